This design comes from an exercise in tuning for a short achievable clock period and few clock cycles on the open sky130 flow, not from production work. The RTL was checked by simulation tests, not by an equivalence proof against the original design. Order is by start time. A run may have started before the one above it ended, and the first run may already hold edits. The series may have gaps, and a smaller design here may also do less where the tests do not look. Power is estimated from default activity; no workload was simulated.

[flow/design.v]
`timescale 1ns / 1ps
module adder(output [31:0] pcout, input [31:0] pcin);
  assign pcout = pcin + 1;
endmodule
`timescale 1ns / 1ps
module add(
    output [31:0] result,
    input [31:0] a, b
    );
    assign result = a + b;
endmodule
`timescale 1ns / 1ps
module mux(
    output wire [31:0] y,
    input wire [31:0] a, b, 
    input wire sel
    );
    assign y = sel ? a: b;
endmodule
`timescale 1ns / 1ps
module mux5(
    output wire [4:0] y,
    input wire [4:0] a, b, 
    input wire sel
    );
    assign y = sel ? a: b;
endmodule
`timescale 1ns / 1ps
module and_gate(
    input Branch,
    input Zero,
    output PCSrc
    );
    assign PCSrc = Branch & Zero;  
endmodule
`timescale 1ns / 1ps
module sign_extend(
    input wire [15:0] immediate,       
    output wire [31:0] extended        
);
    assign extended = {{16{immediate[15]}}, immediate};   
endmodule
`timescale 1ns / 1ps
module program_counter(output reg [31:0] pc, input [31:0] npc, input clk, reset, en);
  always @(posedge clk) begin
    if (reset)   pc <= 0;
    else if (en) pc <= npc;
  end
endmodule
`timescale 1ns / 1ps
module if_id_latch(
  input clk, reset, en, flush,
  input [31:0] npc, instr,
  output reg [31:0] npcout, instrout
);
  always @(posedge clk) begin
    if (reset || flush) begin
      npcout <= 0;
      instrout <= 0;
    end else if (en) begin
      npcout <= npc;
      instrout <= instr;
    end
  end
endmodule
`timescale 1ns / 1ps
module IF_stage (
    input  wire        clk,
    input  wire        reset,
    input  wire        stall,           
    input  wire        ex_mem_pcrsrc,   
    input  wire [31:0] ex_mem_npc,      
    output wire [31:0] imem_addr,       
    input  wire [31:0] imem_data,       
    output wire [31:0] IF_ID_npc,       
    output wire [31:0] IF_ID_instr      
);
    wire [31:0] pc;          
    wire [31:0] pc_plus_1;   
    wire [31:0] npc;         
    program_counter PC (
        .clk   (clk),
        .reset (reset),
        .en    (~stall | ex_mem_pcrsrc),
        .npc   (npc),
        .pc    (pc)
    );
    adder ADD_PC (
        .pcin  (pc),
        .pcout (pc_plus_1)
    );
    assign npc = ex_mem_pcrsrc ? ex_mem_npc : pc_plus_1;
    assign imem_addr = pc;
    if_id_latch IF_ID (
        .clk      (clk),
        .reset    (reset),
        .en       (~stall),
        .flush    (ex_mem_pcrsrc),
        .npc      (pc_plus_1),
        .instr    (imem_data),
        .npcout   (IF_ID_npc),
        .instrout (IF_ID_instr)
    );
endmodule
`timescale 1ns / 1ps
module control(
    output reg [1:0] wb,             
    output reg [2:0] mem,            
    output reg [3:0] ex,             
    input [5:0] opcode               
    );
    parameter RTYPE = 6'b000000;
    parameter LW = 6'b100011;
    parameter SW = 6'b101011;
    parameter BEQ = 6'b000100;
    always @(*) begin
        case(opcode)
            RTYPE: begin
                wb = 2'b11;          
                mem = 3'b000;        
                ex = 4'b1010;        
            end
            LW: begin
                wb = 2'b10;          
                mem = 3'b001;        
                ex = 4'b0001;        
            end
            SW: begin
                wb = 2'b00;          
                mem = 3'b010;        
                ex = 4'b0001;        
            end
            BEQ: begin
                wb = 2'b00;          
                mem = 3'b100;        
                ex = 4'b0111;        
            end
            default: begin
                wb = 2'b00;          
                mem = 3'b000;        
                ex = 4'b0000;        
            end
        endcase
    end
endmodule
`timescale 1ns / 1ps
module register(
    output [31:0] A_readdat1,       
    output [31:0] B_readdat2,       
    input [4:0] rs,                 
    input [4:0] rt,                 
    input [4:0] rd,                 
    input [31:0] write_data,        
    input regwrite,                 
    input clk                       
    );
    reg [31:0] REG [31:1];
    always @(posedge clk) begin
        if (regwrite && rd != 5'd0)
            REG[rd] <= write_data;
    end
    assign A_readdat1 = (rs == 5'd0) ? 32'b0 : REG[rs];
    assign B_readdat2 = (rt == 5'd0) ? 32'b0 : REG[rt];
endmodule
`timescale 1ns / 1ps
module hazard_unit(
    input [4:0] rs, rt,
    input       ex_regwrite,
    input [4:0] ex_dest,
    input       mem_regwrite,
    input [4:0] mem_dest,
    input       wb_regwrite,
    input [4:0] wb_dest,
    output      stall
    );
    wire ex_hit  = ex_regwrite  && ex_dest  != 5'd0 && (ex_dest  == rs || ex_dest  == rt);
    wire mem_hit = mem_regwrite && mem_dest != 5'd0 && (mem_dest == rs || mem_dest == rt);
    wire wb_hit  = wb_regwrite  && wb_dest  != 5'd0 && (wb_dest  == rs || wb_dest  == rt);
    assign stall = ex_hit | mem_hit | wb_hit;
endmodule
`timescale 1ns / 1ps
module latch(
    output reg [1:0] wb_out,
    output reg [2:0] mem_out,
    output reg [3:0] ctl_out,
    output reg [4:0] instr_bits_20_16_out, instr_bits_15_11_out,
    output reg [31:0] npc_out, readdat1_out, readdat2_out, sign_ext_out,
    input clk,                     
    input rst,                     
    input flush,                   
    input [1:0] ctl_wb,
    input [2:0] ctl_mem,
    input [3:0] ctl_ex,
    input [4:0] instr_bits_20_16, instr_bits_15_11,
    input [31:0] npc, readdat1, readdat2, sign_ext
    );
    always @(posedge clk) begin
        if (rst) begin
            wb_out <= 2'b00;
            mem_out <= 3'b000;
            ctl_out <= 4'b0000;
            instr_bits_20_16_out <= 5'b00000;
            instr_bits_15_11_out <= 5'b00000;
            npc_out <= 32'b0;
            readdat1_out <= 32'b0;
            readdat2_out <= 32'b0;
            sign_ext_out <= 32'b0;
        end
        else begin
            wb_out <= flush ? 2'b00 : ctl_wb;
            mem_out <= flush ? 3'b000 : ctl_mem;
            ctl_out <= ctl_ex;
            instr_bits_20_16_out <= instr_bits_20_16;
            instr_bits_15_11_out <= instr_bits_15_11;
            npc_out <= npc;
            readdat1_out <= readdat1;
            readdat2_out <= readdat2;
            sign_ext_out <= sign_ext;
        end
    end
endmodule
`timescale 1ns / 1ps
module ID_stage(
    input wire          clk,
                        rst,
                        flush,
                        wb_reg_write,
    input wire [4:0]    wb_write_reg_location,
    input wire  [31:0]  mem_wb_write_data,
                        if_id_instr,
                        if_id_npc,
    input wire          ex_regwrite,
    input wire [4:0]    ex_dest,
    input wire          mem_regwrite,
    input wire [4:0]    mem_dest,
    output wire         stall,
    output wire [1:0]   id_ex_wb,
    output wire [2:0]    id_ex_mem,
    output wire [3:0]    id_ex_execute,
    output wire [31:0]   id_ex_npc,
                        id_ex_readdat1,
                        id_ex_readdat2,
                        id_ex_sign_ext,
    output wire [4:0]    id_ex_instr_bits_20_16,
                        id_ex_instr_bits_15_11
);
    wire [31:0] sign_ext_internal,
                readdat1_internal,
                readdat2_internal;
    wire [1:0] wb_internal;
    wire [2:0] mem_internal;
    wire [3:0] ex_internal;
    sign_extend sE0(
        .immediate(if_id_instr[15:0]),   
        .extended(sign_ext_internal)      
    );
    register rf0(
        .clk(clk),                          
        .regwrite(wb_reg_write),            
        .rs(if_id_instr[25:21]),           
        .rt(if_id_instr[20:16]),           
        .rd(wb_write_reg_location),        
        .write_data(mem_wb_write_data),     
        .A_readdat1(readdat1_internal),    
        .B_readdat2(readdat2_internal)     
    );
    control c0(
        .opcode(if_id_instr[31:26]),       
        .wb(wb_internal),                  
        .mem(mem_internal),                
        .ex(ex_internal)                   
    );
    hazard_unit hz0(
        .rs(if_id_instr[25:21]),
        .rt(if_id_instr[20:16]),
        .ex_regwrite(ex_regwrite),
        .ex_dest(ex_dest),
        .mem_regwrite(mem_regwrite),
        .mem_dest(mem_dest),
        .wb_regwrite(wb_reg_write),
        .wb_dest(wb_write_reg_location),
        .stall(stall)
    );
    latch iEL0(
        .clk(clk),                          
        .rst(rst),                          
        .flush(flush | stall),             
        .ctl_wb(wb_internal),               
        .ctl_mem(mem_internal),             
        .ctl_ex(ex_internal),               
        .npc(if_id_npc),                   
        .readdat1(readdat1_internal),      
        .readdat2(readdat2_internal),      
        .sign_ext(sign_ext_internal),      
        .instr_bits_20_16(if_id_instr[20:16]),   
        .instr_bits_15_11(if_id_instr[15:11]),   
        .wb_out(id_ex_wb),                 
        .mem_out(id_ex_mem),               
        .ctl_out(id_ex_execute),           
        .npc_out(id_ex_npc),               
        .readdat1_out(id_ex_readdat1),     
        .readdat2_out(id_ex_readdat2),     
        .sign_ext_out(id_ex_sign_ext),     
        .instr_bits_20_16_out(id_ex_instr_bits_20_16),  
        .instr_bits_15_11_out(id_ex_instr_bits_15_11)   
    );
endmodule
`timescale 1ns / 1ps
module alu_control (
    output reg [2:0] select,
    input [5:0] funct,
    input [1:0] alu_op
    );
    always @(*) begin
        case (alu_op)
            2'b00: select = 3'b010;  
            2'b01: select = 3'b110;  
            2'b10: begin
                case (funct)
                    6'b100000: select = 3'b010;  
                    6'b100010: select = 3'b110;  
                    6'b100100: select = 3'b000;  
                    6'b100101: select = 3'b001;  
                    6'b101010: select = 3'b111;  
                    default:   select = 3'b011;  
                endcase
            end
            default: select = 3'b011;
        endcase
    end
endmodule
`timescale 1ns / 1ps
module alu(
    input  [31:0] a, b,
    input  [2:0] control,
    output reg [31:0] result,
    output zero
    );
    always @(*) begin
        case (control)
            3'b000: result = a & b;        
            3'b001: result = a | b;        
            3'b010: result = a + b;        
            3'b110: result = a - b;        
            3'b111: result = (a < b) ? 1 : 0;  
            default: result = 32'b0;
        endcase
    end
    assign zero = (result == 0);
endmodule
`timescale 1ns / 1ps
module ex_latch #(parameter WIDTH = 32) (
    input wire clk,
    input wire reset,
    input wire [WIDTH-1:0] in,
    output reg [WIDTH-1:0] out
    );
    always @(posedge clk) begin
        if (reset)
            out <= 0;
        else
            out <= in;
    end
endmodule
`timescale 1ns / 1ps
module EX_stage(
    input clk,
    input reset,
    input flush,
    input [1:0] ctlwb_in,
    input [2:0] ctlm_in,
    input [31:0] npc, rdata1, rdata2, s_extend,
    input [4:0] instr_2016, instr_1511,
    input [1:0] alu_op,
    input [5:0] funct,
    input alusrc, regdst,
    output [4:0] dest,
    output [1:0] ctlwb_out,
    output [2:0] ctlm_out,
    output [31:0] adder_out, alu_result_out, rdata2_out,
    output zero_out,
    output [4:0] muxout_out
);
    wire [31:0] alu_in2;
    wire [2:0] alu_control;
    wire alu_zero;
    wire [4:0] regdst_muxout;
    wire [31:0] adder_wire, alu_result;
    add adder_inst(
        .a(npc),
        .b(s_extend),
        .result(adder_wire)
    );
    mux mux32_inst(
        .a(rdata2),
        .b(s_extend),
        .sel(alusrc),
        .y(alu_in2)
    );
    alu_control alu_ctrl_inst(
        .alu_op(alu_op),
        .funct(funct),
        .select(alu_control)
    );
    alu alu(
        .a(rdata1),
        .b(alu_in2),
        .control(alu_control),
        .result(alu_result),
        .zero(alu_zero)
    );
    mux5 regdst_mux(
        .a(instr_2016),
        .b(instr_1511),
        .sel(regdst),
        .y(regdst_muxout)
    );
    assign dest = regdst_muxout;
    ex_latch #(2) ex_mem_reg_ctlwb(
        .clk(clk),
        .reset(reset | flush),
        .in(ctlwb_in),
        .out(ctlwb_out)
    );
    ex_latch #(3) ex_mem_reg_ctlm(
        .clk(clk),
        .reset(reset | flush),
        .in(ctlm_in),
        .out(ctlm_out)
    );
    ex_latch #(32) ex_mem_reg_adder(
        .clk(clk),
        .reset(1'b0),
        .in(adder_wire),
        .out(adder_out)
    );
    ex_latch #(32) ex_mem_reg_alu_result(
        .clk(clk),
        .reset(1'b0),
        .in(alu_result),
        .out(alu_result_out)
    );
    ex_latch #(1) ex_mem_reg_zero(
        .clk(clk),
        .reset(1'b0),
        .in(alu_zero),
        .out(zero_out)
    );
    ex_latch #(32) ex_mem_reg_rdata2(
        .clk(clk),
        .reset(1'b0),
        .in(rdata2),
        .out(rdata2_out)
    );
    ex_latch #(5) ex_mem_reg_muxout(
        .clk(clk),
        .reset(1'b0),
        .in(regdst_muxout),
        .out(muxout_out)
    );
endmodule
`timescale 1ns / 1ps
module mem_wb_latch(
    input clk,
    input reset,
    input [31:0] ALUResult_in,
    input [31:0] ReadData_in,
    input [4:0] WriteReg_in,
    input [1:0] WBControl_in,
    output reg [31:0] ALUResult_out,
    output reg [31:0] ReadData_out,
    output reg [4:0] WriteReg_out,
    output reg [1:0] WBControl_out
    );
    always @(posedge clk) begin
        ALUResult_out <= ALUResult_in;
        ReadData_out <= ReadData_in;
        WriteReg_out <= WriteReg_in;
        WBControl_out <= reset ? 2'b00 : WBControl_in;
    end
endmodule
`timescale 1ns / 1ps
module MEM_stage(
    input clk,
    input reset,
    input [31:0] ALUResult,
    input [31:0] WriteData,
    input [4:0] WriteReg,
    input [1:0] WBControl,
    input MemWrite,
    input MemRead,
    input Branch,
    input Zero,
    output [31:0] dmem_addr,
    output [31:0] dmem_wdata,
    output dmem_we,
    input [31:0] dmem_rdata,
    output [31:0] ReadData,
    output [31:0] ALUResult_out,
    output [4:0] WriteReg_out,
    output [1:0] WBControl_out,
    output PCSrc
    );
    and_gate andGate(
        .Branch(Branch),
        .Zero(Zero),
        .PCSrc(PCSrc)
    );
    assign dmem_addr = ALUResult;
    assign dmem_wdata = WriteData;
    assign dmem_we = MemWrite;
    mem_wb_latch memwb(
        .clk(clk),
        .reset(reset),
        .ALUResult_in(ALUResult),
        .ReadData_in(dmem_rdata),
        .WriteReg_in(WriteReg),
        .WBControl_in(WBControl),
        .ALUResult_out(ALUResult_out),
        .ReadData_out(ReadData),
        .WriteReg_out(WriteReg_out),
        .WBControl_out(WBControl_out)
    );
endmodule
`timescale 1ns / 1ps
module WB_stage (
    input [31:0] mem_Read_data,
    input [31:0] mem_ALU_result,
    input MemtoReg,
    output [31:0] wb_data
    );
    mux mux_wb (
        .a(mem_ALU_result),
        .b(mem_Read_data),
        .sel(MemtoReg),
        .y(wb_data)
    );
endmodule
`timescale 1ns / 1ps
module pipeline (
    input wire clk,
    input wire reset,                         
    output wire [31:0] imem_addr,
    input wire [31:0] imem_data,
    output wire [31:0] dmem_addr,
    output wire [31:0] dmem_wdata,
    output wire dmem_we,
    input wire [31:0] dmem_rdata,
    output wire reg_write_out,                
    output wire [4:0] write_reg_out,          
    output wire [31:0] write_data_out         
);
    wire [31:0] IF_ID_instr;
    wire [31:0] IF_ID_npc;
    wire        stall;
    wire [1:0]  id_ex_wb;
    wire [2:0]  id_ex_mem;
    wire [3:0]  id_ex_execute;
    wire [31:0] id_ex_npc, id_ex_readdat1, id_ex_readdat2, id_ex_sign_ext;
    wire [4:0]  id_ex_instr_bits_20_16, id_ex_instr_bits_15_11;
    wire [1:0]  ex_mem_wb;
    wire [2:0]  ex_mem_mem;
    wire        ex_mem_zero;
    wire [31:0] ex_mem_target, alu_result, ex_mem_rdata2;
    wire [4:0]  ex_mem_muxout, ex_dest;
    wire [1:0]  mem_wb_wb;
    wire [31:0] mem_read_data, mem_alu_result;
    wire [4:0]  mem_write_reg;
    wire        pcsrc;
    wire [31:0] wb_data;
    IF_stage IF (
        .clk(clk),
        .reset(reset),
        .stall(stall),
        .ex_mem_pcrsrc(pcsrc),
        .ex_mem_npc(ex_mem_target),
        .imem_addr(imem_addr),
        .imem_data(imem_data),
        .IF_ID_npc(IF_ID_npc),
        .IF_ID_instr(IF_ID_instr)
    );
    ID_stage ID (
        .clk(clk),
        .rst(reset),
        .flush(pcsrc),
        .wb_reg_write(mem_wb_wb[1]),
        .wb_write_reg_location(mem_write_reg),
        .mem_wb_write_data(wb_data),
        .if_id_instr(IF_ID_instr),
        .if_id_npc(IF_ID_npc),
        .ex_regwrite(id_ex_wb[1]),
        .ex_dest(ex_dest),
        .mem_regwrite(ex_mem_wb[1]),
        .mem_dest(ex_mem_muxout),
        .stall(stall),
        .id_ex_wb(id_ex_wb),
        .id_ex_mem(id_ex_mem),
        .id_ex_execute(id_ex_execute),
        .id_ex_npc(id_ex_npc),
        .id_ex_readdat1(id_ex_readdat1),
        .id_ex_readdat2(id_ex_readdat2),
        .id_ex_sign_ext(id_ex_sign_ext),
        .id_ex_instr_bits_20_16(id_ex_instr_bits_20_16),
        .id_ex_instr_bits_15_11(id_ex_instr_bits_15_11)
    );
    EX_stage EX (
        .clk(clk),
        .reset(reset),
        .flush(pcsrc),
        .ctlwb_in(id_ex_wb),
        .ctlm_in(id_ex_mem),
        .npc(id_ex_npc),
        .rdata1(id_ex_readdat1),
        .rdata2(id_ex_readdat2),
        .s_extend(id_ex_sign_ext),
        .instr_2016(id_ex_instr_bits_20_16),
        .instr_1511(id_ex_instr_bits_15_11),
        .alu_op(id_ex_execute[3:2]),
        .funct(id_ex_sign_ext[5:0]),        
        .alusrc(id_ex_execute[1]),
        .regdst(id_ex_execute[0]),
        .dest(ex_dest),
        .ctlwb_out(ex_mem_wb),
        .ctlm_out(ex_mem_mem),
        .adder_out(ex_mem_target),
        .alu_result_out(alu_result),
        .rdata2_out(ex_mem_rdata2),
        .zero_out(ex_mem_zero),
        .muxout_out(ex_mem_muxout)
    );
    MEM_stage MEM (
        .clk(clk),
        .reset(reset),
        .ALUResult(alu_result),
        .WriteData(ex_mem_rdata2),
        .WriteReg(ex_mem_muxout),
        .WBControl(ex_mem_wb),
        .MemWrite(ex_mem_mem[1]),
        .MemRead(ex_mem_mem[0]),
        .Branch(ex_mem_mem[2]),
        .Zero(ex_mem_zero),
        .dmem_addr(dmem_addr),
        .dmem_wdata(dmem_wdata),
        .dmem_we(dmem_we),
        .dmem_rdata(dmem_rdata),
        .ReadData(mem_read_data),
        .ALUResult_out(mem_alu_result),
        .WriteReg_out(mem_write_reg),
        .WBControl_out(mem_wb_wb),
        .PCSrc(pcsrc)
    );
    WB_stage WB (
        .mem_Read_data(mem_read_data),
        .mem_ALU_result(mem_alu_result),
        .MemtoReg(mem_wb_wb[0]),
        .wb_data(wb_data)
    );
    assign reg_write_out = mem_wb_wb[1] && (mem_write_reg != 5'd0);
    assign write_reg_out = mem_write_reg;    
    assign write_data_out = wb_data;         
endmodule
[flow/run.sh]
#!/bin/bash
# synth_recipe.tcl (not shown) runs the flow's synth.tcl, then flattens the netlist and writes it again
# the make line also repeats each setting of config.mk as NAME=value (left out here)
make -C /OpenROAD-flow-scripts/flow DESIGN_CONFIG=/design/flow/config.mk WORK_HOME=/design/flow/orfs CLKGATE_MAP_FILE= SYNTH_SCRIPT=/design/flow/synth_recipe.tcl finish
[flow/config.mk]
export PLATFORM = sky130hd
export DESIGN_NAME = pipeline
export DESIGN_NICKNAME = pipeline
export VERILOG_FILES = /design/flow/design.v
export SDC_FILE = /design/flow/constraint.sdc
export NUM_CORES = 4
export LEC_CHECK = 0
export CAP_MARGIN = 20
export CORE_MARGIN = 2
export CORE_UTILIZATION = 40
export SLEW_MARGIN = 20
[flow/constraint.sdc]
create_clock -name core_clock -period 8.0 [get_ports {clk}]
set_input_delay 1.6000 -clock core_clock [delete_from_list [all_inputs] [get_ports {clk}]]
set_output_delay 1.6000 -clock core_clock [all_outputs]
set_load 0.01 [all_outputs]
==> results.txt, run 1 <==
worst setup path category=register to register; peak supply drop=0.2152 mV; Pre-antenna DRT Iters=6; syn_area_per_cell=14.89 sq um; Area growth syn-to-layout=14.91%; total CTS buffers=150; Num Clock Sinks=1,390; count leader, synth=edfxtp_1; Mapped Cells=4,325; leakage power=24.43 nW; R2R Path End=EX.ex_mem_reg_zero.out; RSZ-0062 raised after global routing=false; via count=41,490; Post-synth EDFFs=992; Worst-Margin Slew=1.231 ns; top_reg_cell synth=edfxtp_1; PwrDens=232.8 nW/um^2; Yosys top cell area share=46.26%; 1st-iter DRT viols=4,739; GR Overflow Total=0; final setup fails=0; Port Buf Inserts=200; hold path startpoint=EX.ex_mem_reg_alu_result.out[3]; pin count of the biggest net entering global routing=94; Synth cell types=105; gpl congestion=0.8823; clk latency of the worst-skew pair=0.81 ns; core footprint=160,200 sq um; setup tns final=0 ns; Worst Setup SP=ID.iEL0.ctl_out[1]; Root Buffer=clkbuf_16; number of setup buffers added after CTS=0; Synth top cells by count=edfxtp_1, mux4_2, dfxtp_1; Synth area leader=edfxtp_1; Max transition margin=17.31%; CP max FO=34; htree depth=4; number of antenna violations at the first check in global routing=19; register bit count reported by yosys=1,390; Final HPWL DP=126,500 microns; Setup crit end kind=register; top post-synthesis cells by area=edfxtp_1, mux4_2, dfxtp_1; Seq/Total Area, Yosys=58.64%; startpoint types=register; Filler cells=13,790; hold-critical path depth=0; Hold Path Class=register to register; GRT Util Overall=25.08%; first-pass GRT wire length=294,900 microns; Nets=4,671; vias in the first global route=40,810; Mapped Area=64,390 sq um; hold_buf cts=0; I/O pin cnt=201; worst hold slack=0.3596 ns; pins over their slew limit=0; Worst-path clk slew=0.06 ns; ratio of final minimum period to clock period=63.64%; CTS tree=done; status=no timing/DRC/antenna violations; crit path time final=5.091 ns; worst reg2reg path depth=16; Die Ht=405.2 microns; f_max=196.4 MHz; maxcap violations=0; post-CTS sizing=0; share of cells above drive strength 1=21.48%; Reg2Reg Launch Point=ID.iEL0.ctl_out[1]; Ys Warns=13; Req. time, crit path=8.72 ns; CP arrival=5.81 ns; starting density of the core=40.19%; Routed Wire Length=208,100 microns; Routed Antenna Nets=0; Fin. Hold Viols=0; Die X=405.2 microns; clock buffer depth=3; Max Clock Skew=0.04985 ns; Post-route DRC=0; row cnt=147; Synth async-reset ratio=0%; slack of the worst reg-to-reg path=2.91 ns; full die area=164,200 sq um; via/cell ratio=6.151; Avg WL per Cell=30.84 microns; hold endpoint=MEM.memwb.ALUResult_out[3]
==> registers in the layout (all words and copies together) (netlist names) <==
register                      cells
IF.IF_ID.instrout                32
EX.ex_mem_reg_alu_result.out     32
IF.IF_ID.npcout                  32
MEM.memwb.WriteReg_out            5
EX.ex_mem_reg_rdata2.out         32
ID.iEL0.sign_ext_out             16
ID.iEL0.npc_out                  32
ID.iEL0.ctl_out                   4
EX.ex_mem_reg_ctlwb.out           2
ID.iEL0.readdat2_out             32
ID.iEL0.mem_out                   2
ID.iEL0.wb_out                    2
EX.ex_mem_reg_muxout.out          5
EX.ex_mem_reg_ctlm.out            2
ID.iEL0.instr_bits_20_16_out      5
ID.iEL0.readdat1_out             32
EX.ex_mem_reg_adder.out          32
ID.rf0.REG                      992
IF.PC.pc                         32
MEM.memwb.ReadData_out           32
MEM.memwb.WBControl_out           2
MEM.memwb.ALUResult_out          32
EX.ex_mem_reg_zero.out            1
==> cells in the final DEF (no fill, tap or decap), drive strengths merged, types with 116 or more instances in the layout <==
master / synthesis / final
a21oi: 190 / 190
a221oi: 123 / 123
clkbuf: 210 / 212
clkdlybuf4s50: 0 / 199
dfxtp: 398 / 398
edfxtp: 992 / 992
ha: 137 / 137
inv: 111 / 116
mux2: 144 / 144
mux2i: 178 / 178
mux4: 422 / 422
nand2: 141 / 141
nor2: 176 / 176
o21ai: 148 / 148
==> area by class of cell <==
class,count,area (sq um),share of cell area [%]
repair buffers,291,2745,3.710
clock inverters,60,757.0,1.023
clock buffers,212,4283,5.788
multi-input cells,2520,25280,34.17
diodes,1,2.502,0.003382
well taps,2160,2703,3.653
inverters,112,420.4,0.5682
flip-flops and latches,1390,37800,51.08
==> logic make-up after synthesis <==
group	synth area share (%)
AND/OR/NAND/NOR	5.608
flip-flops	58.64
buffers and inverters	2.606
adder cells (fa/ha/maj)	2.755
multiplexers	20.05
XOR/XNOR	1.646
AO/OA/AOI/OAI	8.700
==> critical path, cell delays in order, from the launching register on <==
cell and delay (ns):
dfxtp_2 0.89, mux2i_1 0.23, inv_1 0.12, ha_1 0.19, inv_1 0.07, fa_1 0.42
or2_1 0.27, a21oi_1 0.31, o311ai_1 0.22, o31ai_1 0.68, a211oi_2 0.22, a21oi_1 0.29
o221ai_1 0.17, a22o_1 0.24, a2111oi_1 0.42, nand4_1 0.15, nor2b_1 0.12
==> routing by layer <==
layer / GRT usage [%] / wire (microns)
met5: 0 / 13
met2: 38.83 / 95120
met4: 7.148 / 6052
met1: 35.15 / 84420
met3: 6.054 / 22460
==> report_power, final <==
part	switching [mW]	internal (mW)	total [mW]	leakage [nW]
clock network	2.98	4.06	7.04	2.45
logic	1.24	0.824	2.06	9.77
registers	0.226	7.90	8.12	12.2
total	4.45	12.8	17.2	24.4
==> worst max path at each step <==
stage | slack [ns] | endpoint | depth (start not counted)
after floorplan | 3.72 | EX.ex_mem_reg_zero.out | 18
after global placement | 2.92 | EX.ex_mem_reg_zero.out | 16
after detailed placement | 2.96 | EX.ex_mem_reg_zero.out | 16
final | 2.91 | EX.ex_mem_reg_zero.out | 16
after global routing | 2.54 | EX.ex_mem_reg_zero.out | 16
after CTS | 2.92 | EX.ex_mem_reg_zero.out | 16
==> per-stage QoR <==
stage	total power [mW]	instance area (sq um)	cells	util [%]	setup WS, ns
floorplan	9.422	64390	4325	-	3.717
global placement	10.29	68920	6473	43.02	2.917
detailed placement	10.29	68920	6473	43.02	2.955
CTS	17.29	73960	6745	46.17	2.918
global route	17.73	73990	6745	46.19	2.537
finish	17.23	73990	6746	46.19	2.909
Testbench counts, summed over its fixed seeds: cycles 16,158.
==> run 2: changes to the inputs <==
==> flow/design.v (replaced) <==
`timescale 1ns / 1ps
module pipeline (
    input wire clk,
    input wire reset,                         
    output wire [31:0] imem_addr,
    input wire [31:0] imem_data,
    output wire [31:0] dmem_addr,
    output wire [31:0] dmem_wdata,
    output wire dmem_we,
    input wire [31:0] dmem_rdata,
    output wire reg_write_out,
    output wire [4:0] write_reg_out,
    output wire [31:0] write_data_out
);
    reg [31:0] pc;
    reg        fd_v;
    reg [31:0] fd_ins, fd_pc, fd_ptgt;
    reg        fd_pt, fd_hit;
    reg [1:0]  fd_ctr;
    reg        de_v, de_wr, de_ld, de_st, de_br;
    reg [4:0]  de_dst;
    reg [31:0] de_a, de_b, de_s;
    reg        de_fa, de_fb, de_fs, de_fsl;
    reg        de_sub, de_and, de_or, de_slt, de_zero;
    reg        de_early, de_etaken, de_ebad, de_tok, de_fok, de_hit;
    reg [1:0]  de_ctr;
    reg [31:0] de_tgt, de_pc1;
    reg [15:0] de_pc;
    reg        em_wr, em_ld, em_st;
    reg [4:0]  em_dst;
    reg [31:0] em_res, em_sd;
    reg        mw_wr;
    reg [4:0]  mw_dst;
    reg [31:0] mw_val;
    reg [31:0] rf [1:31];
    reg        bt_v   [0:31];
    reg [10:0] bt_tag [0:31];
    reg [31:0] bt_tgt [0:31];
    reg [1:0]  bt_ctr [0:31];
    wire [4:0]  f_idx  = pc[4:0];
    wire        f_hit  = bt_v[f_idx] && bt_tag[f_idx] == pc[15:5];
    wire [1:0]  f_ctr  = bt_ctr[f_idx];
    wire [31:0] f_tgt  = bt_tgt[f_idx];
    wire        f_pt   = f_hit && f_ctr[1];
    wire [31:0] pc1    = pc + 32'd1;
    assign imem_addr = pc;
    wire [5:0] op = fd_ins[31:26];
    wire [5:0] fn = fd_ins[5:0];
    wire [4:0] rs = fd_ins[25:21];
    wire [4:0] rt = fd_ins[20:16];
    wire [4:0] rd = fd_ins[15:11];
    wire [31:0] imm = {{16{fd_ins[15]}}, fd_ins[15:0]};
    wire isR = op == 6'h00;
    wire isL = op == 6'h23;
    wire isS = op == 6'h2B;
    wire isB = op == 6'h04;
    wire useA = isR | isL | isS | isB;
    wire useB = isR | isB;
    wire [4:0] dst = isR ? rd : rt;
    wire wr = (isR | isL) && dst != 5'd0;
    wire eA = de_v && de_wr && de_dst == rs;
    wire eB = de_v && de_wr && de_dst == rt;
    wire mA = em_wr && em_dst == rs;
    wire mB = em_wr && em_dst == rt;
    wire wA = mw_wr && mw_dst == rs;
    wire wB = mw_wr && mw_dst == rt;
    wire [31:0] rfA = (rs == 5'd0) ? 32'd0 : rf[rs];
    wire [31:0] rfB = (rt == 5'd0) ? 32'd0 : rf[rt];
    wire [31:0] cA = mA ? em_res : wA ? mw_val : rfA;
    wire [31:0] cB = mB ? em_res : wB ? mw_val : rfB;
    wire [31:0] vA = (mA && em_ld) ? dmem_rdata : cA;
    wire [31:0] vB = (mB && em_ld) ? dmem_rdata : cB;
    wire stall = fd_v && de_v && de_ld && ((useA && eA) || (useB && eB));
    wire [31:0] d_pc1 = fd_pc + 32'd1;
    wire [31:0] d_tgt = d_pc1 + imm;
    wire [31:0] d_next = fd_pt ? fd_ptgt : d_pc1;    
    wire d_tok = d_next == d_tgt;
    wire d_fok = !fd_pt;
    wire d_ready  = !eA && !eB && !(mA && em_ld) && !(mB && em_ld);
    wire d_taken  = cA == cB;
    wire d_early  = isB && d_ready;
    wire misD_raw = fd_v && !stall && ((d_early && d_taken != fd_pt) || (fd_pt && !isB));
    wire [31:0] redirD = (isB && d_taken) ? d_tgt : d_pc1;
    wire [31:0] xa = de_fa ? em_res : de_a;
    wire [31:0] xb = de_fb ? em_res : de_b;
    wire        bsub = de_sub | de_slt;
    wire [32:0] sum = {1'b0, xa} + {1'b0, bsub ? ~xb : xb} + {32'd0, bsub};
    wire [31:0] res = de_and  ? (xa & xb) :
                      de_or   ? (xa | xb) :
                      de_slt  ? {31'd0, ~sum[32]} :
                      de_zero ? 32'd0 : sum[31:0];
    wire e_eq    = xa == xb;
    wire e_taken = de_early ? de_etaken : e_eq;
    wire misE    = de_v && de_br && (de_early ? de_ebad : (e_eq ? !de_tok : !de_fok));
    wire [31:0] redirE = e_taken ? de_tgt : de_pc1;
    wire misD    = misD_raw && !misE;
    always @(posedge clk) begin
        if (reset)
            pc <= 32'd0;
        else if (misE)
            pc <= redirE;
        else if (stall)
            pc <= pc;
        else if (misD)
            pc <= redirD;
        else if (f_pt)
            pc <= f_tgt;
        else
            pc <= pc1;
    end
    always @(posedge clk) begin
        if (reset || misE || misD)
            fd_v <= 1'b0;
        else if (!stall)
            fd_v <= 1'b1;
        if (!stall) begin
            fd_ins  <= imem_data;
            fd_pc   <= pc;
            fd_ptgt <= f_tgt;
            fd_pt   <= f_pt;
            fd_hit  <= f_hit;
            fd_ctr  <= f_ctr;
        end
    end
    wire go = fd_v && !stall && !misE && !reset;
    always @(posedge clk) begin
        de_v   <= go;
        de_wr  <= go && wr;
        de_ld  <= go && isL;
        de_st  <= go && isS;
        de_br  <= go && isB;
        de_dst <= dst;
        de_a   <= vA;
        de_b   <= (isL || isS) ? imm : vB;
        de_s   <= vB;
        de_fa  <= eA;
        de_fb  <= eB && useB;
        de_fs  <= eB && !de_ld;
        de_fsl <= eB && de_ld;
        de_sub <= isB || (isR && fn == 6'h22);
        de_and <= isR && fn == 6'h24;
        de_or  <= isR && fn == 6'h25;
        de_slt <= isR && fn == 6'h2A;
        de_zero <= isR && fn != 6'h20 && fn != 6'h22 && fn != 6'h24 && fn != 6'h25 && fn != 6'h2A;
        de_early  <= d_early;
        de_etaken <= d_taken;
        de_ebad   <= d_taken && fd_pt && !d_tok;
        de_tok <= d_tok;
        de_fok <= d_fok;
        de_hit <= fd_hit;
        de_ctr <= fd_ctr;
        de_tgt <= d_tgt;
        de_pc1 <= d_pc1;
        de_pc  <= fd_pc[15:0];
    end
    always @(posedge clk) begin
        em_wr  <= de_v && de_wr && !reset;
        em_ld  <= de_v && de_ld && !reset;
        em_st  <= de_v && de_st && !reset;
        em_dst <= de_dst;
        em_res <= res;
        em_sd  <= de_fsl ? dmem_rdata : de_fs ? em_res : de_s;
    end
    assign dmem_addr  = em_res;
    assign dmem_wdata = em_sd;
    assign dmem_we    = em_st;
    always @(posedge clk) begin
        mw_wr  <= em_wr && !reset;
        mw_dst <= em_dst;
        mw_val <= em_ld ? dmem_rdata : em_res;
    end
    always @(posedge clk) begin
        if (mw_wr)
            rf[mw_dst] <= mw_val;
    end
    assign reg_write_out  = mw_wr;
    assign write_reg_out  = mw_dst;
    assign write_data_out = mw_val;
    wire [4:0] u_idx = de_pc[4:0];
    integer i;
    always @(posedge clk) begin
        if (reset) begin
            for (i = 0; i < 32; i = i + 1)
                bt_v[i] <= 1'b0;
        end else if (de_v && de_br) begin
            if (de_hit) begin
                bt_ctr[u_idx] <= e_taken ? (de_ctr == 2'b11 ? 2'b11 : de_ctr + 2'b01)
                                         : (de_ctr == 2'b00 ? 2'b00 : de_ctr - 2'b01);
            end else if (e_taken) begin
                bt_v[u_idx]   <= 1'b1;
                bt_tag[u_idx] <= de_pc[15:5];
                bt_tgt[u_idx] <= de_tgt;
                bt_ctr[u_idx] <= 2'b10;
            end
        end
    end
endmodule
==> results.txt, run 2 <==
worst setup path category=register to register; Die Ht=566.2 microns (+40%); Worst Setup SP=fd_ins[23]; Avg WL per Cell=34.93 microns (+13%); cell internal pwr=27.69 mW (+120%); Post-route DRC=0 (unchanged); Port Buf Inserts=200 (unchanged); final setup fails=0 (unchanged); Setup crit end kind=register; 1st-iter DRT viols=10,100 (+110%); Largest stage delay, worst path=0.88 ns (about the same); number of setup buffers added after CTS=0 (unchanged); Routed Wire Length=415,100 microns (+100%); Post-synth EDFFs=2,532 (+160%); Hold Path Class=register to register; post-CTS sizing=0 (unchanged); switch share=25.33% (-0.47 points); Max Clock Skew=0.06112 ns (+0.01127 ns); Yosys top cell area share=60.13% (+14 points); gpl congestion=0.9593 (+8.7%); Synth cell types=85 (-19%); via count=73,950 (+78%); Final HPWL DP=249,200 microns (+97%); Max transition margin=13.75% (-3.6 points); Die X=566.2 microns (+40%); syn_area_per_cell=17.73 sq um (+19%); Cell Chain, Critical Path=xnor2_1 -> nand4_1 -> o22ai_4 -> nor2_2 -> buf_4 -> a222oi_1 -> xnor2_1 -> nand3_1 -> nor4_4 -> nand3_1 -> nor3_1 -> buf_4 -> ha_1 -> a22o_1 -> and3_1 -> nor2_1 -> a221oi_1 -> o32ai_1; Non-Filler Instances=11,880 (+76%); worst path bufs/invs=2 (unchanged); Routed Antenna Nets=0 (unchanged); full die area=320,600 sq um (+95%); Ys Warns=1 (-12); Worst-path clk slew=0.07 ns (about the same); cell area after layout=144,800 sq um (+96%); Reg power frac=49.6% (+2.5 points); placed inst area=134,600 sq um (+95%); Fin. Hold Viols=0 (unchanged); first-pass GRT wire length=576,800 microns (+96%); via/cell ratio=6.223 (+1.2%); maxcap violations=0 (unchanged); share of cells above drive strength 1=24.95% (+3.5 points); crit path time final=7.270 ns (+2.179 ns); I/O pin cnt=201 (unchanged); Req. time, crit path=8.76 ns (+0.04 ns); pins over their slew limit=0 (unchanged); count leader, synth=edfxtp_1; Placed Cells=11,310 (+75%); Net Switching=9.394 mW (+110%); core footprint=314,700 sq um (+96%); Mapped Area=126,400 sq um (+96%); most frequent cells in the layout=edfxtp_1, mux4_2, dfxtp_1; Synth async-reset ratio=0% (unchanged); row cnt=206 (+40%); clock buffer depth=4 (+1); delay-heaviest family, CP=simple AND/OR/NAND/NOR gates; metal2 WL=195,400 microns (+110%); Root Buffer=clkbuf_16; Regs by FF count=bt_tgt: 1024 flops, rf: 992 flops, bt_tag: 352 flops; leakage power=46.92 nW (+92%); hold path startpoint=fd_hit; Num Clock Sinks=2,925 (+110%); ratio of final minimum period to clock period=90.88% (+27 points); Pre-antenna DRT Iters=6 (unchanged); top_reg_cell synth=edfxtp_1; GR Overflow Total=0 (unchanged); vias in the first global route=73,260 (+79%); peak supply drop=0.2280 mV (+5.9%); total CTS buffers=308 (+110%); uppermost layer routed=met5; Mapped Cells=7,131 (+65%); met3 WL=38,810 microns (+73%); pin count of the biggest net entering global routing=123 (+31%); starting density of the core=40.18% (about the same); Nets=7,665 (+64%); Worst-Margin Slew=1.294 ns (+0.06290 ns); GRT Util Overall=25.42% (+0.33 points); DRT met1 WL=157,300 microns (+86%); Biggest register=bt_tgt; Final Core Density=46.00% (-0.19 points); Synth top cells by count=edfxtp_1, mux4_2, dfxtp_1; CTS tree=done; max reg flops=1,024 (+3.2%); Clk pwr share=38.9% (-2.0 points); clk latency of the worst-skew pair=0.89 ns (+0.08 ns); RSZ-0062 raised after global routing=false; number of antenna violations at the first check in global routing=28 (+9); CP max FO=16 (-53%); CP arrival=8.03 ns (+2.22 ns); Gate power share=11.5% (-0.5 points); htree depth=5 (+1); register bit count reported by yosys=2,925 (+110%); PwrDens=256.2 nW/um^2 (+10%); Seq/Total Area, Yosys=66.36% (+7.7 points); f_max=137.6 MHz (-30%); top post-synthesis cells by area=edfxtp_1, mux4_2, dfxtp_1; commonest non-fill, non-tap cell in the layout=edfxtp_1; setup tns final=0 ns (unchanged); hold_buf cts=0 (unchanged); Reg2Reg Launch Point=fd_ins[23]; startpoint types=register; CP max-delay cell=o22ai_4; Synth area leader=edfxtp_1; status=no timing/DRC/antenna violations; Area growth syn-to-layout=14.50%
-- run 2: changes by cell type after synthesis, moves of 48 or more --
| cell | delta |
|---|---|
| o22ai_1 | +66 |
| mux4_2 | +497 |
| edfxtp_1 | +1540 |
| mux2i_1 | +144 |
| nor3_1 | -66 |
| a221oi_1 | -78 |
| clkbuf_1 | +48 |
| o221ai_1 | -49 |
| xnor2_1 | +73 |
| inv_1 | +63 |
| a211oi_1 | +67 |
| nor2b_1 | -55 |
| nand2_1 | +98 |
| nor2_1 | +158 |
-- run 2: power by group through the flow --
stage | sequential [mW] | combinational [mW] | clock, mW
after floorplan | 18.7 | 1.86 | 0
after global placement | 18.7 | 4.18 | 0
after global routing | 18.4 | 4.48 | 15.2
final | 18.4 | 4.26 | 14.4
after detailed placement | 18.7 | 4.24 | 0
after CTS | 18.4 | 4.25 | 14.6
-- run 2: worst reg2reg max path: cells and delay by family (launching register included) --
family	cells	cell delay [ns]
adder cells (fa/ha/maj)	1	0.22
AND/OR/NAND/NOR	8	3.09
buffers and inverters	2	0.54
flip-flops	1	0.51
AO/OA/AOI/OAI	5	2.32
XOR/XNOR	2	0.46
-- run 2: layout make-up --
| type | count | area, sq um |
|---|---|---|
| timing repair buffer | 468 | 4379 |
| inverter | 173 | 654.4 |
| multi-input combinational | 3587 | 40450 |
| sequential | 2925 | 83990 |
| fill | 26530 | 169900 |
| tap | 4160 | 5205 |
| antenna | 12 | 30.03 |
| clock buffer | 408 | 8454 |
| clock inverter | 150 | 1604 |
-- run 2: through the flow --
step                power, mW  worst slack [ns]  hold WS, ns
global placement        22.87            0.9346       0.3480
detailed placement      22.95             1.065       0.3378
floorplan               20.58             1.827       0.3233
CTS                     37.25            0.9919       0.3524
global route            38.08            0.5845       0.3616
finish                  37.09            0.7299       0.3539
-- run 2: cell families after synthesis --
kind of cell / after synthesis / synth area share [%]
muxes: 1378 / 20.14
and+or+nand+nor: 944 / 3.534
DFF: 2925 / 66.36
AOI/OAI and AO/OA: 889 / 4.791
xor gates and xnor gates: 240 / 1.695
buffers and inverters: 619 / 2.128
adders and majority gates: 136 / 1.358
-- run 2: worst paths after layout --
check | end | slack [ns] | cells after the start
hold reg to reg | de_hit | 0.35 | 0
hold / removal | de_hit | 0.35 | 0
setup reg to reg | pc[29] | 0.73 | 18
setup / recovery | pc[29] | 0.73 | 18
-- run 2: metal layers --
layer  track usage (%)  vias to the layer above
met5                 0                        -
met4             12.60                        8
met1             33.11                    39060
li1                  -                    29780
met3             5.399                      912
met2             40.43                     4192
Testbench counts for the RTL of run 2, summed over its fixed seeds: cycles 10,703.
==> run 3: changes to the inputs <==
==> flow/design.v (replaced) <==
`timescale 1ns / 1ps
module pipeline (
    input wire clk,
    input wire reset,                         
    output wire [31:0] imem_addr,
    input wire [31:0] imem_data,
    output wire [31:0] dmem_addr,
    output wire [31:0] dmem_wdata,
    output wire dmem_we,
    input wire [31:0] dmem_rdata,
    output wire reg_write_out,
    output wire [4:0] write_reg_out,
    output wire [31:0] write_data_out
);
    reg [31:0] pc;
    reg        fd_v;
    reg [31:0] fd_ins, fd_tgt;
    reg [31:1] fd_rsoh, fd_rtoh;              
    reg        de_v, de_wr, de_ld, de_st, de_br, de_sub;
    reg [4:0]  de_dst;
    reg [31:0] de_a, de_b, de_s, de_tgt;
    reg        de_fa, de_fb, de_fs, de_fsl;
    reg        de_oadd, de_osub, de_oand, de_oor, de_oslt;
    reg        em_wr, em_ld, em_st;
    reg [4:0]  em_dst;
    reg [31:0] em_res, em_addr, em_sd;
    reg        mw_wr;
    reg [4:0]  mw_dst;
    reg [31:0] mw_val, mw_out;
    reg [31:0] rf [1:31];
    wire [31:0] pc1    = pc + 32'd1;
    wire [31:0] f_tgt  = pc1 + {{16{imem_data[15]}}, imem_data[15:0]};
    wire        f_jump = imem_data[31:26] == 6'h04 && imem_data[25:21] == imem_data[20:16];
    assign imem_addr = pc;
    wire [5:0] op = fd_ins[31:26];
    wire [5:0] fn = fd_ins[5:0];
    wire [4:0] rs = fd_ins[25:21];
    wire [4:0] rt = fd_ins[20:16];
    wire [4:0] rd = fd_ins[15:11];
    wire [31:0] imm = {{16{fd_ins[15]}}, fd_ins[15:0]};
    wire isR = op == 6'h00;
    wire isL = op == 6'h23;
    wire isS = op == 6'h2B;
    wire isB = op == 6'h04 && rs != rt;       
    wire useA = isR | isL | isS | isB;
    wire useB = isR | isB;
    wire [4:0] dst = isR ? rd : rt;
    wire wr = (isR | isL) && dst != 5'd0;
    wire eA = de_v && de_wr && de_dst == rs;
    wire eB = de_v && de_wr && de_dst == rt;
    wire mA = em_wr && em_dst == rs;
    wire mB = em_wr && em_dst == rt;
    wire wA = mw_wr && mw_dst == rs;
    wire wB = mw_wr && mw_dst == rt;
    reg [31:0] rfA, rfB;
    integer k;
    always @(*) begin
        rfA = 32'd0;
        rfB = 32'd0;
        for (k = 1; k < 32; k = k + 1) begin
            rfA = rfA | ({32{fd_rsoh[k]}} & rf[k]);
            rfB = rfB | ({32{fd_rtoh[k]}} & rf[k]);
        end
    end
    wire [31:0] vA = mA ? (em_ld ? dmem_rdata : em_res) : wA ? mw_val : rfA;
    wire [31:0] vB = mB ? (em_ld ? dmem_rdata : em_res) : wB ? mw_val : rfB;
    wire stall = fd_v && de_v && de_ld && ((useA && eA) || (useB && eB));
    wire dv    = fd_v && !stall;
    wire d_fuse = isB && de_sub &&
                  ((rs == de_dst && rt == 5'd0) || (rt == de_dst && rs == 5'd0));
    wire [31:0] xa = de_fa ? em_res : de_a;
    wire [31:0] xb = de_fb ? em_res : de_b;
    wire [31:0] s_add = xa + xb;
    wire [32:0] s_sub = {1'b0, xa} - {1'b0, xb};
    wire [31:0] res = ({32{de_oadd}} & s_add) |
                      ({32{de_osub}} & s_sub[31:0]) |
                      ({32{de_oand}} & (xa & xb)) |
                      ({32{de_oor}}  & (xa | xb)) |
                      {31'd0, de_oslt & s_sub[32]};
    wire e_eq = xa == xb;
    wire misE = e_eq && de_br;
    wire misD = e_eq && !de_br && dv && d_fuse;
    wire [31:0] base = stall ? pc : f_jump ? f_tgt : pc1;
    wire [31:0] redir = de_br ? de_tgt : fd_tgt;
    always @(posedge clk) begin
        if (reset)
            pc <= 32'd0;
        else if (e_eq && (de_br || (dv && d_fuse)))
            pc <= redir;
        else
            pc <= base;
    end
    integer j;
    always @(posedge clk) begin
        if (reset || misE || misD)
            fd_v <= 1'b0;
        else if (!stall)
            fd_v <= 1'b1;
        if (!stall) begin
            fd_ins <= imem_data;
            fd_tgt <= f_tgt;
            for (j = 1; j < 32; j = j + 1) begin
                fd_rsoh[j] <= imem_data[25:21] == j;
                fd_rtoh[j] <= imem_data[20:16] == j;
            end
        end
    end
    wire go = dv && !misE && !reset;
    always @(posedge clk) begin
        de_v   <= go;
        de_wr  <= go && wr;
        de_ld  <= go && isL;
        de_st  <= go && isS;
        de_br  <= go && isB && !d_fuse;
        de_sub <= go && wr && isR && fn == 6'h22;
        de_dst <= dst;
        de_a   <= vA;
        de_b   <= (isL || isS) ? imm : vB;
        de_s   <= vB;
        de_tgt <= fd_tgt;
        de_fa  <= eA;
        de_fb  <= eB && useB;
        de_fs  <= eB && !de_ld;
        de_fsl <= eB && de_ld;
        de_oadd <= isL || isS || (isR && fn == 6'h20);
        de_osub <= isR && fn == 6'h22;
        de_oand <= isR && fn == 6'h24;
        de_oor  <= isR && fn == 6'h25;
        de_oslt <= isR && fn == 6'h2A;
    end
    always @(posedge clk) begin
        em_wr   <= de_v && de_wr && !reset;
        em_ld   <= de_v && de_ld && !reset;
        em_st   <= de_v && de_st && !reset;
        em_dst  <= de_dst;
        em_res  <= res;
        em_addr <= s_add;
        em_sd   <= de_fsl ? dmem_rdata : de_fs ? em_res : de_s;
    end
    assign dmem_addr  = em_addr;
    assign dmem_wdata = em_sd;
    assign dmem_we    = em_st;
    always @(posedge clk) begin
        mw_wr  <= em_wr && !reset;
        mw_dst <= em_dst;
        mw_val <= em_ld ? dmem_rdata : em_res;
        if (em_wr)
            mw_out <= em_ld ? dmem_rdata : em_res;
    end
    always @(posedge clk) begin
        if (mw_wr)
            rf[mw_dst] <= mw_val;
    end
    assign reg_write_out  = mw_wr;
    assign write_reg_out  = mw_dst;
    assign write_data_out = mw_out;
endmodule
--- a/flow/config.mk
+++ b/flow/config.mk
@@ -5,7 +5,9 @@
 export SDC_FILE = /design/flow/constraint.sdc
 export NUM_CORES = 4
 export LEC_CHECK = 0
+export ABC_CLOCK_PERIOD_IN_PS = 2500
 export CAP_MARGIN = 20
 export CORE_MARGIN = 2
 export CORE_UTILIZATION = 40
+export SETUP_SLACK_MARGIN = 5
 export SLEW_MARGIN = 20
==> results.txt, run 3 <==
starting density of the core=40.15% (about the same); startpoint types=register; Reg2Reg Launch Point=pc[6]; Yosys top cell area share=53.69% (-6.4 points); pin count of the biggest net entering global routing=65 (-47%); syn_area_per_cell=13.04 sq um (-26%); hold_buf cts=0 (unchanged); Die Ht=405.0 microns (-28%); peak supply drop=0.2696 mV (+18%); most frequent cells in the layout=edfxtp_1, a22oi_1, buf_4; Synth top cells by count=edfxtp_1, a22oi_1, dfxtp_1; Largest stage delay, worst path=0.49 ns (-0.39 ns); Routed Wire Length=292,300 microns (-30%); RSZ-0062 raised after global routing=true; maxcap violations=0 (unchanged); Place WS=3.077 ns (+2.012 ns); gpl congestion=0.9589 (about the same); slack of the critical path=4.240 ns (+3.510 ns); pins over their slew limit=0 (unchanged); Final Core Density=50.90% (+4.9 points); number of antenna violations at the first check in global routing=7 (-75%); Port Buf Inserts=200 (unchanged); worst reg2reg path depth=16 (-2); final setup fails=0 (unchanged); Mapped Area=64,320 sq um (-49%); CP arrival=4.41 ns (-3.62 ns); worst setup path category=register to register; Fin. Hold Viols=0 (unchanged); Seq/Total Area, Yosys=63.74% (-2.6 points); Avg WL per Cell=37.83 microns (+8.3%); Num Clock Sinks=1,473 (-50%); Synth cell types=85 (unchanged); Mapped Cells=4,933 (-31%); Max transition margin=22.78% (+9.0 points); CP max FO=4 (-12); Setup crit end=pc[25]; Post-route DRC=0 (unchanged); GRT Util Overall=34.29% (+8.9 points); clk latency of the worst-skew pair=0.80 ns (-0.09 ns); ratio of final minimum period to clock period=47.00% (-44 points); top_reg_cell synth=edfxtp_1; Worst Setup SP=pc[6]; crit path time final=3.760 ns (-3.510 ns); Area growth syn-to-layout=26.77%; f_max=265.9 MHz (+93%); 1st-iter DRT viols=11,490 (+14%); commonest non-fill, non-tap cell in the layout=edfxtp_1; R2R Path End=pc[25]; Synth area leader=edfxtp_1; status=no timing/DRC/antenna violations; full die area=164,000 sq um (-49%); setup tns final=0 ns (unchanged); share of cells above drive strength 1=26.10% (+1.1 points); htree depth=4 (-1); clock buffer depth=3 (-1); count leader, synth=edfxtp_1; slack of the worst reg-to-reg path=4.24 ns (+3.51 ns); Final HPWL DP=150,600 microns (-40%); Root Buffer=clkbuf_16; top post-synthesis cells by area=edfxtp_1, dfxtp_1, a22oi_1; Synth async-reset ratio=0% (unchanged); Nets=5,637 (-26%); row cnt=147 (-29%); via/cell ratio=7.050 (+13%); via count=54,490 (-26%); worst hold slack=0.3640 ns (+0.01017 ns); Pre-antenna DRT Iters=11 (+5); leakage power=28.32 nW (-40%); I/O pin cnt=201 (unchanged); Worst-Margin Slew=1.157 ns (-0.1371 ns); Hold Path Class=register to register; Req. time, crit path=8.65 ns (-0.11 ns); CP max-delay cell=a2111o_1; Setup crit end kind=register; core footprint=160,200 sq um (-49%); CTS tree=done; Max Clock Skew=0.03508 ns (-0.02604 ns); total CTS buffers=150 (-51%); Die X=405.0 microns (-28%); Ys Warns=1 (unchanged); Routed Antenna Nets=0 (unchanged); PwrDens=240.0 nW/um^2 (-6.3%); GR Overflow Total=0 (unchanged); Biggest register=rf; Cell Chain, Critical Path=nand4_1 -> or3_4 -> buf_4 -> xnor2_4 -> ha_4 -> nand2_1 -> o21ai_2 -> a211o_1 -> nand2_4 -> a2111o_1 -> buf_4 -> a21boi_1 -> xor2_1 -> mux2_4 -> nand2_1 -> a21oi_1; Worst-path clk slew=0.06 ns (about the same); first-pass GRT wire length=395,600 microns (-31%); register bit count reported by yosys=1,473 (-50%); vias in the first global route=52,370 (-29%); max reg flops=992 (-3.1%); Post-synth EDFFs=1,150 (-55%)
==> run 3: logic make-up (layout without fill, tap and decap cells) <==
group / after synthesis / in the layout / share of synthesized area (%)
buffers and inverters: 474 / 1102 / 2.828
AO/OA/AOI/OAI: 1543 / 1543 / 18.37
flip-flops: 1473 / 1473 / 63.74
multiplexers: 205 / 205 / 3.301
other: 0 / 4 / 0
adder cells (fa/ha/maj): 131 / 131 / 2.583
AND/OR/NAND/NOR: 973 / 976 / 7.351
XOR/XNOR: 134 / 134 / 1.825
==> run 3: what timing repair did <==
item | 4_1_cts | 5_1_grt
gates resized for setup | 951 | 283
setup endpoints to repair | 491 | 283
cloned | 21 | 3
pin swaps | 163 | 175
setup buffers | 215 | 97
==> run 3: worst max-delay path: cells and delay by family, from the launching register on <==
kind | cells | cell delay, ns
fa+ha+maj | 1 | 0.30
compound gates | 5 | 1.16
flops | 1 | 0.35
buf+inv | 2 | 0.38
xor+xnor | 2 | 0.27
simple gates | 5 | 0.88
mux | 1 | 0.28
==> run 3: routing by layer <==
| metal | vias up | wire, microns | GRT usage [%] |
|---|---|---|---|
| met5 | - | 271 | 0.8623 |
| met4 | 10 | 21760 | 19.68 |
| met3 | 1383 | 48970 | 13.98 |
| met2 | 5512 | 119900 | 48.48 |
| met1 | 26650 | 101400 | 44.12 |
| li1 | 20930 | - | - |
==> run 3: worst min-delay path by stage <==
stage,slack [ns],endpoint,startpoint,depth (start not counted)
floorplan,0.34,de_tgt[12],fd_tgt[12],0
global placement,0.35,de_tgt[12],fd_tgt[12],0
detailed placement,0.35,de_tgt[1],fd_tgt[1],0
CTS,0.37,de_tgt[29],fd_tgt[29],0
global route,0.37,de_tgt[29],fd_tgt[29],0
finish,0.36,de_tgt[1],fd_tgt[1],0
==> run 3: area by class of cell <==
cell class / count / area (sq um)
fill: 13400 / 78650
sequential: 1473 / 41160
multi-input combinational: 2989 / 25680
timing repair buffer: 686 / 6558
clock buffer: 192 / 4068
tap: 2160 / 2703
clock inverter: 84 / 819.5
inverter: 139 / 541.8
antenna: 4 / 10.01
timing repair inverter: 1 / 7.507
==> run 3: power by group <==
part	switching (mW)	internal (mW)
clock network	3.09	4.03
logic	1.84	1.32
registers	0.440	8.85
==> run 3: per-stage QoR <==
step	power [mW]	cell area [sq um]	std cells
global placement	11.73	69830	7110
floorplan	10.65	65160	4933
finish	19.57	81550	7728
CTS	19.21	79320	7623
detailed placement	11.75	69870	7111
global route	20.05	81540	7724
Testbench counts for the RTL of run 3, summed over its fixed seeds: cycles 10,255.
==> run 4: changes to the inputs <==
--- a/flow/design.v
+++ b/flow/design.v
@@ -1,3 +1,34 @@
+`timescale 1ns / 1ps
+module ks_add #(parameter W = 32) (
+    input  wire [W-1:0] a,
+    input  wire [W-1:0] b,
+    input  wire         cin,
+    output wire [W-1:0] sum,
+    output wire         cout
+);
+    parameter L = 6;    
+    wire [W:0] g [0:L];
+    wire [W:0] p [0:L];
+    wire [W-1:0] x = a ^ b;
+    assign g[0] = {a & b, cin};
+    assign p[0] = {x, 1'b0};
+    genvar l, i;
+    generate
+        for (l = 0; l < L; l = l + 1) begin : lvl
+            for (i = 0; i <= W; i = i + 1) begin : bitn
+                if (i >= (1 << l)) begin : op
+                    assign g[l+1][i] = g[l][i] | (p[l][i] & g[l][i-(1<<l)]);
+                    assign p[l+1][i] = p[l][i] & p[l][i-(1<<l)];
+                end else begin : pass
+                    assign g[l+1][i] = g[l][i];
+                    assign p[l+1][i] = p[l][i];
+                end
+            end
+        end
+    endgenerate
+    assign sum  = x ^ g[L][W-1:0];
+    assign cout = g[L][W];
+endmodule
 `timescale 1ns / 1ps
 module pipeline (
     input wire clk,
@@ -28,8 +59,11 @@
     reg [4:0]  mw_dst;
     reg [31:0] mw_val, mw_out;
     reg [31:0] rf [1:31];
-    wire [31:0] pc1    = pc + 32'd1;
-    wire [31:0] f_tgt  = pc1 + {{16{imem_data[15]}}, imem_data[15:0]};
+    wire [31:0] pc1, f_tgt;
+    wire        pc1_c, f_tgt_c;
+    ks_add #(32) add_pc1 (.a(pc), .b(32'd0), .cin(1'b1), .sum(pc1), .cout(pc1_c));
+    ks_add #(32) add_tgt (.a(pc), .b({{16{imem_data[15]}}, imem_data[15:0]}), .cin(1'b1),
+                          .sum(f_tgt), .cout(f_tgt_c));
     wire        f_jump = imem_data[31:26] == 6'h04 && imem_data[25:21] == imem_data[20:16];
     assign imem_addr = pc;
     wire [5:0] op = fd_ins[31:26];
@@ -70,13 +104,15 @@
                   ((rs == de_dst && rt == 5'd0) || (rt == de_dst && rs == 5'd0));
     wire [31:0] xa = de_fa ? em_res : de_a;
     wire [31:0] xb = de_fb ? em_res : de_b;
-    wire [31:0] s_add = xa + xb;
-    wire [32:0] s_sub = {1'b0, xa} - {1'b0, xb};
+    wire [31:0] s_add, s_sub;
+    wire        c_add, c_sub;
+    ks_add #(32) add_e (.a(xa), .b(xb),  .cin(1'b0), .sum(s_add), .cout(c_add));
+    ks_add #(32) sub_e (.a(xa), .b(~xb), .cin(1'b1), .sum(s_sub), .cout(c_sub));
     wire [31:0] res = ({32{de_oadd}} & s_add) |
-                      ({32{de_osub}} & s_sub[31:0]) |
+                      ({32{de_osub}} & s_sub) |
                       ({32{de_oand}} & (xa & xb)) |
                       ({32{de_oor}}  & (xa | xb)) |
-                      {31'd0, de_oslt & s_sub[32]};
+                      {31'd0, de_oslt & !c_sub};
     wire e_eq = xa == xb;
     wire misE = e_eq && de_br;
     wire misD = e_eq && !de_br && dv && d_fuse;
--- a/flow/config.mk
+++ b/flow/config.mk
@@ -11,3 +11,5 @@
 export CORE_UTILIZATION = 40
 export SETUP_SLACK_MARGIN = 5
 export SLEW_MARGIN = 20
+export SYNTH_HIERARCHICAL = 1
+export SYNTH_MINIMUM_KEEP_SIZE = 0
==> results.txt, run 4 <==
Mapped Cells=5,335 (+8.1%); Root Buffer=clkbuf_16; slack of the critical path=4.355 ns (+0.1150 ns); Port Buf Inserts=200 (unchanged); via count=56,720 (+4.1%); maxcap violations=0 (unchanged); CP max FO=8 (+4); commonest non-fill, non-tap cell in the layout=edfxtp_1; first-pass GRT wire length=411,500 microns (+4.0%); startpoint types=register; Place WS=2.595 ns (-0.4813 ns); final setup fails=0 (unchanged); worst hold slack=0.3617 ns (-0.002335 ns); Fin. Hold Viols=0 (unchanged); Die X=413.8 microns (+2.2%); max reg flops=992 (unchanged); Reg power frac=43.3% (-4.2 points); total power draw=20.81 mW (+6.4%); Pre-antenna DRT Iters=10 (-1); Final HPWL DP=157,400 microns (+4.5%); switch share=28.99% (+1.6 points); Max Clock Skew=0.02596 ns (-0.009125 ns); Worst-Margin Slew=1.161 ns (+0.003855 ns); CTS tree=done; Biggest register=rf; CP arrival=4.31 ns (-0.10 ns); Clk pwr share=34.9% (-1.5 points); worst setup path category=register to register; Area growth syn-to-layout=22.00%; Max transition margin=22.63% (-0.15 points); peak supply drop=0.2228 mV (-17%); clk latency of the worst-skew pair=0.81 ns (about the same); GRT Util Overall=34.33% (+0.038 points); hold_buf cts=0 (unchanged); number of antenna violations at the first check in global routing=2 (-5); gpl congestion=0.9578 (-0.11%); status=no timing/DRC/antenna violations; syn_area_per_cell=12.59 sq um (-3.4%); PwrDens=253.9 nW/um^2 (+5.8%); Gate power share=21.8% (+5.7 points); Post-route DRC=0 (unchanged); Net Switching=6.034 mW (+12%); core footprint=167,000 sq um (+4.3%); Worst-path clk slew=0.06 ns (about the same); row cnt=150 (+2.0%); f_max=274.3 MHz (+3.2%); Mapped Area=67,180 sq um (+4.4%); full die area=171,300 sq um (+4.4%); GR Overflow Total=0 (unchanged); 1st-iter DRT viols=11,790 (+2.6%); starting density of the core=40.22% (+0.069 points); share of cells above drive strength 1=21.04% (-5.1 points); Nets=5,994 (+6.3%); clock buffer depth=3 (unchanged); Avg WL per Cell=37.93 microns (+0.27%); Routed Wire Length=306,100 microns (+4.7%); vias in the first global route=53,460 (+2.1%); RSZ-0062 raised after global routing=true; total CTS buffers=156 (+4.0%); Die Ht=413.8 microns (+2.2%); Setup crit end kind=register; Hold Path Class=register to register; I/O pin cnt=201 (unchanged); Req. time, crit path=8.66 ns (about the same); htree depth=4 (unchanged); setup tns final=0 ns (unchanged); most frequent cells in the layout=edfxtp_1, a22oi_1, buf_4; Routed Antenna Nets=0 (unchanged); ratio of final minimum period to clock period=45.57% (-1.4 points); Ys Warns=8 (+7); leakage power=27.39 nW (-3.3%); cell internal pwr=14.78 mW (+4.1%); via/cell ratio=7.028 (-0.32%); crit path time final=3.645 ns (-0.1150 ns); Num Clock Sinks=1,473 (unchanged); pins over their slew limit=0 (unchanged); pin count of the biggest net entering global routing=76 (+17%)
run 4: layout make-up:
cell class,instances,area [sq um]
Sequential cell,1473,41180
Multi-Input combinational cell,3421,27810
Inverter,125,489.2
Tap cell,2204,2758
Fill cell,14550,85070
Timing Repair Buffer,555,4690
Clock inverter,63,651.9
Clock buffer,222,4375
Antenna cell,7,17.52
run 4: worst max-delay path, cell delays in order (launching register included):
cell and delay, ns:
dfxtp_4 0.43, buf_12 0.15, buf_16 0.17, mux2i_4 0.26, ha_1 0.26, nor4_1 0.53, nand4_1 0.24, nor2_4 0.24
nand2_2 0.12, o41ai_4 0.37, buf_4 0.21, clkbuf_16 0.19, mux2_4 0.31
run 4: stage by stage:
| stage | utilization, % | std cells | area, sq um |
|---|---|---|---|
| after floorplan | - | 5374 | 68000 |
| after global placement | 43.35 | 7545 | 72410 |
| after detailed placement | 43.35 | 7545 | 72420 |
| after CTS | 47.98 | 7960 | 80150 |
| after global routing | 49.06 | 8064 | 81950 |
| final | 49.07 | 8070 | 81960 |
run 4: timing repair:
| action | CTS | global route |
|---|---|---|
| setup buffers | 122 | 98 |
| pin swaps | 86 | 128 |
| resized for setup | 820 | 229 |
| setup endpoints to repair | 473 | 284 |
| gates cloned | 8 | 4 |
run 4: path summary, 6_finish.rpt:
path	slack (ns)	startpoint	endpoint	depth (start not counted)
worst max-delay path	4.35	de_fa	pc[30]	12
worst min-delay path	0.36	fd_tgt[11]	de_tgt[11]	0
worst max register to register	4.35	de_fa	pc[30]	12
worst min register to register	0.36	fd_tgt[11]	de_tgt[11]	0
run 4: power groups by stage:
stage                     Clock (mW)  Combinational (mW)  Sequential (mW)
after floorplan                    0                2.43             9.13
after global placement             0                3.75             9.16
after detailed placement           0                3.76             9.17
after CTS                       7.26                4.12             9.01
after global routing            7.57                4.81             9.05
final                           7.26                4.54             9.01
run 4: metal layers:
layer,GRT usage [%],up-vias,routed length (microns)
met1,44.46,27820,108200
met2,48.36,5359,125900
met5,0,-,13
met3,13.92,1359,49300
li1,-,22180,-
met4,19.59,2,22670
Testbench counts for the RTL of run 4, summed over its fixed seeds: cycles 10,255.
==> run 5: changes to the inputs <==
--- a/flow/design.v
+++ b/flow/design.v
@@ -43,15 +43,17 @@
     output wire [4:0] write_reg_out,
     output wire [31:0] write_data_out
 );
-    reg [31:0] pc;
+    reg [31:0] pc;                            
+    reg [31:0] pc_n;                          
     reg        fd_v;
     reg [31:0] fd_ins, fd_tgt;
     reg [31:1] fd_rsoh, fd_rtoh;              
+    reg        stall_r;                       
     reg        de_v, de_wr, de_ld, de_st, de_br, de_sub;
     reg [4:0]  de_dst;
     reg [31:0] de_a, de_b, de_s, de_tgt;
-    reg        de_fa, de_fb, de_fs, de_fsl;
-    reg        de_oadd, de_osub, de_oand, de_oor, de_oslt;
+    reg        de_fa, de_fb, de_fs, de_fsl, de_eqab;
+    reg [4:0]  de_op_ab, de_op_rb, de_op_ar, de_op_rr;    
     reg        em_wr, em_ld, em_st;
     reg [4:0]  em_dst;
     reg [31:0] em_res, em_addr, em_sd;
@@ -59,11 +61,17 @@
     reg [4:0]  mw_dst;
     reg [31:0] mw_val, mw_out;
     reg [31:0] rf [1:31];
-    wire [31:0] pc1, f_tgt;
-    wire        pc1_c, f_tgt_c;
-    ks_add #(32) add_pc1 (.a(pc), .b(32'd0), .cin(1'b1), .sum(pc1), .cout(pc1_c));
-    ks_add #(32) add_tgt (.a(pc), .b({{16{imem_data[15]}}, imem_data[15:0]}), .cin(1'b1),
-                          .sum(f_tgt), .cout(f_tgt_c));
+    wire [31:0] pci = ~pc_n;
+    wire [31:0] pc1;
+    wire        pc1_c;
+    ks_add #(32) add_pc1 (.a(pci), .b(32'd0), .cin(1'b1), .sum(pc1), .cout(pc1_c));
+    wire [15:0] t_lo, hi_p1, hi_m1;
+    wire        t_c, hi_p1_c, hi_m1_c;
+    ks_add #(16) add_tlo (.a(pci[15:0]), .b(imem_data[15:0]), .cin(1'b1), .sum(t_lo), .cout(t_c));
+    ks_add #(16) add_hp1 (.a(pci[31:16]), .b(16'd0), .cin(1'b1), .sum(hi_p1), .cout(hi_p1_c));
+    ks_add #(16) add_hm1 (.a(pci[31:16]), .b(16'hFFFF), .cin(1'b0), .sum(hi_m1), .cout(hi_m1_c));
+    wire [15:0] t_hi = (t_c == imem_data[15]) ? pci[31:16] : t_c ? hi_p1 : hi_m1;
+    wire [31:0] f_tgt = {t_hi, t_lo};
     wire        f_jump = imem_data[31:26] == 6'h04 && imem_data[25:21] == imem_data[20:16];
     assign imem_addr = pc;
     wire [5:0] op = fd_ins[31:26];
@@ -98,36 +106,57 @@
     end
     wire [31:0] vA = mA ? (em_ld ? dmem_rdata : em_res) : wA ? mw_val : rfA;
     wire [31:0] vB = mB ? (em_ld ? dmem_rdata : em_res) : wB ? mw_val : rfB;
-    wire stall = fd_v && de_v && de_ld && ((useA && eA) || (useB && eB));
-    wire dv    = fd_v && !stall;
+    wire stall = stall_r && fd_v && de_v;
+    wire [5:0] f_op = imem_data[31:26];
+    wire f_isB  = f_op == 6'h04 && imem_data[25:21] != imem_data[20:16];
+    wire f_useA = f_op == 6'h00 || f_op == 6'h23 || f_op == 6'h2B || f_isB;
+    wire f_useB = f_op == 6'h00 || f_isB;
+    wire stall_n = fd_v && !stall && isL && wr &&
+                   ((f_useA && imem_data[25:21] == dst) || (f_useB && imem_data[20:16] == dst));
+    wire dv = fd_v && !stall;
     wire d_fuse = isB && de_sub &&
                   ((rs == de_dst && rt == 5'd0) || (rt == de_dst && rs == 5'd0));
-    wire [31:0] xa = de_fa ? em_res : de_a;
-    wire [31:0] xb = de_fb ? em_res : de_b;
-    wire [31:0] s_add, s_sub;
-    wire        c_add, c_sub;
-    ks_add #(32) add_e (.a(xa), .b(xb),  .cin(1'b0), .sum(s_add), .cout(c_add));
-    ks_add #(32) sub_e (.a(xa), .b(~xb), .cin(1'b1), .sum(s_sub), .cout(c_sub));
-    wire [31:0] res = ({32{de_oadd}} & s_add) |
-                      ({32{de_osub}} & s_sub) |
-                      ({32{de_oand}} & (xa & xb)) |
-                      ({32{de_oor}}  & (xa | xb)) |
-                      {31'd0, de_oslt & !c_sub};
-    wire e_eq = xa == xb;
+    wire [4:0] d_op = {isR && fn == 6'h2A, isR && fn == 6'h25, isR && fn == 6'h24,
+                       isR && fn == 6'h22, isL || isS || (isR && fn == 6'h20)};
+    wire d_fa = eA;
+    wire d_fb = eB && useB;
+    wire [31:0] ad_ab, su_ab, ad_rb, su_rb, ad_ar, su_ar;
+    wire        ac_ab, sc_ab, ac_rb, sc_rb, ac_ar, sc_ar;
+    ks_add #(32) add_ab (.a(de_a),   .b(de_b),    .cin(1'b0), .sum(ad_ab), .cout(ac_ab));
+    ks_add #(32) sub_ab (.a(de_a),   .b(~de_b),   .cin(1'b1), .sum(su_ab), .cout(sc_ab));
+    ks_add #(32) add_rb (.a(em_res), .b(de_b),    .cin(1'b0), .sum(ad_rb), .cout(ac_rb));
+    ks_add #(32) sub_rb (.a(em_res), .b(~de_b),   .cin(1'b1), .sum(su_rb), .cout(sc_rb));
+    ks_add #(32) add_ar (.a(de_a),   .b(em_res),  .cin(1'b0), .sum(ad_ar), .cout(ac_ar));
+    ks_add #(32) sub_ar (.a(de_a),   .b(~em_res), .cin(1'b1), .sum(su_ar), .cout(sc_ar));
+    wire [31:0] res =
+        ({32{de_op_ab[0]}} & ad_ab) | ({32{de_op_ab[1]}} & su_ab) |
+        ({32{de_op_ab[2]}} & (de_a & de_b)) | ({32{de_op_ab[3]}} & (de_a | de_b)) |
+        {31'd0, de_op_ab[4] & !sc_ab} |
+        ({32{de_op_rb[0]}} & ad_rb) | ({32{de_op_rb[1]}} & su_rb) |
+        ({32{de_op_rb[2]}} & (em_res & de_b)) | ({32{de_op_rb[3]}} & (em_res | de_b)) |
+        {31'd0, de_op_rb[4] & !sc_rb} |
+        ({32{de_op_ar[0]}} & ad_ar) | ({32{de_op_ar[1]}} & su_ar) |
+        ({32{de_op_ar[2]}} & (de_a & em_res)) | ({32{de_op_ar[3]}} & (de_a | em_res)) |
+        {31'd0, de_op_ar[4] & !sc_ar} |
+        ({32{de_op_rr[0]}} & {em_res[30:0], 1'b0}) | ({32{de_op_rr[2] | de_op_rr[3]}} & em_res);
+    wire [31:0] s_add = de_fa ? ad_rb : ad_ab;    
+    wire e_eq = (de_fa && de_fb) ? 1'b1 :
+                de_fa ? em_res == de_b :
+                de_fb ? de_a == em_res : de_eqab;
     wire misE = e_eq && de_br;
     wire misD = e_eq && !de_br && dv && d_fuse;
-    wire [31:0] base = stall ? pc : f_jump ? f_tgt : pc1;
+    wire        take_red = e_eq && (de_br || (dv && d_fuse));
     wire [31:0] redir = de_br ? de_tgt : fd_tgt;
-    always @(posedge clk) begin
-        if (reset)
-            pc <= 32'd0;
-        else if (e_eq && (de_br || (dv && d_fuse)))
-            pc <= redir;
-        else
-            pc <= base;
+    wire [31:0] other = reset ? 32'd0 : take_red ? redir : stall ? pci : pc1;
+    wire        pick_tgt = f_jump && !reset && !take_red && !stall;
+    wire [31:0] npc = pick_tgt ? f_tgt : other;
+    always @(posedge clk) begin
+        pc   <= npc;
+        pc_n <= ~npc;
     end
     integer j;
     always @(posedge clk) begin
+        stall_r <= stall_n && !reset;
         if (reset || misE || misD)
             fd_v <= 1'b0;
         else if (!stall)
@@ -153,16 +182,16 @@
         de_a   <= vA;
         de_b   <= (isL || isS) ? imm : vB;
         de_s   <= vB;
+        de_eqab <= vA == vB;
         de_tgt <= fd_tgt;
-        de_fa  <= eA;
-        de_fb  <= eB && useB;
+        de_fa  <= d_fa;
+        de_fb  <= d_fb;
         de_fs  <= eB && !de_ld;
         de_fsl <= eB && de_ld;
-        de_oadd <= isL || isS || (isR && fn == 6'h20);
-        de_osub <= isR && fn == 6'h22;
-        de_oand <= isR && fn == 6'h24;
-        de_oor  <= isR && fn == 6'h25;
-        de_oslt <= isR && fn == 6'h2A;
+        de_op_ab <= d_op & {5{!d_fa && !d_fb}};
+        de_op_rb <= d_op & {5{d_fa && !d_fb}};
+        de_op_ar <= d_op & {5{!d_fa && d_fb}};
+        de_op_rr <= d_op & {5{d_fa && d_fb}};
     end
     always @(posedge clk) begin
         em_wr   <= de_v && de_wr && !reset;
--- a/flow/config.mk
+++ b/flow/config.mk
@@ -8,7 +8,7 @@
 export ABC_CLOCK_PERIOD_IN_PS = 2500
 export CAP_MARGIN = 20
 export CORE_MARGIN = 2
-export CORE_UTILIZATION = 40
+export CORE_UTILIZATION = 55
 export SETUP_SLACK_MARGIN = 5
 export SLEW_MARGIN = 20
 export SYNTH_HIERARCHICAL = 1
==> results.txt, run 5 <==
status=no timing/DRC/antenna violations; total power draw=24.68 mW (+19%); setup tns final=0 ns (unchanged); crit path time final=3.334 ns (-0.3112 ns); via/cell ratio=7.661 (+9.0%); pins over their slew limit=0 (unchanged); slack of the worst reg-to-reg path=4.70 ns (+0.35 ns); delay-heaviest family, CP=compound AO/OA/AOI/OAI gates; hold_buf cts=0 (unchanged); CP max FO=6 (-2); Post-route DRC=0 (unchanged); R2R Path End=em_res[0]; RSZ-0062 raised after global routing=true; clk latency of the worst-skew pair=0.84 ns (+0.03 ns); row cnt=139 (-7.3%); Setup crit end kind=register; number of antenna violations at the first check in global routing=25 (+23); share of cells above drive strength 1=24.51% (+3.5 points); Die Ht=385.2 microns (-6.9%); gpl congestion=1.022 (+6.7%); Port Buf Inserts=200 (unchanged); max reg flops=992 (unchanged); Worst-path clk slew=0.06 ns (about the same); vias in the first global route=67,960 (+27%); Mapped Area=79,920 sq um (+19%); ratio of final minimum period to clock period=41.68% (-3.9 points); Nets=8,055 (+34%); startpoint types=primary input; f_max=299.9 MHz (+9.3%); GRT Util Overall=48.65% (+14 points); Pre-antenna DRT Iters=11 (+1); Avg WL per Cell=39.01 microns (+2.8%); worst path bufs/invs=3 (-1); hold endpoint=de_tgt[31]; I/O pin cnt=201 (unchanged); total CTS buffers=162 (+3.8%); CTS tree=done; cell area after layout=98,620 sq um (+20%); Ys Warns=9 (+1); maxcap violations=0 (unchanged); Mapped Cells=7,048 (+32%); Max Clock Skew=0.06515 ns (+0.03920 ns); most frequent cells in the layout=edfxtp_1, a22oi_1, nand2_1; hold path startpoint=fd_tgt[31]; peak supply drop=0.2723 mV (+22%); Max transition margin=20.13% (-2.5 points); Req. time, crit path=8.71 ns (+0.05 ns); Routed Antenna Nets=0 (unchanged); hold-critical path depth=0 (unchanged); Routed Wire Length=375,300 microns (+23%); worst setup path category=primary input to register; via count=73,710 (+30%); CP dominant cell by count=buf_6; commonest non-fill, non-tap cell in the layout=edfxtp_1; core footprint=144,000 sq um (-14%); Reg area=42,230 sq um (+2.6%); Fin. Hold Viols=0 (unchanged); leakage power=35.88 nW (+31%); placed inst area=84,970 sq um (+17%); Hold Path Class=register to register; CP arrival=4.04 ns (-0.27 ns); Largest stage delay, worst path=0.51 ns (-0.02 ns); GR Overflow Total=0 (unchanged); CP max-delay cell=a221o_4; final setup fails=0 (unchanged); Area growth syn-to-layout=23.39%; Die X=385.2 microns (-6.9%); Reg2Reg Launch Point=de_b[25]; Worst-Margin Slew=1.198 ns (+0.03747 ns); syn_area_per_cell=11.34 sq um (-9.9%); 1st-iter DRT viols=13,990 (+19%); PwrDens=250.3 nW/um^2 (-1.4%); Root Buffer=clkbuf_16; full die area=148,400 sq um (-13%); Final HPWL DP=226,100 microns (+44%); Biggest register=rf; worst reg2reg path depth=14 (+2); Cell Chain, Critical Path=buf_8 -> ha_4 -> a21oi_4 -> o21bai_1 -> a221oi_2 -> o41ai_4 -> buf_6 -> buf_6 -> a221o_4 -> o21ai_2 -> a21oi_2 -> a22o_1; Filler cells=10,620 (-27%); Num Clock Sinks=1,520 (+3.2%); area of the multi-input gates=41,070 sq um (+48%); pin count of the biggest net entering global routing=80 (+5.3%); starting density of the core=55.50% (+15 points); first-pass GRT wire length=509,000 microns (+24%); htree depth=4 (unchanged); clock buffer depth=3 (unchanged)
## run 5: per-stage QoR
| step | hold WS, ns | cells | utilization, % | setup WS, ns |
|---|---|---|---|---|
| after detailed placement | 0.3528 | 8998 | 59.00 | 2.525 |
| after global routing | 0.3758 | 9614 | 68.47 | 4.610 |
| after CTS | 0.3668 | 9536 | 66.76 | 4.732 |
| after global placement | 0.3500 | 8998 | 59.00 | 2.526 |
| final | 0.3675 | 9621 | 68.48 | 4.666 |
| after floorplan | 0.3473 | 7136 | - | 4.270 |
## run 5: metal layers
layer / vias to the layer above / part of all wire (%) / global-route usage, %
met3: 1832 / 18 / 22.31
met5: - / 0.18 / 0.7147
met2: 7109 / 39 / 65.91
li1: 28990 / - / -
met1: 35750 / 35 / 62.67
met4: 38 / 8.0 / 30.36
## run 5: layout make-up
| class | instances | share of cell area [%] |
|---|---|---|
| clock buffers | 203 | 4.351 |
| clock inverters | 93 | 1.024 |
| flip-flops and latches | 1520 | 42.82 |
| well taps | 1903 | 2.414 |
| repair buffers | 702 | 6.766 |
| inverters | 248 | 0.9604 |
| diodes | 7 | 0.01776 |
| multi-input cells | 4945 | 41.65 |
## run 5: worst max-delay path by stage
stage	start	end	depth (start not counted)
after floorplan	imem_data[5]	pc[25]	12
final	imem_data[9]	pc[16]	12
after global placement	imem_data[2]	pc_n[30]	12
after detailed placement	imem_data[2]	pc_n[30]	12
after global routing	de_b[25]	em_res[0]	14
after CTS	imem_data[9]	pc[16]	12
## run 5: power breakdown
part | leakage, nW | switching (mW) | internal (mW)
registers | 14.1 | 0.437 | 9.00
clock network | 2.57 | 3.40 | 4.24
logic | 19.2 | 4.61 | 2.99
total | 35.9 | 8.45 | 16.2
## run 5: timing repair
item	4_1_cts	5_1_grt
gates resized for setup	1358	387
gates cloned	24	8
buffers inserted	218	70
pin swaps	206	156
setup endpoints to repair	734	199
## run 5: worst register-to-register path: stages, from the launching register on
cell and delay, ns:
dfxtp_1 0.39, inv_1 0.13, ha_1 0.46, a21o_1 0.22, a21o_1 0.18, a21oi_1 0.36, o21ai_0 0.23, a211oi_2 0.37
o2bb2ai_1 0.22, a21oi_4 0.12, nor2b_1 0.14, a21oi_1 0.06, nand3_1 0.14, nor2_1 0.06, o21ai_0 0.09
Testbench counts for the RTL of run 5, summed over its fixed seeds: cycles 10,255.
==> run 6: changes to the inputs <==
--- a/flow/design.v
+++ b/flow/design.v
@@ -46,32 +46,34 @@
     reg [31:0] pc;                            
     reg [31:0] pc_n;                          
     reg        fd_v;
-    reg [31:0] fd_ins, fd_tgt;
+    reg [31:0] fd_ins;
+    reg [15:0] fd_tlo, fd_pchi;               
+    reg        fd_tc, fd_cross;               
     reg [31:1] fd_rsoh, fd_rtoh;              
     reg        stall_r;                       
     reg        de_v, de_wr, de_ld, de_st, de_br, de_sub;
     reg [4:0]  de_dst;
     reg [31:0] de_a, de_b, de_s, de_tgt;
-    reg        de_fa, de_fb, de_fs, de_fsl, de_eqab;
+    reg        de_fa, de_fb, de_fs, de_fsl;
     reg [4:0]  de_op_ab, de_op_rb, de_op_ar, de_op_rr;    
     reg        em_wr, em_ld, em_st;
     reg [4:0]  em_dst;
     reg [31:0] em_res, em_addr, em_sd;
-    reg        mw_wr;
-    reg [4:0]  mw_dst;
-    reg [31:0] mw_val, mw_out;
+    reg        mw_wr;                         
+    reg [4:0]  mw_dst;                        
+    reg [31:0] mw_val;                        
+    reg [31:0] mw_out;                        
+    reg [31:1] mw_we;                         
     reg [31:0] rf [1:31];
     wire [31:0] pci = ~pc_n;
     wire [31:0] pc1;
     wire        pc1_c;
     ks_add #(32) add_pc1 (.a(pci), .b(32'd0), .cin(1'b1), .sum(pc1), .cout(pc1_c));
-    wire [15:0] t_lo, hi_p1, hi_m1;
-    wire        t_c, hi_p1_c, hi_m1_c;
+    wire [15:0] t_lo;
+    wire        t_c;
     ks_add #(16) add_tlo (.a(pci[15:0]), .b(imem_data[15:0]), .cin(1'b1), .sum(t_lo), .cout(t_c));
-    ks_add #(16) add_hp1 (.a(pci[31:16]), .b(16'd0), .cin(1'b1), .sum(hi_p1), .cout(hi_p1_c));
-    ks_add #(16) add_hm1 (.a(pci[31:16]), .b(16'hFFFF), .cin(1'b0), .sum(hi_m1), .cout(hi_m1_c));
-    wire [15:0] t_hi = (t_c == imem_data[15]) ? pci[31:16] : t_c ? hi_p1 : hi_m1;
-    wire [31:0] f_tgt = {t_hi, t_lo};
+    wire [31:0] f_tgt  = {pci[31:16], t_lo};
+    wire        f_cross = t_c != imem_data[15];
     wire        f_jump = imem_data[31:26] == 6'h04 && imem_data[25:21] == imem_data[20:16];
     assign imem_addr = pc;
     wire [5:0] op = fd_ins[31:26];
@@ -114,6 +116,12 @@
     wire stall_n = fd_v && !stall && isL && wr &&
                    ((f_useA && imem_data[25:21] == dst) || (f_useB && imem_data[20:16] == dst));
     wire dv = fd_v && !stall;
+    wire [15:0] d_hp1, d_hm1;
+    wire        d_hp1_c, d_hm1_c;
+    ks_add #(16) add_hp1 (.a(fd_pchi), .b(16'd0), .cin(1'b1), .sum(d_hp1), .cout(d_hp1_c));
+    ks_add #(16) add_hm1 (.a(fd_pchi), .b(16'hFFFF), .cin(1'b0), .sum(d_hm1), .cout(d_hm1_c));
+    wire [15:0] d_thi = (fd_tc == fd_ins[15]) ? fd_pchi : fd_tc ? d_hp1 : d_hm1;
+    wire [31:0] d_tgt = {d_thi, fd_tlo};
     wire d_fuse = isB && de_sub &&
                   ((rs == de_dst && rt == 5'd0) || (rt == de_dst && rs == 5'd0));
     wire [4:0] d_op = {isR && fn == 6'h2A, isR && fn == 6'h25, isR && fn == 6'h24,
@@ -131,22 +139,24 @@
     wire [31:0] res =
         ({32{de_op_ab[0]}} & ad_ab) | ({32{de_op_ab[1]}} & su_ab) |
         ({32{de_op_ab[2]}} & (de_a & de_b)) | ({32{de_op_ab[3]}} & (de_a | de_b)) |
-        {31'd0, de_op_ab[4] & !sc_ab} |
+        {31'd0, de_op_ab[4] & (de_a < de_b)} |
         ({32{de_op_rb[0]}} & ad_rb) | ({32{de_op_rb[1]}} & su_rb) |
         ({32{de_op_rb[2]}} & (em_res & de_b)) | ({32{de_op_rb[3]}} & (em_res | de_b)) |
-        {31'd0, de_op_rb[4] & !sc_rb} |
+        {31'd0, de_op_rb[4] & (em_res < de_b)} |
         ({32{de_op_ar[0]}} & ad_ar) | ({32{de_op_ar[1]}} & su_ar) |
         ({32{de_op_ar[2]}} & (de_a & em_res)) | ({32{de_op_ar[3]}} & (de_a | em_res)) |
-        {31'd0, de_op_ar[4] & !sc_ar} |
+        {31'd0, de_op_ar[4] & (de_a < em_res)} |
         ({32{de_op_rr[0]}} & {em_res[30:0], 1'b0}) | ({32{de_op_rr[2] | de_op_rr[3]}} & em_res);
     wire [31:0] s_add = de_fa ? ad_rb : ad_ab;    
     wire e_eq = (de_fa && de_fb) ? 1'b1 :
                 de_fa ? em_res == de_b :
-                de_fb ? de_a == em_res : de_eqab;
-    wire misE = e_eq && de_br;
-    wire misD = e_eq && !de_br && dv && d_fuse;
-    wire        take_red = e_eq && (de_br || (dv && d_fuse));
-    wire [31:0] redir = de_br ? de_tgt : fd_tgt;
+                de_fb ? de_a == em_res : de_a == de_b;
+    wire red_E = e_eq && de_br;
+    wire red_D = !red_E && dv && ((e_eq && d_fuse) || fd_cross);
+    wire misE = red_E;
+    wire misD = red_D;
+    wire        take_red = red_E || red_D;
+    wire [31:0] redir = red_E ? de_tgt : d_tgt;
     wire [31:0] other = reset ? 32'd0 : take_red ? redir : stall ? pci : pc1;
     wire        pick_tgt = f_jump && !reset && !take_red && !stall;
     wire [31:0] npc = pick_tgt ? f_tgt : other;
@@ -163,7 +173,10 @@
             fd_v <= 1'b1;
         if (!stall) begin
             fd_ins <= imem_data;
-            fd_tgt <= f_tgt;
+            fd_tlo   <= t_lo;
+            fd_tc    <= t_c;
+            fd_pchi  <= pci[31:16];
+            fd_cross <= f_jump && f_cross;
             for (j = 1; j < 32; j = j + 1) begin
                 fd_rsoh[j] <= imem_data[25:21] == j;
                 fd_rtoh[j] <= imem_data[20:16] == j;
@@ -182,8 +195,7 @@
         de_a   <= vA;
         de_b   <= (isL || isS) ? imm : vB;
         de_s   <= vB;
-        de_eqab <= vA == vB;
-        de_tgt <= fd_tgt;
+        de_tgt <= d_tgt;
         de_fa  <= d_fa;
         de_fb  <= d_fb;
         de_fs  <= eB && !de_ld;
@@ -209,12 +221,15 @@
         mw_wr  <= em_wr && !reset;
         mw_dst <= em_dst;
         mw_val <= em_ld ? dmem_rdata : em_res;
-        if (em_wr)
-            mw_out <= em_ld ? dmem_rdata : em_res;
-    end
-    always @(posedge clk) begin
-        if (mw_wr)
-            rf[mw_dst] <= mw_val;
+        mw_out <= em_wr ? (em_ld ? dmem_rdata : em_res) : 32'd0;
+        for (j = 1; j < 32; j = j + 1)
+            mw_we[j] <= em_wr && !reset && em_dst == j;
+    end
+    integer w;
+    always @(posedge clk) begin
+        for (w = 1; w < 32; w = w + 1)
+            if (mw_we[w])
+                rf[w] <= mw_val;
     end
     assign reg_write_out  = mw_wr;
     assign write_reg_out  = mw_dst;
==> results.txt, run 6 <==
max reg flops=992 (unchanged); starting density of the core=55.28% (-0.22 points); GRT Util Overall=47.03% (-1.6 points); Area growth syn-to-layout=19.86%; crit path time final=3.303 ns (-0.03138 ns); Max Clock Skew=0.08969 ns (+0.02454 ns); peak supply drop=0.2411 mV (-11%); leakage power=37.53 nW (+4.6%); Die Ht=391.5 microns (+1.6%); Mapped Area=82,600 sq um (+3.3%); maxcap violations=0 (unchanged); Port Buf Inserts=200 (unchanged); via/cell ratio=7.575 (-1.1%); Setup crit end kind=register; worst path bufs/invs=3 (unchanged); gpl congestion=1.013 (-0.91%); most frequent cells in the layout=edfxtp_1, ha_1, buf_4; ratio of final minimum period to clock period=41.28% (-0.39 points); Num Clock Sinks=1,552 (+2.1%); vias in the first global route=68,690 (+1.1%); Biggest register=rf; hold_buf cts=0 (unchanged); Mapped Cells=7,070 (+0.31%); total power draw=25.41 mW (+2.9%); PwrDens=256.7 nW/um^2 (+2.5%); status=no timing/DRC/antenna violations; delay-heaviest family, CP=compound AO/OA/AOI/OAI gates; CP max FO=6 (unchanged); setup tns final=0 ns (unchanged); Post-route DRC=0 (unchanged); Pre-antenna DRT Iters=17 (+6); CTS tree=done; Root Buffer=clkbuf_16; Placed Cells=9,107 (+1.2%); syn_area_per_cell=11.68 sq um (+3.0%); core footprint=149,400 sq um (+3.8%); CP dominant cell by count=buf_6; Final HPWL DP=221,300 microns (-2.1%); Hold Path Class=register to register; Ys Warns=10 (+1); full die area=153,300 sq um (+3.3%); Final Core Density=66.26% (-2.2 points); Nets=8,168 (+1.4%); CP max-delay cell=a222oi_1; number of antenna violations at the first check in global routing=11 (-56%); worst hold slack=0.3666 ns (-0.0009010 ns); Worst-path clk slew=0.06 ns (about the same); total CTS buffers=165 (+1.9%); htree depth=4 (unchanged); Avg WL per Cell=38.81 microns (-0.51%); final setup fails=0 (unchanged); Non-Filler Instances=9,696 (+0.78%); share of cells above drive strength 1=21.95% (-2.6 points); Fin. Hold Viols=0 (unchanged); Worst-Margin Slew=1.188 ns (-0.01043 ns); GR Overflow Total=0 (unchanged); via count=73,450 (-0.35%); clock buffer depth=3 (unchanged); row cnt=142 (+2.2%); slack of the worst reg-to-reg path=4.70 ns (about the same); commonest non-fill, non-tap cell in the layout=edfxtp_1; clk latency of the worst-skew pair=0.87 ns (+0.03 ns); RSZ-0062 raised after global routing=true; Routed Antenna Nets=0 (unchanged); Cell Chain, Critical Path=buf_6 -> fa_2 -> a211oi_2 -> o21ai_2 -> buf_6 -> a211oi_4 -> buf_6 -> nor2_4 -> a31oi_4 -> xnor2_2 -> a222oi_1 -> and3_1 -> nand3_1; I/O pin cnt=201 (unchanged); CP arrival=3.96 ns (-0.08 ns); pin count of the biggest net entering global routing=79 (-1.3%); Die X=391.5 microns (+1.6%); 1st-iter DRT viols=14,710 (+5.1%); worst setup path category=register to register; Req. time, crit path=8.65 ns (-0.06 ns); first-pass GRT wire length=508,300 microns (-0.15%); Max transition margin=20.83% (+0.70 points); pins over their slew limit=0 (unchanged); Routed Wire Length=376,300 microns (+0.26%); f_max=302.8 MHz (+0.95%); startpoint types=register; Largest stage delay, worst path=0.65 ns (+0.14 ns)
-- run 6: changes by cell type in the layout (fill, tap and decap cells not counted), moves of 38 or more --
cell	before	now
a222oi_1	65	110
o211ai_1	20	70
a22oi_1	750	296
ha_1	282	444
nand4_1	227	176
o21a_1	68	22
nor2b_1	12	86
o21ai_0	200	151
nor2_1	317	278
buf_6	71	26
a22o_1	145	317
a221oi_1	142	337
mux2i_1	103	142
and3_1	21	59
-- run 6: path summary, 6_finish.rpt --
kind             start    endpoint  cells past startpoint
max reg2reg    de_b[0]  em_res[21]                     13
min reg2reg  fd_tlo[3]   de_tgt[3]                      0
max            de_b[0]  em_res[21]                     13
min          fd_tlo[3]   de_tgt[3]                      0
-- run 6: area by class of cell --
type / count / area (sq um)
Fill cell: 11420 / 50420
Sequential cell: 1552 / 42690
Multi-Input combinational cell: 4938 / 41890
Timing Repair Buffer: 631 / 5365
Clock buffer: 239 / 4571
Tap cell: 2016 / 2522
Clock inverter: 71 / 991.0
Inverter: 244 / 954.7
Antenna cell: 5 / 12.51
-- run 6: stage by stage --
stage	setup WS, ns	cell area [sq um]
finish	4.697	99000
global route	4.637	98990
CTS	4.735	96610
detailed placement	3.093	87190
global placement	3.144	87180
floorplan	4.356	83190
-- run 6: repair_timing --
item / 4_1_cts / 5_1_grt
pin swaps: 126 / 190
setup buffers: 154 / 100
setup endpoints to repair: 319 / 172
gates cloned: 11 / 9
gates resized for setup: 1080 / 317
-- run 6: where the power goes --
group          total, mW  internal (mW)  switching (mW)  leakage [nW]
logic               7.88           3.19            4.69          19.7
registers           9.60           9.13           0.477          15.1
clock network       7.92           4.45            3.47          2.67
-- run 6: per-layer routing --
layer | up-vias | track usage, % | part of all wire [%]
met5 | - | 0.2871 | 0.055
met4 | 21 | 29.18 | 8.0
met3 | 1873 | 20.20 | 17
met2 | 6989 | 64.99 | 40
met1 | 35420 | 60.38 | 35
li1 | 29150 | - | -
Testbench counts for the RTL of run 6, summed over its fixed seeds: cycles 10,255.
==> run 7: changes to the inputs <==
--- a/flow/design.v
+++ b/flow/design.v
@@ -47,13 +47,14 @@
     reg [31:0] pc_n;                          
     reg        fd_v;
     reg [31:0] fd_ins;
-    reg [15:0] fd_tlo, fd_pchi;               
-    reg        fd_tc, fd_cross;               
+    reg [15:0] fd_tlo, fd_thi;                
+    reg        fd_cross;                      
     reg [31:1] fd_rsoh, fd_rtoh;              
     reg        stall_r;                       
     reg        de_v, de_wr, de_ld, de_st, de_br, de_sub;
     reg [4:0]  de_dst;
-    reg [31:0] de_a, de_b, de_s, de_tgt;
+    reg [31:0] de_a, de_b, de_bx, de_s, de_tgt;
+    reg        de_bsub;                       
     reg        de_fa, de_fb, de_fs, de_fsl;
     reg [4:0]  de_op_ab, de_op_rb, de_op_ar, de_op_rr;    
     reg        em_wr, em_ld, em_st;
@@ -74,6 +75,11 @@
     ks_add #(16) add_tlo (.a(pci[15:0]), .b(imem_data[15:0]), .cin(1'b1), .sum(t_lo), .cout(t_c));
     wire [31:0] f_tgt  = {pci[31:16], t_lo};
     wire        f_cross = t_c != imem_data[15];
+    wire [15:0] f_hp1, f_hm1;
+    wire        f_hp1_c, f_hm1_c;
+    ks_add #(16) add_hp1 (.a(pci[31:16]), .b(16'd0), .cin(1'b1), .sum(f_hp1), .cout(f_hp1_c));
+    ks_add #(16) add_hm1 (.a(pci[31:16]), .b(16'hFFFF), .cin(1'b0), .sum(f_hm1), .cout(f_hm1_c));
+    wire [15:0] f_thi = !f_cross ? pci[31:16] : t_c ? f_hp1 : f_hm1;
     wire        f_jump = imem_data[31:26] == 6'h04 && imem_data[25:21] == imem_data[20:16];
     assign imem_addr = pc;
     wire [5:0] op = fd_ins[31:26];
@@ -116,38 +122,33 @@
     wire stall_n = fd_v && !stall && isL && wr &&
                    ((f_useA && imem_data[25:21] == dst) || (f_useB && imem_data[20:16] == dst));
     wire dv = fd_v && !stall;
-    wire [15:0] d_hp1, d_hm1;
-    wire        d_hp1_c, d_hm1_c;
-    ks_add #(16) add_hp1 (.a(fd_pchi), .b(16'd0), .cin(1'b1), .sum(d_hp1), .cout(d_hp1_c));
-    ks_add #(16) add_hm1 (.a(fd_pchi), .b(16'hFFFF), .cin(1'b0), .sum(d_hm1), .cout(d_hm1_c));
-    wire [15:0] d_thi = (fd_tc == fd_ins[15]) ? fd_pchi : fd_tc ? d_hp1 : d_hm1;
-    wire [31:0] d_tgt = {d_thi, fd_tlo};
+    wire [31:0] d_tgt = {fd_thi, fd_tlo};
     wire d_fuse = isB && de_sub &&
                   ((rs == de_dst && rt == 5'd0) || (rt == de_dst && rs == 5'd0));
     wire [4:0] d_op = {isR && fn == 6'h2A, isR && fn == 6'h25, isR && fn == 6'h24,
                        isR && fn == 6'h22, isL || isS || (isR && fn == 6'h20)};
     wire d_fa = eA;
     wire d_fb = eB && useB;
-    wire [31:0] ad_ab, su_ab, ad_rb, su_rb, ad_ar, su_ar;
-    wire        ac_ab, sc_ab, ac_rb, sc_rb, ac_ar, sc_ar;
-    ks_add #(32) add_ab (.a(de_a),   .b(de_b),    .cin(1'b0), .sum(ad_ab), .cout(ac_ab));
-    ks_add #(32) sub_ab (.a(de_a),   .b(~de_b),   .cin(1'b1), .sum(su_ab), .cout(sc_ab));
-    ks_add #(32) add_rb (.a(em_res), .b(de_b),    .cin(1'b0), .sum(ad_rb), .cout(ac_rb));
-    ks_add #(32) sub_rb (.a(em_res), .b(~de_b),   .cin(1'b1), .sum(su_rb), .cout(sc_rb));
-    ks_add #(32) add_ar (.a(de_a),   .b(em_res),  .cin(1'b0), .sum(ad_ar), .cout(ac_ar));
-    ks_add #(32) sub_ar (.a(de_a),   .b(~em_res), .cin(1'b1), .sum(su_ar), .cout(sc_ar));
-    wire [31:0] res =
-        ({32{de_op_ab[0]}} & ad_ab) | ({32{de_op_ab[1]}} & su_ab) |
+    wire [31:0] as_ab, as_rb, ad_ar, su_ar;
+    wire        ac_ab, ac_rb, ac_ar, sc_ar;
+    ks_add #(32) as_ab_u (.a(de_a),   .b(de_bx),    .cin(de_bsub), .sum(as_ab), .cout(ac_ab));
+    ks_add #(32) as_rb_u (.a(em_res), .b(de_bx),    .cin(de_bsub), .sum(as_rb), .cout(ac_rb));
+    ks_add #(32) add_ar  (.a(de_a),   .b(em_res),   .cin(1'b0),    .sum(ad_ar), .cout(ac_ar));
+    ks_add #(32) sub_ar  (.a(de_a),   .b(~em_res),  .cin(1'b1),    .sum(su_ar), .cout(sc_ar));
+    wire [31:0] res_early =
         ({32{de_op_ab[2]}} & (de_a & de_b)) | ({32{de_op_ab[3]}} & (de_a | de_b)) |
         {31'd0, de_op_ab[4] & (de_a < de_b)} |
-        ({32{de_op_rb[0]}} & ad_rb) | ({32{de_op_rb[1]}} & su_rb) |
         ({32{de_op_rb[2]}} & (em_res & de_b)) | ({32{de_op_rb[3]}} & (em_res | de_b)) |
         {31'd0, de_op_rb[4] & (em_res < de_b)} |
-        ({32{de_op_ar[0]}} & ad_ar) | ({32{de_op_ar[1]}} & su_ar) |
         ({32{de_op_ar[2]}} & (de_a & em_res)) | ({32{de_op_ar[3]}} & (de_a | em_res)) |
         {31'd0, de_op_ar[4] & (de_a < em_res)} |
         ({32{de_op_rr[0]}} & {em_res[30:0], 1'b0}) | ({32{de_op_rr[2] | de_op_rr[3]}} & em_res);
-    wire [31:0] s_add = de_fa ? ad_rb : ad_ab;    
+    wire [31:0] res =
+        ({32{de_op_ab[0] | de_op_ab[1]}} & as_ab) |
+        ({32{de_op_rb[0] | de_op_rb[1]}} & as_rb) |
+        ({32{de_op_ar[0]}} & ad_ar) | ({32{de_op_ar[1]}} & su_ar) |
+        res_early;
+    wire [31:0] s_add = de_fa ? as_rb : as_ab;    
     wire e_eq = (de_fa && de_fb) ? 1'b1 :
                 de_fa ? em_res == de_b :
                 de_fb ? de_a == em_res : de_a == de_b;
@@ -155,11 +156,13 @@
     wire red_D = !red_E && dv && ((e_eq && d_fuse) || fd_cross);
     wire misE = red_E;
     wire misD = red_D;
-    wire        take_red = red_E || red_D;
-    wire [31:0] redir = red_E ? de_tgt : d_tgt;
-    wire [31:0] other = reset ? 32'd0 : take_red ? redir : stall ? pci : pc1;
-    wire        pick_tgt = f_jump && !reset && !take_red && !stall;
-    wire [31:0] npc = pick_tgt ? f_tgt : other;
+    wire        redD_eq = dv && (d_fuse || fd_cross);    
+    wire        redD_ne = dv && fd_cross;
+    wire [31:0] oth_eq = reset ? 32'd0 : de_br ? de_tgt : redD_eq ? d_tgt : stall ? pci : pc1;
+    wire [31:0] oth_ne = reset ? 32'd0 : redD_ne ? d_tgt : stall ? pci : pc1;
+    wire        ft_eq  = f_jump && !reset && !de_br && !redD_eq && !stall;
+    wire        ft_ne  = f_jump && !reset && !redD_ne && !stall;
+    wire [31:0] npc = (e_eq ? ft_eq : ft_ne) ? f_tgt : e_eq ? oth_eq : oth_ne;
     always @(posedge clk) begin
         pc   <= npc;
         pc_n <= ~npc;
@@ -174,8 +177,7 @@
         if (!stall) begin
             fd_ins <= imem_data;
             fd_tlo   <= t_lo;
-            fd_tc    <= t_c;
-            fd_pchi  <= pci[31:16];
+            fd_thi   <= f_thi;
             fd_cross <= f_jump && f_cross;
             for (j = 1; j < 32; j = j + 1) begin
                 fd_rsoh[j] <= imem_data[25:21] == j;
@@ -194,6 +196,8 @@
         de_dst <= dst;
         de_a   <= vA;
         de_b   <= (isL || isS) ? imm : vB;
+        de_bx  <= ((isL || isS) ? imm : vB) ^ {32{d_op[1]}};
+        de_bsub <= d_op[1];
         de_s   <= vB;
         de_tgt <= d_tgt;
         de_fa  <= d_fa;
--- a/flow/config.mk
+++ b/flow/config.mk
@@ -8,7 +8,7 @@
 export ABC_CLOCK_PERIOD_IN_PS = 2500
 export CAP_MARGIN = 20
 export CORE_MARGIN = 2
-export CORE_UTILIZATION = 55
+export CORE_UTILIZATION = 45
 export SETUP_SLACK_MARGIN = 5
 export SLEW_MARGIN = 20
 export SYNTH_HIERARCHICAL = 1
==> results.txt, run 7 <==
htree depth=4 (unchanged); cell area after layout=98,180 sq um (-0.83%); most frequent cells in the layout=edfxtp_1, a22oi_1, buf_4; switch share=33.07% (-0.94 points); I/O pin cnt=201 (unchanged); GR Overflow Total=0 (unchanged); uppermost layer routed=met5; starting density of the core=45.20% (-10 points); 1st-iter DRT viols=13,990 (-4.9%); Reg power frac=38.9% (+1.1 points); share of cells above drive strength 1=23.79% (+1.8 points); CP dominant cell by count=buf_12; vias in the first global route=67,350 (-2.0%); met3 WL=57,500 microns (-8.5%); Routed Antenna Nets=0 (unchanged); commonest non-fill, non-tap cell in the layout=edfxtp_1; full die area=182,200 sq um (+19%); Placed Cells=9,304 (+2.2%); Hold Path Class=register to register; Place WS=2.693 ns (-0.4002 ns); setup tns final=0 ns (unchanged); Biggest register=rf; Mapped Area=80,470 sq um (-2.6%); RSZ-0062 raised after global routing=true; Final HPWL DP=213,600 microns (-3.5%); worst setup path category=register to register; Max transition margin=22.03% (+1.2 points); Max Clock Skew=0.04550 ns (-0.04419 ns); Pre-antenna DRT Iters=10 (-7); Gate power share=29.4% (-1.6 points); startpoint types=register; peak supply drop=0.1931 mV (-20%); Port Buf Inserts=200 (unchanged); Root Buffer=clkbuf_16; CTS tree=done; clk latency of the worst-skew pair=0.86 ns (about the same); placed inst area=85,790 sq um (-1.6%); status=no timing/DRC/antenna violations; GRT Util Overall=38.88% (-8.1 points); number of antenna violations at the first check in global routing=10 (-1); Ys Warns=10 (unchanged); Die Ht=426.9 microns (+9.0%); DRT met1 WL=132,500 microns (-0.21%); CP max-delay cell=dfxtp_4; Cell Chain, Critical Path=inv_1 -> ha_1 -> nor4_2 -> nand4_1 -> buf_6 -> o311ai_4 -> nand3_2 -> buf_12 -> o21a_4 -> buf_12 -> buf_12 -> a311oi_4 -> a211oi_2; maxcap violations=0 (unchanged); Post-route DRC=0 (unchanged); Clk pwr share=31.7% (+0.5 points); Worst-Margin Slew=1.170 ns (-0.01802 ns); CP arrival=3.89 ns (-0.07 ns); total CTS buffers=169 (+2.4%); Final Core Density=55.15% (-11 points); cell internal pwr=16.93 mW (+0.99%); first-pass GRT wire length=502,200 microns (-1.2%); f_max=311.1 MHz (+2.7%); Nets=7,995 (-2.1%); ratio of final minimum period to clock period=40.19% (-1.1 points); max reg flops=992 (unchanged); Avg WL per Cell=37.31 microns (-3.9%); Mapped Cells=6,925 (-2.1%); crit path time final=3.215 ns (-0.08781 ns); Routed Wire Length=370,500 microns (-1.6%); Worst-path clk slew=0.06 ns (about the same); total power draw=25.30 mW (-0.44%); final setup fails=0 (unchanged); metal2 WL=151,000 microns (+0.50%); via/cell ratio=7.153 (-5.6%); pin count of the biggest net entering global routing=90 (+14%); pins over their slew limit=0 (unchanged); Num Clock Sinks=1,584 (+2.1%); Net Switching=8.366 mW (-3.2%); Req. time, crit path=8.68 ns (+0.03 ns); syn_area_per_cell=11.62 sq um (-0.54%); PwrDens=257.7 nW/um^2 (+0.39%); row cnt=155 (+9.2%); Die X=426.9 microns (+9.0%); Fin. Hold Viols=0 (unchanged); worst hold slack=0.3897 ns (+0.02314 ns); Setup crit end kind=register; leakage power=37.15 nW (-1.0%); clock buffer depth=3 (unchanged); slack of the critical path=4.785 ns (+0.08781 ns); Non-Filler Instances=9,928 (+2.4%); CP max FO=6 (unchanged); Area growth syn-to-layout=22.01%; gpl congestion=1.003 (-0.91%); Largest stage delay, worst path=0.41 ns (-0.24 ns); core footprint=178,000 sq um (+19%); via count=71,010 (-3.3%)
-- run 7: worst max-delay path: cells and delay by family, from the launching register on --
kind	cells	cell delay, ns
AOI/OAI and AO/OA	4	0.88
adders and majority gates	1	0.33
and+or+nand+nor	3	0.63
buffers and inverters	5	0.76
DFF	1	0.41
-- run 7: final timing paths --
check	startpoint	end	slack (ns)	cells past startpoint
min	fd_tlo[2]	de_tgt[2]	0.39	0
max reg2reg	de_a[18]	pc[8]	4.79	13
min reg2reg	fd_tlo[2]	de_tgt[2]	0.39	0
max	de_a[18]	pc[8]	4.79	13
-- run 7: cell type report --
class / instances / area, sq um
fillers: 14940 / 79850
inverters: 265 / 1042
multi-input cells: 4726 / 39570
clock buffers: 235 / 4696
repair buffers: 679 / 5709
well taps: 2355 / 2947
flip-flops and latches: 1584 / 43300
diodes: 6 / 15.01
clock inverters: 78 / 900.9
-- run 7: per-layer routing --
layer	up-vias	track usage, %
li1	28250	-
met1	34720	50.71
met2	6435	54.97
met3	1608	13.54
met4	6	24.45
met5	-	0
-- run 7: timing repair --
action | CTS | global route
hold buffers | 0 | 0
buffers inserted | 154 | 133
gates resized for setup | 1185 | 368
pin swaps | 146 | 177
gates cloned | 12 | 6
setup endpoints to repair | 383 | 171
-- run 7: power groups by stage --
stage               sequential, mW  clock, mW  combinational, mW
floorplan                     9.79          0               4.09
global placement              9.95          0               5.77
detailed placement            9.95          0               5.82
CTS                           9.80       8.01               6.51
global route                  9.88       8.33               7.85
finish                        9.84       8.02               7.44
Testbench counts for the RTL of run 7, summed over its fixed seeds: cycles 10,255.
==> run 8: changes to the inputs <==
--- a/flow/design.v
+++ b/flow/design.v
@@ -49,6 +49,7 @@
     reg [31:0] fd_ins;
     reg [15:0] fd_tlo, fd_thi;                
     reg        fd_cross;                      
+    reg        fd_bz_rs, fd_bz_rt;            
     reg [31:1] fd_rsoh, fd_rtoh;              
     reg        stall_r;                       
     reg        de_v, de_wr, de_ld, de_st, de_br, de_sub;
@@ -123,8 +124,7 @@
                    ((f_useA && imem_data[25:21] == dst) || (f_useB && imem_data[20:16] == dst));
     wire dv = fd_v && !stall;
     wire [31:0] d_tgt = {fd_thi, fd_tlo};
-    wire d_fuse = isB && de_sub &&
-                  ((rs == de_dst && rt == 5'd0) || (rt == de_dst && rs == 5'd0));
+    wire d_fuse = de_sub && ((fd_bz_rs && rs == de_dst) || (fd_bz_rt && rt == de_dst));
     wire [4:0] d_op = {isR && fn == 6'h2A, isR && fn == 6'h25, isR && fn == 6'h24,
                        isR && fn == 6'h22, isL || isS || (isR && fn == 6'h20)};
     wire d_fa = eA;
@@ -178,6 +178,8 @@
             fd_ins <= imem_data;
             fd_tlo   <= t_lo;
             fd_thi   <= f_thi;
+            fd_bz_rs <= f_isB && imem_data[20:16] == 5'd0;
+            fd_bz_rt <= f_isB && imem_data[25:21] == 5'd0;
             fd_cross <= f_jump && f_cross;
             for (j = 1; j < 32; j = j + 1) begin
                 fd_rsoh[j] <= imem_data[25:21] == j;
--- a/flow/config.mk
+++ b/flow/config.mk
@@ -8,7 +8,7 @@
 export ABC_CLOCK_PERIOD_IN_PS = 2500
 export CAP_MARGIN = 20
 export CORE_MARGIN = 2
-export CORE_UTILIZATION = 45
+export CORE_UTILIZATION = 55
 export SETUP_SLACK_MARGIN = 5
 export SLEW_MARGIN = 20
 export SYNTH_HIERARCHICAL = 1
==> results.txt, run 8 <==
Final HPWL DP=207,400 microns (-2.9%); worst reg2reg path depth=11 (-2); Clk pwr share=32.4% (+0.7 points); leakage power=36.02 nW (-3.0%); Pre-antenna DRT Iters=14 (+4); max reg flops=992 (unchanged); Die X=386.9 microns (-9.4%); commonest non-fill, non-tap cell in the layout=edfxtp_1; Routed Antenna Nets=0 (unchanged); Fin. Hold Viols=0 (unchanged); via/cell ratio=7.585 (+6.0%); CP arrival=4.11 ns (+0.22 ns); Final Core Density=67.09% (+12 points); startpoint types=register; pins over their slew limit=0 (unchanged); GRT Util Overall=46.28% (+7.4 points); Port Buf Inserts=200 (unchanged); peak supply drop=0.2045 mV (+5.9%); CP max FO=8 (+2); PwrDens=264.7 nW/um^2 (+2.7%); RSZ-0062 raised after global routing=true; number of antenna violations at the first check in global routing=14 (+4); CP max-delay cell=mux2_8; full die area=149,700 sq um (-18%); htree depth=4 (unchanged); Worst-path clk slew=0.06 ns (about the same); crit path time final=3.473 ns (+0.2585 ns); Post-route DRC=0 (unchanged); Die Ht=386.9 microns (-9.4%); maxcap violations=0 (unchanged); worst setup path category=register to register; Nets=7,915 (-1.0%); Max transition margin=21.56% (-0.47 points); most frequent cells in the layout=edfxtp_1, a22oi_1, ha_1; Num Clock Sinks=1,586 (+0.13%); Mapped Area=80,640 sq um (+0.21%); worst path bufs/invs=3 (-2); slack of the worst reg-to-reg path=4.53 ns (-0.26 ns); first-pass GRT wire length=494,800 microns (-1.5%); CP dominant cell by count=buf_12; 1st-iter DRT viols=13,950 (-0.25%); starting density of the core=55.40% (+10 points); CP Depth=11 (-2); status=no timing/DRC/antenna violations; hold_buf cts=0 (unchanged); Max Clock Skew=0.06622 ns (+0.02072 ns); hold-critical path depth=0 (unchanged); f_max=287.9 MHz (-7.4%); pin count of the biggest net entering global routing=114 (+27%); Net Switching=8.378 mW (+0.15%); GR Overflow Total=0 (unchanged); Area growth syn-to-layout=21.11%; syn_area_per_cell=11.66 sq um (+0.38%); Gate power share=29.0% (-0.4 points); Avg WL per Cell=38.55 microns (+3.3%); clock buffer depth=3 (unchanged); via count=71,380 (+0.51%); cell internal pwr=17.48 mW (+3.2%); delay-heaviest family, CP=simple AND/OR/NAND/NOR gates; switch share=32.40% (-0.66 points); Largest stage delay, worst path=0.46 ns (+0.05 ns); vias in the first global route=67,010 (-0.50%); Mapped Cells=6,913 (-0.17%); Routed Wire Length=362,700 microns (-2.1%); Biggest register=rf; Reg power frac=38.5% (-0.4 points); share of cells above drive strength 1=22.68% (-1.1 points); Cell Chain, Critical Path=inv_1 -> ha_1 -> or4_4 -> nor4_4 -> nand4_1 -> nand4b_1 -> buf_12 -> buf_12 -> mux2_8 -> a2111oi_4 -> a211oi_1; gpl congestion=0.9700 (-3.3%); row cnt=140 (-9.7%); Worst-Margin Slew=1.177 ns (+0.007122 ns); Setup crit end kind=register; core footprint=145,600 sq um (-18%); clk latency of the worst-skew pair=0.84 ns (-0.02 ns); final setup fails=0 (unchanged); CTS tree=done; setup tns final=0 ns (unchanged); I/O pin cnt=201 (unchanged); Req. time, crit path=8.64 ns (-0.04 ns); worst hold slack=0.3859 ns (-0.003848 ns); Hold Path Class=register to register; ratio of final minimum period to clock period=43.42% (+3.2 points); Ys Warns=10 (unchanged); Root Buffer=clkbuf_16; total CTS buffers=166 (-1.8%)
==> run 8: cell types whose count changed in the layout (fill, tap and decap cells not counted), moves of 18 or more <==
| cell | before | now |
|---|---|---|
| a211oi_4 | 28 | 4 |
| a22oi_1 | 631 | 652 |
| buf_2 | 93 | 65 |
| buf_4 | 420 | 336 |
| clkdlybuf4s15_1 | 7 | 33 |
| clkdlybuf4s15_2 | 32 | 12 |
| dfxtp_1 | 310 | 291 |
| dfxtp_2 | 76 | 109 |
| dlygate4sd2_1 | 5 | 28 |
| inv_1 | 222 | 189 |
| nor2_1 | 362 | 330 |
| nor2b_1 | 55 | 84 |
| nor3_1 | 82 | 64 |
==> run 8: worst reg2reg max path, stage by stage, from the launching register on <==
cell and delay [ns]:
dfxtp_1 0.37, inv_1 0.11, ha_1 0.32, or4_4 0.45, nor4_4 0.33, nand4_1 0.23
nand4b_1 0.25, buf_12 0.17, buf_12 0.14, mux2_8 0.47, a2111oi_4 0.40, a211oi_1 0.08
==> run 8: worst paths after layout <==
| kind | from | to |
|---|---|---|
| setup / recovery | de_b[17] | pc[25] |
| hold / removal | de_dst[4] | em_dst[4] |
| setup reg to reg | de_b[17] | pc[25] |
| hold reg to reg | de_dst[4] | em_dst[4] |
==> run 8: power groups by stage <==
stage | sequential, mW | clock (mW) | combinational (mW)
3_5_place_dp | 10.0 | 0 | 6.05
3_3_place_gp | 10.0 | 0 | 6.03
5_1_grt | 10.0 | 8.70 | 7.93
4_1_cts | 9.92 | 8.38 | 6.67
2_1_floorplan | 9.91 | 0 | 4.21
6_report | 9.96 | 8.39 | 7.51
==> run 8: repair_timing <==
action / CTS / global route
setup endpoints to repair: 366 / 190
cloned: 21 / 2
pin swaps: 138 / 208
gates resized for setup: 982 / 426
setup buffers: 123 / 123
==> run 8: area by class of cell <==
cell class	instances	area, sq um
Fill cell	10940	47910
Sequential cell	1586	43350
Multi-Input combinational cell	4749	39730
Timing Repair Buffer	604	5285
Clock buffer	219	4619
Tap cell	1917	2399
Clock inverter	88	1301
Inverter	238	952.2
Antenna cell	9	22.52
==> run 8: stage by stage <==
step	cells	power, mW	worst slack, ns	area [sq um]
floorplan	6993	14.13	4.179	81450
global placement	8825	16.06	3.100	85150
detailed placement	8825	16.09	3.059	85150
CTS	9276	24.97	4.600	94720
global route	9401	26.63	4.454	97640
finish	9410	25.85	4.527	97660
==> run 8: metal layers <==
layer | vias to the layer above | track usage (%) | part of all wire, %
met1 | 34590 | 60.22 | 35
met5 | - | 0.4147 | 0.077
met2 | 6919 | 64.07 | 40
met3 | 1703 | 19.40 | 17
met4 | 20 | 27.53 | 7.8
li1 | 28150 | - | -
Testbench counts for the RTL of run 8, summed over its fixed seeds: cycles 10,255.

-- re-timing with driven ports --
In the flow no input, the clock included, has a driving cell. The finished layouts below were timed again as built, in two steps. Step 1, drivers: a clkbuf_16 drives clk and a buf_2 each remaining input, both assumed. Step 2 also shifts input and output timing later by t, the mid clock arrival at the registers, as if the neighbouring blocks saw the same clock. Slacks: ideal ports / drivers / drivers and shift; pairs: ideal ports / drivers.
run | t, ns | slack for setup (ns) | worst setup path after step 2 | cell pins on the clock port's net
run 1 | 0.865 | 2.909 / 2.909 / 2.909 | register to register | 1
run 2 | 0.956 | 0.730 / 0.730 / 0.730 | register to register | 1
run 3 | 0.873 | 4.240 / 4.240 / 3.587 | input to register | 1
run 4 | 0.883 | 4.355 / 4.355 / 3.715 | input to register | 1
run 5 | 0.893 | 4.666 / 4.701 / 3.822 | input to register | 1
run 6 | 0.916 | 4.697 / 4.697 / 3.887 | input to register | 1
run 7 | 0.922 | 4.785 / 4.785 / 4.030 | input to register | 1
run 8 | 0.901 | 4.527 / 4.527 / 3.869 | input to register | 1
After both steps setup and hold are still met in every run listed. The setup slack of run 5, which loses most, moves by +0.035 ns with the drivers and by -0.844 ns with both steps.
